Source: an optimization exercise on an open RTL-to-GDS flow (aim: small area and a short achievable clock period). Production flows keep margins and buffers that such runs may drop.
The RTL was checked by simulation tests, not by an equivalence proof against the original design.
Runs are listed by start time; runs that overlapped did not see each other's results, and the first one shown may already differ from the original design.
Not every run is shown, and edits may drop behaviour that the tests do not exercise.
Power figures rest on the tool's default switching activity, not on a simulated workload.

**flow/constraint.sdc**
```tcl
create_clock -name core_clock -period 7.0 [get_ports {clk}]
set_input_delay 1.4000 -clock core_clock [delete_from_list [all_inputs] [get_ports {clk}]]
set_output_delay 1.4000 -clock core_clock [all_outputs]
set_load 0.01 [all_outputs]
```
**flow/run.sh**
```bash
#!/bin/bash
# synth_recipe.tcl (not shown) runs the flow's synth.tcl, then flattens the netlist and writes it again
# the make line also repeats each setting of config.mk as NAME=value (left out here)
make -C /OpenROAD-flow-scripts/flow DESIGN_CONFIG=/design/flow/config.mk WORK_HOME=/design/flow/orfs CLKGATE_MAP_FILE= SYNTH_SCRIPT=/design/flow/synth_recipe.tcl finish
```
**flow/design.v**
```verilog
module mips (
    input             clk,
    input             rst,
    output     [ 7:0] imem_addr,
    input      [31:0] imem_data,
    output     [31:0] ret,
    output            st_en,
    output     [ 7:0] st_addr,
    output     [31:0] st_data
);
    reg  [ 7:0] curr_address;
    reg  [31:0] registers [0:12];
    reg  [31:0] curr_instr;
    reg  [31:0] stack     [0:31];
    reg  [ 4:0] stack_addr;
    reg  [31:0] memory    [0:31];
    wire [7:0] opcode;
    wire [7:0] dest;
    wire [7:0] src1;
    wire [7:0] src2;
    assign {opcode, dest, src1, src2} = curr_instr;
    localparam NOOP = 8'h0;
    localparam LOAD = 8'h1;
    localparam LDNM = 8'h2;
    localparam STR  = 8'h3;
    localparam ADD  = 8'h4;
    localparam SUB  = 8'h5;
    localparam XOR  = 8'h6;
    localparam AND  = 8'h7;
    localparam JMP  = 8'h8;
    localparam JMP0 = 8'h9;
    localparam PUSH = 8'hA;
    localparam POP  = 8'hB;
    wire [31:0] reg_s1  = (src1 < 8'd13) ? registers[src1[3:0]] : 32'h0;
    wire [31:0] reg_s2  = (src2 < 8'd13) ? registers[src2[3:0]] : 32'h0;
    wire [31:0] mem_s2  = (src2 < 8'd32) ? memory[src2[4:0]]    : 32'h0;
    wire [ 4:0] stack_top = stack_addr - 5'd1;
    assign imem_addr = curr_address;
    assign ret       = registers[12];
    assign st_en     = (opcode == STR);
    assign st_addr   = dest;
    assign st_data   = reg_s2;
    integer i;
    always @(posedge clk) begin
        if (rst) begin
            curr_instr   <= 32'h0;
            curr_address <= 8'h0;
            stack_addr   <= 5'h0;
            for (i = 0; i < 13; i = i + 1)
                registers[i] <= 32'h0;
            for (i = 0; i < 32; i = i + 1)
                stack[i] <= 32'h0;
            for (i = 0; i < 32; i = i + 1)
                memory[i] <= 32'h0;
            memory[0] <= 32'hF;  
            memory[2] <= 32'h3;  
            memory[3] <= 32'hF;
        end else begin
            curr_instr <= imem_data;
            case (opcode)
                JMP:
                    curr_address <= dest;
                JMP0: begin
                    if (reg_s2 != 0)
                        curr_address <= dest;
                    else
                        curr_address <= curr_address + 8'd1;
                end
                default:
                    curr_address <= curr_address + 8'd1;
            endcase
            case (opcode)
                NOOP: begin end
                LOAD:
                    if (dest < 8'd13) registers[dest[3:0]] <= mem_s2;
                LDNM:
                    if (dest < 8'd13) registers[dest[3:0]] <= {24'h0, src2};
                STR:
                    if (dest < 8'd32) memory[dest[4:0]] <= reg_s2;
                PUSH: begin
                    stack[stack_addr] <= reg_s2;
                    stack_addr <= stack_addr + 5'd1;
                end
                POP: begin
                    stack_addr <= stack_top;
                    if (dest < 8'd13) registers[dest[3:0]] <= stack[stack_top];
                end
                ADD:
                    if (dest < 8'd13) registers[dest[3:0]] <= reg_s1 + reg_s2;
                SUB:
                    if (dest < 8'd13) registers[dest[3:0]] <= reg_s1 - reg_s2;
                XOR:
                    if (dest < 8'd13) registers[dest[3:0]] <= reg_s1 ^ reg_s2;
                AND:
                    if (dest < 8'd13) registers[dest[3:0]] <= reg_s1 & reg_s2;
                default: begin end
            endcase
        end
    end
endmodule
```
**flow/config.mk**
```make
export PLATFORM = sky130hd
export DESIGN_NAME = mips
export DESIGN_NICKNAME = mips
export VERILOG_FILES = /design/flow/design.v
export SDC_FILE = /design/flow/constraint.sdc
export NUM_CORES = 4
export LEC_CHECK = 0
export CAP_MARGIN = 20
export CORE_MARGIN = 2
export CORE_UTILIZATION = 45
export PLACE_DENSITY = 0.6
export SLEW_MARGIN = 20
```
==> results.yml, run 1 <==
timing:
  setup_ws_ns: 0.3511
  final-hold-violation-count: 0
  clock_skew_ns: 0.07706
  setup_viol: 0
  fmax_ghz: 0.1504
  worstMarginPinSlew_ns: 1.186
  finalMaxSlewViolations: 0
  finalSetupTns_ns: 0
  period_needed_ns: 6.649
  maxSlewHeadroom_pct: 18.69
  finalCritPeriodShare_pct: 94.98
  rsz0062_at_grt: "no"
drt:
  drc: 0
  dr.pass1.iters: 6
  route.detailed.wl_per_inst_microns: 32.66
  routed_via_density: 6.215
  vias: 75430
  dr.first_iter.drc_count: 10440
  drt_wl_total_mm: 396.4
  ant_nets: 0
hold_path:
  min_path_type: "register to register"
critical_path:
  path_buf_inv: 5
  critPathRequiredTime_ns: 5.60
  worstPathArrival_ns: 5.25
  max_stage_delay_ns: 0.84
  critical-path-slowest-cell: "dfxtp_4"
  worst-path-max-fanout: 66
  endpoint_kind: "output port"
  worst_setup_path_start_kind: "register"
  crit_chain: "buf_12 > buf_12 > mux4_2 > mux4_2 > nand2_4 > buf_4 > inv_1 > clkdlybuf4s50_1"
  worstSetupPathType: "register to output port"
  cp_top_family: "buffers and inverters"
placed_design:
  gp_congestion: 0.9685
  dp_slack_ns: 0.7746
  place_area_sq_um: 126500
  hpwl_mm: 245.3
  io_buffers: 114
clocking:
  cts_tree: "done"
  clock_sinks: 2605
  numCtsBuffers: 288
  ctsHtreeMaxLevel: 5
  cts_hold_buf: 0
  cts_resized: 0
  clock_latency_ns: 0.93
  postCtsSetupBuffers: 0
  clock_tree.root_cell: "clkbuf_16"
  cts.clk_slew.worst_paths_ns: 0.06
  clock_path_buffers: 4
logic_synthesis:
  syn_area_sq_um: 120700
  synth_most_common_cell: "edfxtp_1"
  ys_top_cells_by_area: "edfxtp_1 64%, mux4_2 17%, nor2_1 7.6%"
  synth_edf_count: 2560
  yosys_register_bits: 2605
  synth_seq_area_share_pct: 64.45
  avgSynthCellArea_sq_um: 14.49
  synth_cells: 8328
  ys_warn_count: 1
  yosys.cell_types.count: 86
  yosys-top-cells-count: "2560 x edfxtp_1, 2455 x nor2_1, 888 x mux4_2"
  async_flop_share_pct: 0
  synth_ff_type: "edfxtp_1"
  yosys.area.top_type: "edfxtp_1"
  synth_top_cell_area_share_pct: 63.71
power_and_ir_drop:
  p_leak_nw: 45.50
  powerDensity_nw_per_um2: 266.8
  vdd_ir_drop_max_uv: 200.6
layout:
  finalNetCount: 8464
  final_layout_size_suffix_gt1_share_pct: 20.46
  final_area_sq_um: 135500
  syn2layout_area_growth_pct: 12.32
grt:
  grt_max_degree: 84
  grt_pass1_vias: 74610
  grt_overflow: 0
  grt_util_all_layers_pct: 28.90
  grt_pass1_wl_mm: 558.7
  antenna_found_initial: 17
floorplan:
  io_pins: 115
  die_x_microns: 521.8
  std_cell_rows: 190
  die_area_sq_um: 272300
  die_h_microns: 521.8
  start_util_pct: 45.12
  core_sq_um: 267400
flow_run:
  drv_cap: 0
run_status:
  status: "timing/DRC/antenna clean"
-- stage by stage --
| stage | utilization (%) | power [mW] | std cells | hold WS [ns] |
|---|---|---|---|---|
| 2_1_floorplan | - | 20.16 | 8423 | 0.4861 |
| 5_1_grt | 50.68 | 37.07 | 12140 | 0.5411 |
| 3_3_place_gp | 47.31 | 21.69 | 11620 | 0.5057 |
| 4_1_cts | 50.65 | 36.26 | 12130 | 0.5202 |
| 6_report | 50.68 | 36.17 | 12140 | 0.5212 |
| 3_5_place_dp | 47.32 | 21.74 | 11620 | 0.5120 |
-- worst reg2reg max path, stage by stage (launching register included) --
cell and delay, ns:
dfxtp_4 0.84, buf_4 0.43, mux4_2 0.53, mux4_2 0.55
nand2_4 0.31, inv_1 0.15, ha_1 0.37, o21ba_2 0.25
o21ai_0 0.07, nand2_1 0.12, a31oi_1 0.16, o211a_1 0.34
or3_1 0.38, nand3_1 0.12, o2bb2ai_1 0.13, or3b_2 0.47
a21oi_2 0.63, nor3_1 0.18
-- layout make-up --
| cell class | instances | area, sq um |
|---|---|---|
| Fill cell | 22440 | 131900 |
| Timing Repair Buffer | 451 | 3965 |
| Tap cell | 3552 | 4444 |
| Inverter | 105 | 401.6 |
| Antenna cell | 8 | 20.02 |
| Clock buffer | 354 | 7507 |
| Multi-Input combinational cell | 4908 | 39980 |
| Clock inverter | 155 | 1418 |
| Sequential cell | 2605 | 77800 |
-- cell families after synthesis --
group | share of synthesized area, %
AND/OR/NAND/NOR | 10.33
XOR/XNOR | 0.3401
AO/OA/AOI/OAI | 2.988
flip-flops | 64.45
other | 0.003108
adder cells (fa/ha/maj) | 0.7486
buffers and inverters | 3.125
multiplexers | 18.01
-- cell usage in the layout, fill, tap and decap left out, drive strengths merged, types with 51 or more instances in the layout --
cell type / n
and2: 55
nand2: 304
a22oi: 51
o21ai: 69
nor3: 57
mux2i: 160
a21oi: 161
nand3: 63
clkbuf: 354
a211oi: 51
edfxtp: 2560
clkinv: 125
nor2: 2455
mux4: 888
conb: 96
clkdlybuf4s50: 113
inv: 114
ha: 69
buf: 338
-- state kept, by name (all words and copies together) (netlist names) --
register / flops
curr_address: 8
curr_instr: 32
stack: 1024
memory: 1024
stack_addr: 5
registers: 512
-- routing by layer --
layer	up-vias	global-route usage [%]	wire, microns
met4	4	12.55	19070
met1	39430	39.77	151700
met3	694	6.114	41970
met2	4298	44.63	183600
li1	31010	-	-
met5	-	0	28
-- worst paths after layout --
check | start | end | slack, ns | cells past startpoint
hold reg to reg | curr_instr[23] | curr_address[7] | 0.52 | 2
hold / removal | curr_instr[23] | curr_address[7] | 0.52 | 2
setup reg to reg | curr_instr[0] | registers[14][26] | 0.69 | 17
setup / recovery | curr_instr[0] | st_data[26] | 0.35 | 8
-- power breakdown --
part           internal (mW)  switching [mW]
Sequential              17.6           0.225
Clock                   8.36            6.33
Combinational           1.16            2.44
Total                   27.2            9.00
==> inputs of run 2 (changes only) <==
==> flow/design.v (replaced) <==
module mips (
    input             clk,
    input             rst,
    output     [ 7:0] imem_addr,
    input      [31:0] imem_data,
    output     [31:0] ret,
    output            st_en,
    output     [ 7:0] st_addr,
    output     [31:0] st_data
);
    localparam NOOP = 8'h0;
    localparam LOAD = 8'h1;
    localparam LDNM = 8'h2;
    localparam STR  = 8'h3;
    localparam ADD  = 8'h4;
    localparam SUB  = 8'h5;
    localparam XOR  = 8'h6;
    localparam AND  = 8'h7;
    localparam JMP  = 8'h8;
    localparam JMP0 = 8'h9;
    localparam PUSH = 8'hA;
    localparam POP  = 8'hB;
    integer i;
    reg  [ 7:0] pc;
    reg  [31:0] rf    [0:12];
    reg  [12:0] rf_v;
    reg  [31:0] mem   [0:31];
    reg  [31:0] mem_v;
    reg  [31:0] stk   [0:31];
    reg  [31:0] stk_v;
    reg  [ 4:0] sp;
    reg         d_load, d_ldnm, d_str, d_add, d_sub, d_xor, d_and;
    reg         d_jmp, d_jmp0, d_push, d_pop;
    reg  [ 7:0] d_dest;
    reg  [ 7:0] d_src2;
    reg  [12:0] d_sel1;    
    reg  [12:0] d_sel2;    
    reg  [12:0] d_we;      
    reg  [31:0] rs1, rs2;
    always @* begin
        rs1 = 32'h0;
        rs2 = 32'h0;
        for (i = 0; i < 13; i = i + 1) begin
            rs1 = rs1 | (rf[i] & {32{d_sel1[i]}});
            rs2 = rs2 | (rf[i] & {32{d_sel2[i]}});
        end
    end
    wire        m_in  = (d_src2[7:5] == 3'b000);
    wire [ 4:0] m_idx = d_src2[4:0];
    wire        m_vld = mem_v[m_idx];
    reg  [31:0] m_init;
    always @* begin
        case (m_idx)
            5'd0:    m_init = 32'hF;
            5'd2:    m_init = 32'h3;
            5'd3:    m_init = 32'hF;
            default: m_init = 32'h0;
        endcase
    end
    wire [31:0] m_rd = !m_in ? 32'h0 : (m_vld ? mem[m_idx] : m_init);
    wire [ 4:0] sp_top = sp - 5'd1;
    wire [31:0] s_rd   = stk[sp_top] & {32{stk_v[sp_top]}};
    wire [31:0] sum = rs1 + ((d_sub ? ~rs2 : rs2)) + {31'h0, d_sub};
    wire [31:0] wd  = ((d_add | d_sub) ? sum : 32'h0)
                    | (d_xor  ? (rs1 ^ rs2)      : 32'h0)
                    | (d_and  ? (rs1 & rs2)      : 32'h0)
                    | (d_load ? m_rd             : 32'h0)
                    | (d_ldnm ? {24'h0, d_src2}  : 32'h0)
                    | (d_pop  ? s_rd             : 32'h0);
    always @(posedge clk) begin
        for (i = 0; i < 13; i = i + 1)
            if (d_we[i]) rf[i] <= wd;
    end
    wire [12:0] rf_v_nx = rst ? 13'h0 : (rf_v | d_we);
    always @(posedge clk) rf_v <= rf_v_nx;
    wire [31:0] m_we = (d_str && d_dest[7:5] == 3'b000) ? (32'h1 << d_dest[4:0]) : 32'h0;
    always @(posedge clk) begin
        for (i = 0; i < 32; i = i + 1)
            if (m_we[i]) mem[i] <= rs2;
        mem_v <= rst ? 32'h0 : (mem_v | m_we);
    end
    wire [31:0] s_we = d_push ? (32'h1 << sp) : 32'h0;
    always @(posedge clk) begin
        for (i = 0; i < 32; i = i + 1)
            if (s_we[i]) stk[i] <= rs2;
        stk_v <= rst ? 32'h0 : (stk_v | s_we);
        if (rst)         sp <= 5'd0;
        else if (d_push) sp <= sp + 5'd1;
        else if (d_pop)  sp <= sp_top;
    end
    wire take = d_jmp | (d_jmp0 & (|rs2));
    always @(posedge clk) begin
        if (rst)       pc <= 8'h0;
        else if (take) pc <= d_dest;
        else           pc <= pc + 8'd1;
    end
    wire [7:0] f_op   = imem_data[31:24];
    wire [7:0] f_dest = imem_data[23:16];
    wire [7:0] f_src1 = imem_data[15:8];
    wire [7:0] f_src2 = imem_data[7:0];
    wire f_wr = (f_op == LOAD) | (f_op == LDNM) | (f_op == ADD) | (f_op == SUB) |
                (f_op == XOR)  | (f_op == AND)  | (f_op == POP);
    reg [12:0] f_sel1, f_sel2, f_we;
    always @* begin
        for (i = 0; i < 13; i = i + 1) begin
            f_sel1[i] = (f_src1 == i) & rf_v_nx[i];
            f_sel2[i] = (f_src2 == i) & rf_v_nx[i];
            f_we[i]   = (f_dest == i) & f_wr;
        end
    end
    always @(posedge clk) begin
        if (rst) begin
            d_load <= 1'b0; d_ldnm <= 1'b0; d_str  <= 1'b0; d_add  <= 1'b0;
            d_sub  <= 1'b0; d_xor  <= 1'b0; d_and  <= 1'b0; d_jmp  <= 1'b0;
            d_jmp0 <= 1'b0; d_push <= 1'b0; d_pop  <= 1'b0;
            d_sel1 <= 13'h0; d_sel2 <= 13'h0; d_we <= 13'h0;
            d_dest <= 8'h0; d_src2 <= 8'h0;
        end else begin
            d_load <= (f_op == LOAD);
            d_ldnm <= (f_op == LDNM);
            d_str  <= (f_op == STR);
            d_add  <= (f_op == ADD);
            d_sub  <= (f_op == SUB);
            d_xor  <= (f_op == XOR);
            d_and  <= (f_op == AND);
            d_jmp  <= (f_op == JMP);
            d_jmp0 <= (f_op == JMP0);
            d_push <= (f_op == PUSH);
            d_pop  <= (f_op == POP);
            d_sel1 <= f_sel1;
            d_sel2 <= f_sel2;
            d_we   <= f_we;
            d_dest <= f_dest;
            d_src2 <= f_src2;
        end
    end
    assign imem_addr = pc;
    assign ret       = rf[12] & {32{rf_v[12]}};
    assign st_en     = d_str;
    assign st_addr   = d_dest;
    assign st_data   = rs2;
endmodule
==> results.yml, run 2 <==
critical_path:
  endpoint_kind: "register"
  worstPathArrival_ns: 6.83
  reg2reg_slack_ns: 0.69
  rr_endpoint: "rf[2][26]"
  critPathRequiredTime_ns: 7.52
  worst_setup_path_start_kind: "register"
  worstSetupPathType: "register to register"
  worst-path-max-fanout: 32
  r2r_start: "d_sel1[4]"
  rr_worst_depth: 15
clocking:
  numCtsBuffers: 288
  clock_sinks: 2620
  clock_path_buffers: 4
  cts_resized: 0
  cts_hold_buf: 0
  postCtsSetupBuffers: 0
  ctsHtreeMaxLevel: 5
  cts_tree: "done"
  clock_latency_ns: 0.94
  cts.clk_slew.worst_paths_ns: 0.06
  clock_tree.root_cell: "clkbuf_16"
hold_path:
  min_path_type: "register to register"
  holdPathStages: 2
  min_to: "stk_v[21]"
  holdCritStartpoint: "stk_v[21]"
layout:
  stdcell_count: 9692
  fin_util_pct: 52.32
  mostFrequentLayoutCells: "2464 x edfxtp_1, 790 x a22oi_1, 313 x buf_4"
  top_regs: "mem x1024, stk x1024, rf x416"
  finalNetCount: 6606
  syn2layout_area_growth_pct: 15.81
  final_layout_size_suffix_gt1_share_pct: 14.29
  final_common_cell: "edfxtp_1"
floorplan:
  std_cell_rows: 173
  core_sq_um: 221900
  die_h_microns: 476.0
  die_x_microns: 476.0
  die_area_sq_um: 226500
  start_util_pct: 45.18
  io_pins: 115
grt:
  grt_max_degree: 79
  antenna_found_initial: 30
  grt_pass1_vias: 62390
  grt_pass1_wl_mm: 506.8
  grt_util_all_layers_pct: 32.25
  grt_overflow: 0
drt:
  dr.pass1.iters: 14
  ant_nets: 0
  drc: 0
  vias: 66710
  routed_via_density: 6.882
  dr.first_iter.drc_count: 14070
  drt_wl_total_mm: 372.1
  route.detailed.wl_per_inst_microns: 38.39
logic_synthesis:
  synth_most_common_cell: "edfxtp_1"
  ys_warn_count: 4
  ys_top_cells_by_area: "edfxtp_1 74%, a22oi_1 5.9%, dfxtp_1 3.1%"
  synth_ff_type: "edfxtp_1"
  yosys_register_bits: 2620
  avgSynthCellArea_sq_um: 16.35
  synth_seq_area_share_pct: 76.93
  yosys-top-cells-count: "2464 x edfxtp_1, 790 x a22oi_1, 375 x nor2_1"
  yosys.cell_types.count: 90
  yosys.area.top_type: "edfxtp_1"
  synth_edf_count: 2464
  synth_top_cell_area_share_pct: 73.82
  async_flop_share_pct: 0
  synth_cells: 6132
  syn_area_sq_um: 100200
power_and_ir_drop:
  powerDensity_nw_per_um2: 275.2
  vdd_ir_drop_max_uv: 180.4
  p_leak_nw: 33.03
timing:
  clock_skew_ns: 0.09950
  maxSlewHeadroom_pct: 7.495
  finalMaxSlewViolations: 0
  final-hold-violation-count: 0
  period_needed_ns: 6.314
  finalCritPeriodShare_pct: 90.21
  rsz0062_at_grt: "no"
  fmax_ghz: 0.1584
  finalSetupTns_ns: 0
  setup_ws_ns: 0.6855
  setup_viol: 0
  worstMarginPinSlew_ns: 1.375
placed_design:
  gp_congestion: 0.9562
  io_buffers: 114
  dp_slack_ns: 0.9314
  dp_cells: 9184
  hpwl_mm: 215.7
flow_run:
  drv_cap: 0
run_status:
  status: "timing/DRC/antenna clean"
-- run 2: cell count changes after synthesis, sizes merged, moves of 207 or more --
cell,before,now
nor2,2455,376
a221oi,9,216
mux4,888,18
a22oi,51,790
clkbuf,490,249
buf,315,108
-- run 2: routing by layer --
metal | part of all wire, % | track usage [%]
met5 | 0.037 | 0
met4 | 4.9 | 13.96
met3 | 14 | 7.836
met2 | 44 | 48.39
met1 | 37 | 44.90
-- run 2: worst max path at each step --
stage	startpoint	end	slack, ns	cells after the start
2_1_floorplan	d_sel2[0]	rf[0][30]	1.76	17
3_3_place_gp	d_sel1[4]	rf[12][24]	0.85	15
3_5_place_dp	d_sel1[4]	rf[3][24]	0.93	15
4_1_cts	d_sel1[4]	rf[8][24]	0.93	15
5_1_grt	d_sel1[4]	rf[2][26]	0.53	15
6_report	d_sel1[4]	rf[2][26]	0.69	15
-- run 2: logic make-up (layout without fill, tap and decap cells) --
family / Yosys count / count (layout) / share of synthesized area, %
multiplexers: 45 / 45 / 0.6866
AO/OA/AOI/OAI: 1695 / 1695 / 13.36
flip-flops: 2620 / 2620 / 76.93
adder cells (fa/ha/maj): 72 / 72 / 0.9063
buffers and inverters: 422 / 994 / 1.688
XOR/XNOR: 59 / 59 / 0.5155
AND/OR/NAND/NOR: 1219 / 1219 / 5.909
other: 0 / 13 / 0
-- run 2: power by group --
| part | internal [mW] | switching [mW] |
|---|---|---|
| Sequential | 16.9 | 0.0131 |
| Combinational | 0.168 | 0.372 |
| Clock | 8.48 | 6.04 |
-- run 2: worst max-delay path: stages (launching register included) --
cell and delay, ns:
dfxtp_1 0.31, buf_4 0.31, a222oi_1 0.45, nand3_1 0.13
nor3_1 0.70, a21oi_1 0.28, fa_1 0.50, a21o_1 0.20
a21oi_1 0.25, o21bai_1 0.14, a2111oi_2 0.55, nor2_1 0.23
a211o_1 0.33, a31oi_1 0.48, a32oi_1 0.11, o2111ai_1 0.97
-- run 2: layout make-up --
cell class,count,area (sq um)
tap,2975,3722
fill,17740,105800
antenna,13,32.53
clock buffer,371,7864
clock inverter,123,1005
inverter,65,244.0
sequential,2620,77130
timing repair buffer,435,3661
multi-input combinational,3090,22420
-- run 2: per-stage QoR --
| stage | power, mW | area [sq um] | hold slack [ns] |
|---|---|---|---|
| 2_1_floorplan | 17.45 | 100200 | 0.4348 |
| 3_3_place_gp | 17.73 | 107100 | 0.4442 |
| 3_5_place_dp | 17.73 | 107100 | 0.4567 |
| 4_1_cts | 32.00 | 116000 | 0.4709 |
| 5_1_grt | 32.62 | 116100 | 0.4928 |
| 6_report | 31.95 | 116100 | 0.4661 |
==> inputs of run 3 (changes only) <==
--- a/flow/design.v
+++ b/flow/design.v
@@ -35,14 +35,4 @@
     reg  [ 7:0] d_src2;
-    reg  [12:0] d_sel1;    
-    reg  [12:0] d_sel2;    
     reg  [12:0] d_we;      
-    reg  [31:0] rs1, rs2;
-    always @* begin
-        rs1 = 32'h0;
-        rs2 = 32'h0;
-        for (i = 0; i < 13; i = i + 1) begin
-            rs1 = rs1 | (rf[i] & {32{d_sel1[i]}});
-            rs2 = rs2 | (rf[i] & {32{d_sel2[i]}});
-        end
-    end
+    reg  [31:0] op1, op2;  
     wire        m_in  = (d_src2[7:5] == 3'b000);
@@ -62,6 +52,6 @@
     wire [31:0] s_rd   = stk[sp_top] & {32{stk_v[sp_top]}};
-    wire [31:0] sum = rs1 + ((d_sub ? ~rs2 : rs2)) + {31'h0, d_sub};
+    wire [31:0] sum = op1 + ((d_sub ? ~op2 : op2)) + {31'h0, d_sub};
     wire [31:0] wd  = ((d_add | d_sub) ? sum : 32'h0)
-                    | (d_xor  ? (rs1 ^ rs2)      : 32'h0)
-                    | (d_and  ? (rs1 & rs2)      : 32'h0)
+                    | (d_xor  ? (op1 ^ op2)      : 32'h0)
+                    | (d_and  ? (op1 & op2)      : 32'h0)
                     | (d_load ? m_rd             : 32'h0)
@@ -70,7 +60,8 @@
     always @(posedge clk) begin
-        for (i = 0; i < 13; i = i + 1)
+        for (i = 0; i < 12; i = i + 1)
             if (d_we[i]) rf[i] <= wd;
+        if (rst)           rf[12] <= 32'h0;
+        else if (d_we[12]) rf[12] <= wd;
     end
-    wire [12:0] rf_v_nx = rst ? 13'h0 : (rf_v | d_we);
-    always @(posedge clk) rf_v <= rf_v_nx;
+    always @(posedge clk) rf_v <= rst ? 13'h0 : (rf_v | d_we);
     wire [31:0] m_we = (d_str && d_dest[7:5] == 3'b000) ? (32'h1 << d_dest[4:0]) : 32'h0;
@@ -78,3 +69,3 @@
         for (i = 0; i < 32; i = i + 1)
-            if (m_we[i]) mem[i] <= rs2;
+            if (m_we[i]) mem[i] <= op2;
         mem_v <= rst ? 32'h0 : (mem_v | m_we);
@@ -84,3 +75,3 @@
         for (i = 0; i < 32; i = i + 1)
-            if (s_we[i]) stk[i] <= rs2;
+            if (s_we[i]) stk[i] <= op2;
         stk_v <= rst ? 32'h0 : (stk_v | s_we);
@@ -90,3 +81,3 @@
     end
-    wire take = d_jmp | (d_jmp0 & (|rs2));
+    wire take = d_jmp | (d_jmp0 & (|op2));
     always @(posedge clk) begin
@@ -103,10 +94,23 @@
     reg [12:0] f_sel1, f_sel2, f_we;
+    reg [31:0] f_rd1, f_rd2;
     always @* begin
         for (i = 0; i < 13; i = i + 1) begin
-            f_sel1[i] = (f_src1 == i) & rf_v_nx[i];
-            f_sel2[i] = (f_src2 == i) & rf_v_nx[i];
+            f_sel1[i] = (f_src1 == i);
+            f_sel2[i] = (f_src2 == i);
             f_we[i]   = (f_dest == i) & f_wr;
         end
+        f_rd1 = 32'h0;
+        f_rd2 = 32'h0;
+        for (i = 0; i < 13; i = i + 1) begin
+            f_rd1 = f_rd1 | (rf[i] & {32{f_sel1[i] & rf_v[i]}});
+            f_rd2 = f_rd2 | (rf[i] & {32{f_sel2[i] & rf_v[i]}});
+        end
     end
+    wire f_fw1 = |(f_sel1 & d_we);
+    wire f_fw2 = |(f_sel2 & d_we);
     always @(posedge clk) begin
+        op1 <= f_fw1 ? wd : f_rd1;
+        op2 <= f_fw2 ? wd : f_rd2;
+        d_dest <= f_dest;
+        d_src2 <= f_src2;
         if (rst) begin
@@ -115,4 +119,3 @@
             d_jmp0 <= 1'b0; d_push <= 1'b0; d_pop  <= 1'b0;
-            d_sel1 <= 13'h0; d_sel2 <= 13'h0; d_we <= 13'h0;
-            d_dest <= 8'h0; d_src2 <= 8'h0;
+            d_we   <= 13'h0;
         end else begin
@@ -129,7 +132,3 @@
             d_pop  <= (f_op == POP);
-            d_sel1 <= f_sel1;
-            d_sel2 <= f_sel2;
             d_we   <= f_we;
-            d_dest <= f_dest;
-            d_src2 <= f_src2;
         end
@@ -137,6 +136,6 @@
     assign imem_addr = pc;
-    assign ret       = rf[12] & {32{rf_v[12]}};
+    assign ret       = rf[12];
     assign st_en     = d_str;
     assign st_addr   = d_dest;
-    assign st_data   = rs2;
+    assign st_data   = op2;
 endmodule
==> results.yml, run 3 <==
logic_synthesis:
  avgSynthCellArea_sq_um: 15.51
  synth_seq_area_share_pct: 74.66
  synth_cells: 6698
  ys_warn_count: 4
  synth_edf_count: 2432
  syn_area_sq_um: 103900
  async_flop_share_pct: 0
  yosys.area.top_type: "edfxtp_1"
  synth_top_cell_area_share_pct: 70.30
  ys_top_cells_by_area: "edfxtp_1 70%, a22oi_1 5.6%, dfxtp_1 4.4%"
  yosys_register_bits: 2658
  synth_most_common_cell: "edfxtp_1"
  yosys-top-cells-count: "2432 x edfxtp_1, 780 x a22oi_1, 388 x nor2_1"
  synth_ff_type: "edfxtp_1"
  yosys.cell_types.count: 99
clocking:
  clock_tree.root_cell: "clkbuf_16"
  ctsHtreeMaxLevel: 5
  cts_tree: "done"
  cts_hold_buf: 0
  clock_sinks: 2658
  cts.clk_slew.worst_paths_ns: 0.06
  clock_path_buffers: 4
  numCtsBuffers: 294
  clock_latency_ns: 0.99
  cts_resized: 0
  postCtsSetupBuffers: 0
timing:
  final-hold-violation-count: 0
  finalMaxSlewViolations: 0
  maxSlewHeadroom_pct: 14.37
  setup_viol: 0
  fmax_ghz: 0.1545
  worstMarginPinSlew_ns: 1.284
  finalCritPeriodShare_pct: 92.45
  clock_skew_ns: 0.08163
  rsz0062_at_grt: "no"
  period_needed_ns: 6.471
  finalSetupTns_ns: 0
grt:
  grt_max_degree: 79
  antenna_found_initial: 28
  grt_util_all_layers_pct: 34.67
  grt_pass1_vias: 67170
  grt_overflow: 0
  grt_pass1_wl_mm: 563.5
critical_path:
  reg2reg_slack_ns: 0.53
  endpoint_kind: "register"
  worst_setup_path_start_kind: "register"
  worstPathArrival_ns: 7.09
  worstSetupPathType: "register to register"
  critPathRequiredTime_ns: 7.62
  worst-path-max-fanout: 36
layout:
  mostFrequentLayoutCells: "2432 x edfxtp_1, 780 x a22oi_1, 349 x buf_4"
  syn2layout_area_growth_pct: 15.51
  finalNetCount: 7136
  top_regs: "mem x1024, stk x1024, rf x416"
  stdcell_count: 10280
  final_common_cell: "edfxtp_1"
  fin_util_pct: 52.24
  final_layout_size_suffix_gt1_share_pct: 14.51
drt:
  routed_via_density: 7.082
  drt_wl_total_mm: 418.1
  dr.first_iter.drc_count: 15700
  ant_nets: 0
  dr.pass1.iters: 10
  vias: 72810
  drc: 0
  route.detailed.wl_per_inst_microns: 40.67
placed_design:
  dp_cells: 9751
  hpwl_mm: 246.0
  gp_congestion: 0.9980
  io_buffers: 114
floorplan:
  die_x_microns: 484.5
  std_cell_rows: 176
  die_area_sq_um: 234700
  core_sq_um: 229700
  die_h_microns: 484.5
  io_pins: 115
  start_util_pct: 45.23
power_and_ir_drop:
  combinationalPowerShare_pct: 1.6
  vdd_ir_drop_max_uv: 273.3
  p_leak_nw: 41.07
  internal_power_mw: 25.93
  netSwitchingFraction_pct: 20.27
  power.switching_mw: 6.595
  powerDensity_nw_per_um2: 271.1
  pwr-share-clk_pct: 45.8
  power_frac_seq_pct: 52.7
hold_path:
  min_path_type: "register to register"
run_status:
  status: "timing/DRC/antenna clean"
flow_run:
  drv_cap: 0
[run 3: cell types whose count changed after synthesis, moves of 55 or more]
cell / change
nand3_1: +97
dfxtp_1: +70
and3_1: +69
a22o_1: -55
a221oi_1: -158
nor3_1: +57
clkbuf_1: +123
[run 3: cell families after synthesis]
family	after synthesis	share of synthesized area (%)
muxes	97	1.239
xor gates and xnor gates	65	0.5625
and+or+nand+nor	1497	7.172
AOI/OAI and AO/OA	1818	13.57
adders and majority gates	79	0.9588
buffers and inverters	484	1.838
DFF	2658	74.66
[run 3: power by group through the flow]
stage	Clock [mW]	Sequential [mW]	Combinational [mW]
6_report	14.9	17.1	0.506
5_1_grt	15.5	17.1	0.510
4_1_cts	14.9	17.1	0.485
3_5_place_dp	0	17.5	0.483
3_3_place_gp	0	17.5	0.480
2_1_floorplan	0	17.5	0.186
[run 3: stage by stage]
| stage | total power [mW] | hold slack (ns) | cell area (sq um) | setup slack, ns |
|---|---|---|---|---|
| after floorplan | 17.66 | 0.4348 | 103900 | 2.349 |
| after global placement | 17.95 | 0.4441 | 110800 | 0.9789 |
| after detailed placement | 17.95 | 0.4542 | 110800 | 0.7459 |
| after global routing | 33.15 | 0.4839 | 120000 | 0.4334 |
| after CTS | 32.54 | 0.4661 | 119900 | 0.7623 |
| final | 32.53 | 0.4702 | 120000 | 0.5286 |
[run 3: worst max-delay path, stage by stage, from the launching register on]
cell and delay [ns]:
dfxtp_1 1.00, inv_1 0.33, ha_1 0.32, buf_4 0.29
and3b_1 0.32, a31oi_2 0.56, buf_4 0.39, nor2_1 0.11
buf_4 0.25, a22o_1 0.26, nor4_1 0.56, o2111ai_1 0.56
a221oi_2 0.83, inv_1 0.35
[run 3: path summary, 6_finish.rpt]
kind	start	to	cells past startpoint
worst max-delay path	sp[0]	rf[10][21]	13
worst min-delay path	mem_v[12]	mem_v[12]	2
worst max register to register	sp[0]	rf[10][21]	13
worst min register to register	mem_v[12]	mem_v[12]	2
[run 3: layout make-up]
cell class / count / area, sq um
well taps: 3026 / 3786
flip-flops and latches: 2658 / 77640
diodes: 20 / 50.05
fillers: 18510 / 109700
inverters: 43 / 161.4
clock buffers: 392 / 7996
clock inverters: 116 / 1089
repair buffers: 470 / 3871
multi-input cells: 3556 / 25400
[run 3: metal layers]
metal	track usage [%]	share of wire (%)
met1	47.02	36
met2	50.85	43
met3	10.36	15
met4	17.20	6.0
met5	0	0.0098
==> inputs of run 4 (changes only) <==
==> flow/design.v (replaced) <==
module mips (
    input             clk,
    input             rst,
    output     [ 7:0] imem_addr,
    input      [31:0] imem_data,
    output     [31:0] ret,
    output            st_en,
    output     [ 7:0] st_addr,
    output     [31:0] st_data
);
    localparam NOOP = 8'h0;
    localparam LOAD = 8'h1;
    localparam LDNM = 8'h2;
    localparam STR  = 8'h3;
    localparam ADD  = 8'h4;
    localparam SUB  = 8'h5;
    localparam XOR  = 8'h6;
    localparam AND  = 8'h7;
    localparam JMP  = 8'h8;
    localparam JMP0 = 8'h9;
    localparam PUSH = 8'hA;
    localparam POP  = 8'hB;
    integer i, k;
    reg  [ 7:0] pc;
    reg  [31:0] rf    [0:12];
    reg  [11:0] rf_v;
    reg  [31:0] mem   [0:31];
    reg  [31:0] mem_v;
    reg  [31:0] stk   [0:31];
    reg  [31:0] stk_v;
    reg  [ 4:0] sp;
    reg         d_str, d_arith, d_sub, d_xor, d_and, d_jmp, d_jmp0, d_push, d_pop;
    reg  [ 7:0] d_dest;
    reg  [12:0] d_we;      
    reg  [31:0] op1;       
    reg  [31:0] op2;       
    reg  [31:0] op2w;      
    reg  [31:0] ld_q;      
    wire [31:0] p = op1 ^ op2;
    wire [31:0] g = op1 & op2;
    reg  [31:0] gg, pp, gn, pn;
    always @* begin
        gg = g;
        pp = p;
        gg[0] = g[0] | (p[0] & d_sub);
        for (k = 1; k < 32; k = k * 2) begin
            gn = gg;
            pn = pp;
            for (i = k; i < 32; i = i + 1) begin
                gn[i] = gg[i] | (pp[i] & gg[i-k]);
                pn[i] = pp[i] & pp[i-k];
            end
            gg = gn;
            pp = pn;
        end
    end
    wire [31:0] cy    = {gg[30:0], d_sub};       
    wire [31:0] sum   = p ^ cy;
    wire [31:0] other = (d_xor ? p : 32'h0) | (d_and ? g : 32'h0) | ld_q;
    wire [31:0] wd    = d_arith ? sum : other;
    always @(posedge clk) begin
        for (i = 0; i < 12; i = i + 1)
            if (d_we[i]) rf[i] <= wd;
        if (rst)           rf[12] <= 32'h0;
        else if (d_we[12]) rf[12] <= wd;
        rf_v <= rst ? 12'h0 : (rf_v | d_we[11:0]);
    end
    wire [31:0] m_we = (d_str && d_dest[7:5] == 3'b000) ? (32'h1 << d_dest[4:0]) : 32'h0;
    always @(posedge clk) begin
        for (i = 0; i < 32; i = i + 1)
            if (m_we[i]) mem[i] <= op2w;
        mem_v <= rst ? 32'h0 : (mem_v | m_we);
    end
    wire [31:0] s_we = d_push ? (32'h1 << sp) : 32'h0;
    always @(posedge clk) begin
        for (i = 0; i < 32; i = i + 1)
            if (s_we[i]) stk[i] <= op2w;
        stk_v <= rst ? 32'h0 : (stk_v | s_we);
        if (rst)         sp <= 5'd0;
        else if (d_push) sp <= sp + 5'd1;
        else if (d_pop)  sp <= sp - 5'd1;
    end
    wire take = d_jmp | (d_jmp0 & (|op2w));
    always @(posedge clk) begin
        if (rst)       pc <= 8'h0;
        else if (take) pc <= d_dest;
        else           pc <= pc + 8'd1;
    end
    wire [7:0] f_op   = imem_data[31:24];
    wire [7:0] f_dest = imem_data[23:16];
    wire [7:0] f_src1 = imem_data[15:8];
    wire [7:0] f_src2 = imem_data[7:0];
    wire f_load = (f_op == LOAD);
    wire f_ldnm = (f_op == LDNM);
    wire f_sub  = (f_op == SUB);
    wire f_pop  = (f_op == POP);
    wire f_wr   = f_load | f_ldnm | (f_op == ADD) | f_sub | (f_op == XOR) |
                  (f_op == AND) | f_pop;
    reg [12:0] f_sel1, f_sel2, f_we;
    reg [31:0] f_rd1, f_rd2;
    always @* begin
        for (i = 0; i < 13; i = i + 1) begin
            f_sel1[i] = (f_src1 == i);
            f_sel2[i] = (f_src2 == i);
            f_we[i]   = (f_dest == i) & f_wr;
        end
        f_rd1 = 32'h0;
        f_rd2 = 32'h0;
        for (i = 0; i < 13; i = i + 1) begin
            f_rd1 = f_rd1 | (rf[i] & {32{f_sel1[i] & ((i == 12) | rf_v[i % 12])}});
            f_rd2 = f_rd2 | (rf[i] & {32{f_sel2[i] & ((i == 12) | rf_v[i % 12])}});
        end
    end
    wire        f_fw1 = |(f_sel1 & d_we);
    wire        f_fw2 = |(f_sel2 & d_we);
    wire [31:0] f_sx  = {32{f_sub}};
    wire [31:0] f_mhit = (32'h1 << f_src2[4:0]) & {32{f_src2[7:5] == 3'b000}};
    reg  [31:0] f_mrd;
    always @* begin
        f_mrd = 32'h0;
        for (i = 0; i < 32; i = i + 1)
            f_mrd = f_mrd | (mem[i] & {32{f_mhit[i] & mem_v[i]}});
        if (f_mhit[0] & ~mem_v[0]) f_mrd = f_mrd | 32'hF;
        if (f_mhit[2] & ~mem_v[2]) f_mrd = f_mrd | 32'h3;
        if (f_mhit[3] & ~mem_v[3]) f_mrd = f_mrd | 32'hF;
    end
    wire        f_mfw  = |(f_mhit & m_we);
    wire [31:0] f_mval = f_mfw ? op2w : f_mrd;
    wire [ 4:0] f_sidx = d_pop ? (sp - 5'd2) : (sp - 5'd1);
    wire [31:0] f_shit = 32'h1 << f_sidx;
    reg  [31:0] f_srd;
    always @* begin
        f_srd = 32'h0;
        for (i = 0; i < 32; i = i + 1)
            f_srd = f_srd | (stk[i] & {32{f_shit[i] & stk_v[i]}});
    end
    wire [31:0] f_sval = d_push ? op2w : f_srd;
    always @(posedge clk) begin
        op1  <= f_fw1 ? wd : f_rd1;
        op2  <= f_fw2 ? (wd ^ f_sx) : (f_rd2 ^ f_sx);
        op2w <= f_fw2 ? wd : f_rd2;
        d_dest <= f_dest;
        if (rst) begin
            d_str  <= 1'b0; d_arith <= 1'b0; d_sub  <= 1'b0; d_xor  <= 1'b0;
            d_and  <= 1'b0; d_jmp   <= 1'b0; d_jmp0 <= 1'b0; d_push <= 1'b0;
            d_pop  <= 1'b0;
            d_we   <= 13'h0;
            ld_q   <= 32'h0;
        end else begin
            d_str   <= (f_op == STR);
            d_arith <= (f_op == ADD) | f_sub;
            d_sub   <= f_sub;
            d_xor   <= (f_op == XOR);
            d_and   <= (f_op == AND);
            d_jmp   <= (f_op == JMP);
            d_jmp0  <= (f_op == JMP0);
            d_push  <= (f_op == PUSH);
            d_pop   <= f_pop;
            d_we    <= f_we;
            ld_q    <= (f_load ? f_mval : 32'h0) | (f_pop ? f_sval : 32'h0) |
                       (f_ldnm ? {24'h0, f_src2} : 32'h0);
        end
    end
    assign imem_addr = pc;
    assign ret       = rf[12];
    assign st_en     = d_str;
    assign st_addr   = d_dest;
    assign st_data   = op2w;
endmodule
--- a/flow/config.mk
+++ b/flow/config.mk
@@ -11,2 +11,3 @@
 export PLACE_DENSITY = 0.6
+export SETUP_SLACK_MARGIN = 4.0
 export SLEW_MARGIN = 20
==> results.yml, run 4 <==
hold_path:
  min_path_type: "register to register"
floorplan:
  start_util_pct: 45.28
  io_pins: 115
  die_h_microns: 482.5
  core_sq_um: 227500
  std_cell_rows: 175
  die_area_sq_um: 232800
  die_x_microns: 482.5
drt:
  drc: 0
  ant_nets: 0
  drt_wl_total_mm: 423.8
  vias: 73490
  dr.first_iter.drc_count: 14380
  routed_via_density: 7.085
  dr.pass1.iters: 8
  route.detailed.wl_per_inst_microns: 40.86
logic_synthesis:
  muxShareOfSynthArea_pct: 0.2356
  yosys.cell_types.count: 99
  synthAdderAreaFrac_pct: 0.5611
  ys_warn_count: 4
  yosys-top-cells-count: "2432 x edfxtp_1, 719 x a22oi_1, 313 x nor2_1"
  synth_top_cell_area_share_pct: 70.89
  synth_ff_type: "edfxtp_1"
  syn_area_sq_um: 103000
  synth-simple-area-share_pct: 6.146
  synth_top_family_by_area: "compound AO/OA/AOI/OAI gates"
  synthXorXnorAreaFrac_pct: 0.4870
  synth-compound-area-share_pct: 14.08
  async_flop_share_pct: 0
  synth_seq_area_share_pct: 76.31
  avgSynthCellArea_sq_um: 16.14
  synth_cells: 6381
  ys_top_cells_by_area: "edfxtp_1 71%, dfxtp_1 5.4%, a22oi_1 5.2%"
  yosys_register_bits: 2711
  synth_most_common_cell: "edfxtp_1"
  synth_edf_count: 2432
  yosys.area.top_type: "edfxtp_1"
timing:
  rsz0062_at_grt: "yes"
  finalCritPeriodShare_pct: 50.12
  fmax_ghz: 0.2850
  finalSetupTns_ns: 0
  period_needed_ns: 3.509
  maxSlewHeadroom_pct: 29.63
  setup_viol: 0
  final-hold-violation-count: 0
  worstMarginPinSlew_ns: 1.056
  clock_skew_ns: 0.04459
  finalMaxSlewViolations: 0
clocking:
  numCtsBuffers: 293
  cts.clk_slew.worst_paths_ns: 0.06
  clock_path_buffers: 4
  cts_hold_buf: 0
  clock_sinks: 2711
  clock_latency_ns: 0.96
  ctsHtreeMaxLevel: 5
  clock_tree.root_cell: "clkbuf_16"
  cts_tree: "done"
grt:
  grt_overflow: 0
  grt_pass1_wl_mm: 564.2
  grt_max_degree: 69
  grt_pass1_vias: 67840
  antenna_found_initial: 50
  grt_util_all_layers_pct: 35.24
critical_path:
  endpoint_kind: "register"
  critPathRequiredTime_ns: 7.88
  worst_setup_path_start_kind: "register"
  worst-path-max-fanout: 6
  worstSetupPathType: "register to register"
  worstPathArrival_ns: 4.39
placed_design:
  dp_cells: 9348
  io_buffers: 114
  gp_congestion: 0.8938
  hpwl_mm: 207.8
layout:
  final_common_cell: "edfxtp_1"
  finalNetCount: 7214
  top_regs: "mem x1024, stk x1024, rf x416"
  stdcell_count: 10370
  syn2layout_area_growth_pct: 24.89
  final_layout_size_suffix_gt1_share_pct: 26.74
  mostFrequentLayoutCells: "2432 x edfxtp_1, 667 x a22oi_1, 417 x buf_4"
flow_run:
  drv_cap: 0
run_status:
  status: "timing/DRC/antenna clean"
[run 4: cell type report]
| class | instances | area (sq um) |
|---|---|---|
| Tap cell | 3009 | 3765 |
| Inverter | 67 | 351.6 |
| Timing Repair inverter | 16 | 116.4 |
| Timing Repair Buffer | 866 | 10480 |
| Fill cell | 17080 | 98850 |
| Clock buffer | 384 | 7940 |
| Sequential cell | 2711 | 78900 |
| Clock inverter | 112 | 983.4 |
| Antenna cell | 28 | 70.07 |
| Multi-Input combinational cell | 3180 | 26050 |
[run 4: worst max-delay path, cell delays in order (launching register included)]
cell       delay (ns)
dfxtp_4          0.38
inv_6            0.06
ha_4             0.15
nand3b_1         0.14
and3b_2          0.29
buf_6            0.15
o21ai_4          0.07
buf_12           0.14
nor4_4           0.82
bufbuf_16        0.43
a22oi_1          0.08
nand4_1          0.14
a2111oi_2        0.06
a31oi_2          0.40
a21o_1           0.13
[run 4: worst paths after layout]
| check | to | depth (start not counted) | slack [ns] | from |
|---|---|---|---|---|
| setup / recovery | ld_q[22] | 14 | 3.49 | sp[1] |
| setup reg to reg | ld_q[22] | 14 | 3.49 | sp[1] |
| hold reg to reg | mem_v[22] | 1 | 0.46 | mem_v[22] |
| hold / removal | mem_v[22] | 1 | 0.46 | mem_v[22] |
[run 4: through the flow]
step                utilization [%]  hold WS, ns  setup slack (ns)  cell area [sq um]
detailed placement            48.08       0.4497             1.259             109400
floorplan                         -       0.4317             3.243             103900
global placement              48.07       0.4407             1.314             109400
global route                  56.53       0.4705             3.432             128600
finish                        56.55       0.4568             3.491             128700
CTS                           55.35       0.4619             3.589             125900
[run 4: cell families (layout without fill, tap and decap cells)]
family / Yosys count / after routing
DFF: 2711 / 2711
AOI/OAI and AO/OA: 1876 / 1877
and+or+nand+nor: 1174 / 1183
buffers and inverters: 500 / 1445
xor gates and xnor gates: 53 / 53
adders and majority gates: 45 / 45
muxes: 22 / 22
other: 0 / 28
[run 4: repair_timing]
| action | 4_1_cts | 5_1_grt |
|---|---|---|
| pin swaps | 197 | 141 |
| setup endpoints to repair | 638 | 477 |
| endpoints found under the hold margin | 0 | 0 |
| gates resized for setup | 1119 | 322 |
| setup buffers | 297 | 116 |
| gates cloned | 69 | 18 |
[run 4: metal layers]
layer  wire [microns]  vias up  GRT usage [%]
li1                 -    28080              -
met2           181000     6988          51.28
met1           143000    36840          45.37
met5              482        -              0
met4            29400       56          19.86
met3            69960     1528          13.26
Power of run 4 is not shown: the default activity estimate is doubtful for this run.
==> inputs of run 5 (changes only) <==
--- a/flow/design.v
+++ b/flow/design.v
@@ -38,2 +38,3 @@
     reg  [31:0] ld_q;      
+    reg  [31:0] s_sel;     
     wire [31:0] p = op1 ^ op2;
@@ -57,5 +58,6 @@
     wire [31:0] cy    = {gg[30:0], d_sub};       
-    wire [31:0] sum   = p ^ cy;
     wire [31:0] other = (d_xor ? p : 32'h0) | (d_and ? g : 32'h0) | ld_q;
-    wire [31:0] wd    = d_arith ? sum : other;
+    wire [31:0] wd0   = d_arith ?  p : other;
+    wire [31:0] wd1   = d_arith ? ~p : other;
+    wire [31:0] wd    = (cy & wd1) | (~cy & wd0);
     always @(posedge clk) begin
@@ -82,2 +84,3 @@
     end
+    always @(posedge clk) s_sel <= rst ? 32'h0 : s_sel_d;
     wire take = d_jmp | (d_jmp0 & (|op2w));
@@ -128,4 +131,2 @@
     wire [31:0] f_mval = f_mfw ? op2w : f_mrd;
-    wire [ 4:0] f_sidx = d_pop ? (sp - 5'd2) : (sp - 5'd1);
-    wire [31:0] f_shit = 32'h1 << f_sidx;
     reg  [31:0] f_srd;
@@ -134,5 +135,8 @@
         for (i = 0; i < 32; i = i + 1)
-            f_srd = f_srd | (stk[i] & {32{f_shit[i] & stk_v[i]}});
+            f_srd = f_srd | (stk[i] & {32{s_sel[i]}});
     end
     wire [31:0] f_sval = d_push ? op2w : f_srd;
+    wire [ 4:0] sp_nx   = d_push ? sp + 5'd1 : d_pop ? sp - 5'd1 : sp;
+    wire [ 4:0] s_idx   = (f_op == POP) ? (sp_nx - 5'd2) : (sp_nx - 5'd1);
+    wire [31:0] s_sel_d = (32'h1 << s_idx) & (stk_v | s_we);
     always @(posedge clk) begin
--- a/flow/config.mk
+++ b/flow/config.mk
@@ -10,2 +10,4 @@
 export CORE_UTILIZATION = 45
+export CTS_CLUSTER_DIAMETER = 80
+export CTS_CLUSTER_SIZE = 25
 export PLACE_DENSITY = 0.6
==> results.yml, run 5 <==
timing:
  period_needed_ns: 3.217
  final-hold-violation-count: 0
  finalMaxSlewViolations: 0
  finalCritPeriodShare_pct: 45.95
  fmax_ghz: 0.3109
  worstMarginPinSlew_ns: 1.443
  maxSlewHeadroom_pct: 2.788
  rsz0062_at_grt: "yes"
  setup_viol: 0
  clock_skew_ns: 0.06041
  finalSetupTns_ns: 0
logic_synthesis:
  yosys_register_bits: 2743
  yosys.area.top_type: "edfxtp_1"
  synthAdderAreaFrac_pct: 0.5197
  synth_edf_count: 2432
  synth_most_common_cell: "edfxtp_1"
  yosys.cell_types.count: 97
  synth_ff_type: "edfxtp_1"
  synth_top_cell_area_share_pct: 70.55
  synthXorXnorAreaFrac_pct: 0.5161
  synth-compound-area-share_pct: 13.97
  syn_area_sq_um: 103500
  ys_top_cells_by_area: "edfxtp_1 71%, dfxtp_1 6.0%, a22oi_1 4.7%"
  synth-simple-area-share_pct: 5.942
  muxShareOfSynthArea_pct: 0.4980
  synth_top_family_by_area: "compound AO/OA/AOI/OAI gates"
  avgSynthCellArea_sq_um: 16.12
  synth_seq_area_share_pct: 76.56
  ys_warn_count: 4
  yosys-top-cells-count: "2432 x edfxtp_1, 642 x a22oi_1, 351 x nor2_1"
  async_flop_share_pct: 0
  synth_cells: 6422
drt:
  dr.pass1.iters: 10
  dr.first_iter.drc_count: 15140
  vias: 73390
  drc: 0
  route.detailed.wl_per_inst_microns: 43.13
  routed_via_density: 7.246
  drt_wl_total_mm: 436.8
  ant_nets: 0
placed_design:
  hpwl_mm: 218.0
  io_buffers: 114
  place_area_sq_um: 109800
  gp_congestion: 0.9322
floorplan:
  die_x_microns: 483.6
  std_cell_rows: 176
  die_h_microns: 483.6
  start_util_pct: 45.11
  io_pins: 115
  core_sq_um: 229500
  die_area_sq_um: 233900
layout:
  mostFrequentLayoutCells: "2432 x edfxtp_1, 600 x a22oi_1, 485 x buf_4"
  multi_input_area_sq_um: 25240
  top_regs: "mem x1024, stk x1024, rf x416"
  fillers: 18080
  final_area_sq_um: 122900
  final_layout_size_suffix_gt1_share_pct: 22.71
  syn2layout_area_growth_pct: 18.75
  finalNetCount: 7070
  register_area_sq_um: 79540
  final_common_cell: "edfxtp_1"
clocking:
  clock_path_buffers: 3
  numCtsBuffers: 136
  cts_tree: "done"
  cts.clk_slew.worst_paths_ns: 0.09
  clock_sinks: 2743
  clock_latency_ns: 0.87
  clock_tree.root_cell: "clkbuf_16"
  ctsHtreeMaxLevel: 4
grt:
  grt_overflow: 0
  grt_pass1_wl_mm: 573.0
  grt_util_all_layers_pct: 35.58
  grt_max_degree: 67
  antenna_found_initial: 46
  grt_pass1_vias: 66290
flow_run:
  drv_cap: 0
critical_path:
  endpoint_kind: "register"
  worst_setup_path_start_kind: "input port"
  r2r_start: "s_sel[19]"
  cp_top_family: "simple AND/OR/NAND/NOR gates"
  critPathRequiredTime_ns: 7.73
  crit_chain: "buf_16 > nor3b_1 > clkbuf_8 > and4_4 > buf_4 > a22oi_1 > o21ai_0 > or4_4 > nor2_4 > o21ai_1"
  worst-path-max-fanout: 18
  rr_endpoint: "ld_q[2]"
  max_stage_delay_ns: 0.73
  path_buf_inv: 3
  worstSetupPathType: "input port to register"
  critical-path-slowest-cell: "or4_4"
  worstPathArrival_ns: 3.95
  rr_worst_depth: 9
  reg2reg_slack_ns: 3.85
hold_path:
  min_path_type: "register to register"
  holdPathStages: 1
  min_to: "mem_v[18]"
  holdCritStartpoint: "mem_v[18]"
run_status:
  status: "timing/DRC/antenna clean"
[run 5: cell count changes after synthesis, sizes merged, moves of 37 or more]
cell    change
a22oi      -77
nand3      -59
a22o       +49
nor2       +37
a21oi      -37
clkbuf     +41
buf        -39
[run 5: cells by family (layout without fill, tap and decap cells)]
family | count (synthesis) | after routing
AO/OA/AOI/OAI | 1848 | 1848
XOR/XNOR | 61 | 61
adder cells (fa/ha/maj) | 43 | 43
buffers and inverters | 488 | 1123
flip-flops | 2743 | 2743
multiplexers | 50 | 50
other | 0 | 35
AND/OR/NAND/NOR | 1189 | 1200
[run 5: per-layer routing]
metal / global-route usage [%] / routed length (microns) / part of all wire (%) / vias up
met2: 52.17 / 185600 / 42 / 7031
met1: 45.28 / 145800 / 33 / 37040
li1: - / - / - / 27740
met3: 11.26 / 67390 / 15 / 1543
met4: 24.09 / 37820 / 8.7 / 38
met5: 0 / 249 / 0.057 / -
[run 5: worst register-to-register path, delay by kind of cell (launching register included)]
| family | cells | cell delay (ns) |
|---|---|---|
| and+or+nand+nor | 5 | 1.57 |
| buffers and inverters | 2 | 0.62 |
| DFF | 1 | 0.32 |
| AOI/OAI and AO/OA | 2 | 0.53 |
[run 5: how the worst max path moves through the flow]
| stage | from | end | cells after the start |
|---|---|---|---|
| 6_report | imem_data[3] | ld_q[9] | 10 |
| 5_1_grt | imem_data[2] | ld_q[0] | 10 |
| 4_1_cts | imem_data[5] | ld_q[1] | 10 |
| 3_5_place_dp | imem_data[1] | ld_q[15] | 10 |
| 3_3_place_gp | imem_data[1] | ld_q[15] | 10 |
| 2_1_floorplan | d_dest[1] | mem[19][0] | 3 |
[run 5: per-stage QoR]
stage          instances  util [%]  hold WS, ns  setup slack, ns
6_report           10130     53.57       0.4651            3.783
5_1_grt            10100     53.54       0.4852            3.806
4_1_cts             9949     52.37       0.4681            3.863
3_5_place_dp        9401     47.83       0.4438            1.475
3_3_place_gp        9400     47.82       0.4357            1.475
2_1_floorplan       6422         -       0.4267            3.212
[run 5: final cells by class]
type | instances | share of cell area [%]
Multi-Input combinational cell | 3202 | 20.53
Clock buffer | 179 | 3.020
Clock inverter | 34 | 0.3227
Timing Repair Buffer | 854 | 8.070
Inverter | 53 | 0.1853
Timing Repair inverter | 3 | 0.01730
Sequential cell | 2743 | 64.70
Tap cell | 3026 | 3.080
Antenna cell | 35 | 0.07125
[run 5: repair_timing]
action                                   CTS  global route
endpoints found under the setup margin  1065           350
cloned                                    63            17
setup buffers                            272           127
hold buffers                               0             0
resized for setup                        844           292
pin swaps                                143           150
Power of run 5 is not shown: the default activity estimate is doubtful for this run.
==> inputs of run 6 (changes only) <==
--- a/flow/design.v
+++ b/flow/design.v
@@ -34,2 +34,3 @@
     reg  [12:0] d_we;      
+    reg         d_wr;      
     reg  [31:0] op1;       
@@ -37,2 +38,3 @@
     reg  [31:0] op2w;      
+    reg  [31:0] st_d;      
     reg  [31:0] ld_q;      
@@ -116,4 +118,4 @@
     end
-    wire        f_fw1 = |(f_sel1 & d_we);
-    wire        f_fw2 = |(f_sel2 & d_we);
+    wire        f_fw1 = d_wr & (f_src1 == d_dest);
+    wire        f_fw2 = d_wr & (f_src2 == d_dest);
     wire [31:0] f_sx  = {32{f_sub}};
@@ -129,3 +131,3 @@
     end
-    wire        f_mfw  = |(f_mhit & m_we);
+    wire        f_mfw  = d_str & (d_dest == f_src2) & (f_src2[7:5] == 3'b000);
     wire [31:0] f_mval = f_mfw ? op2w : f_mrd;
@@ -139,4 +141,5 @@
     wire [ 4:0] sp_nx   = d_push ? sp + 5'd1 : d_pop ? sp - 5'd1 : sp;
-    wire [ 4:0] s_idx   = (f_op == POP) ? (sp_nx - 5'd2) : (sp_nx - 5'd1);
-    wire [31:0] s_sel_d = (32'h1 << s_idx) & (stk_v | s_we);
+    wire [31:0] s_oh1   = (32'h1 << (sp_nx - 5'd1)) & (stk_v | s_we);
+    wire [31:0] s_oh2   = (32'h1 << (sp_nx - 5'd2)) & (stk_v | s_we);
+    wire [31:0] s_sel_d = f_pop ? s_oh2 : s_oh1;
     always @(posedge clk) begin
@@ -151,2 +154,4 @@
             d_we   <= 13'h0;
+            d_wr   <= 1'b0;
+            st_d   <= 32'h0;
             ld_q   <= 32'h0;
@@ -163,2 +168,4 @@
             d_we    <= f_we;
+            d_wr    <= |f_we;
+            st_d    <= (f_op == STR) ? (f_fw2 ? wd : f_rd2) : 32'h0;
             ld_q    <= (f_load ? f_mval : 32'h0) | (f_pop ? f_sval : 32'h0) |
@@ -171,3 +178,3 @@
     assign st_addr   = d_dest;
-    assign st_data   = op2w;
+    assign st_data   = st_d;
 endmodule
==> results.yml, run 6 <==
critical_path:
  critical-path-slowest-cell: "or4_4"
  cp_common_cell: "buf_12"
  rr_worst_depth: 6
  critPathRequiredTime_ns: 7.70
  worstPathArrival_ns: 3.95
  crit_chain: "buf_12 > or4_4 > nor3b_4 > buf_6 > buf_12 > and3_4 > buf_12 > buf_12 > buf_12 > a22oi_2 > nand3_2 > nor2_4 > a21oi_4 > xnor2_1"
  worst_setup_path_start_kind: "input port"
  reg2reg_slack_ns: 3.88
  r2r_start: "s_sel[5]"
  endpoint_kind: "register"
  worst-path-max-fanout: 6
  rr_endpoint: "ld_q[11]"
  worstSetupPathType: "input port to register"
  max_stage_delay_ns: 0.64
grt:
  grt_max_degree: 68
  grt_pass1_vias: 65110
  antenna_found_initial: 27
  grt_util_all_layers_pct: 33.82
  grt_overflow: 0
  grt_pass1_wl_mm: 549.7
layout:
  stdcell_count: 10090
  final_common_cell: "edfxtp_1"
  syn2layout_area_growth_pct: 18.47
  final_layout_size_suffix_gt1_share_pct: 24.01
  finalNetCount: 7041
  top_regs: "mem x1024, stk x1024, rf x416"
  mostFrequentLayoutCells: "2432 x edfxtp_1, 466 x buf_4, 442 x a22oi_1"
  fillers: 18010
logic_synthesis:
  yosys.cell_types.count: 85
  synth_edf_count: 2432
  avgSynthCellArea_sq_um: 16.18
  synth_most_common_cell: "edfxtp_1"
  async_flop_share_pct: 0
  synth_top_cell_area_share_pct: 70.59
  yosys_register_bits: 2776
  yosys.area.top_type: "edfxtp_1"
  ys_top_cells_by_area: "edfxtp_1 71%, dfxtp_1 6.7%, a22oi_1 4.1%"
  synth_seq_area_share_pct: 77.25
  synth_cells: 6395
  ys_warn_count: 4
  synth_ff_type: "edfxtp_1"
  yosys-top-cells-count: "2432 x edfxtp_1, 559 x a22oi_1, 356 x a221oi_1"
  syn_area_sq_um: 103500
timing:
  rsz0062_at_grt: "yes"
  final-hold-violation-count: 0
  finalSetupTns_ns: 0
  finalMaxSlewViolations: 0
  period_needed_ns: 3.245
  worstMarginPinSlew_ns: 1.274
  hold_ws_ns: 0.4801
  maxSlewHeadroom_pct: 14.41
  finalCritPeriodShare_pct: 46.36
  setup_ws_ns: 3.755
  clock_skew_ns: 0.04280
  fmax_ghz: 0.3082
  setup_viol: 0
placed_design:
  dp_cells: 9402
  dp_slack_ns: 1.608
  io_buffers: 114
  gp_congestion: 0.8924
  hpwl_mm: 220.1
hold_path:
  min_path_type: "register to register"
  holdCritStartpoint: "stk_v[17]"
  holdPathStages: 2
  min_to: "stk_v[17]"
clocking:
  numCtsBuffers: 139
  clock_latency_ns: 0.86
  cts_hold_buf: 0
  clock_tree.root_cell: "clkbuf_16"
  ctsHtreeMaxLevel: 4
  cts.clk_slew.worst_paths_ns: 0.11
  clock_sinks: 2776
  cts_tree: "done"
  clock_path_buffers: 3
drt:
  drc: 0
  drt_wl_total_mm: 410.9
  route.detailed.wl_per_inst_microns: 40.71
  dr.first_iter.drc_count: 14390
  vias: 71200
  ant_nets: 0
  dr.pass1.iters: 8
  routed_via_density: 7.054
floorplan:
  die_h_microns: 483.5
  core_sq_um: 229200
  start_util_pct: 45.13
  die_area_sq_um: 233700
  die_x_microns: 483.5
  io_pins: 115
  std_cell_rows: 176
run_status:
  status: "timing/DRC/antenna clean"
flow_run:
  drv_cap: 0
[run 6: cell count changes in the layout (fill, tap and decap cells not counted), moves of 36 or more]
cell | before | now
dfxtp_2 | 71 | 116
a22o_1 | 282 | 320
bufbuf_16 | 42 | 6
a222oi_1 | 133 | 96
a22oi_2 | 42 | 117
nand3_1 | 134 | 181
a22oi_1 | 600 | 442
a221oi_2 | 20 | 62
[run 6: cells by family (layout without fill, tap and decap cells)]
| kind of cell | after synthesis | count (layout) | synth area share [%] |
|---|---|---|---|
| AND/OR/NAND/NOR | 1157 | 1180 | 5.550 |
| multiplexers | 15 | 15 | 0.1524 |
| XOR/XNOR | 76 | 76 | 0.6434 |
| AO/OA/AOI/OAI | 1851 | 1851 | 13.98 |
| buffers and inverters | 477 | 1111 | 1.906 |
| adder cells (fa/ha/maj) | 43 | 43 | 0.5201 |
| other | 0 | 16 | 0 |
| flip-flops | 2776 | 2776 | 77.25 |
[run 6: through the flow]
stage | utilization, % | cell area (sq um)
after floorplan | - | 104700
after global placement | 48.08 | 110200
after detailed placement | 48.09 | 110200
after CTS | 52.08 | 119400
after global routing | 53.45 | 122500
final | 53.46 | 122600
[run 6: worst max path at each step]
stage,start,to,slack [ns],cells past startpoint
after floorplan,imem_data[7],op2[26],3.69,10
after global placement,imem_data[0],ld_q[17],1.57,10
after detailed placement,imem_data[1],ld_q[17],1.61,10
after CTS,imem_data[4],st_d[17],3.93,12
after global routing,imem_data[5],ld_q[30],3.76,14
final,imem_data[5],op2[15],3.76,14
[run 6: area by class of cell]
cell class / count / area [sq um] / share of cell area, %
Antenna cell: 16 / 40.04 / 0.03267
Clock buffer: 187 / 3732 / 3.045
Clock inverter: 42 / 535.5 / 0.4369
Inverter: 57 / 242.7 / 0.1981
Multi-Input combinational cell: 3165 / 25360 / 20.70
Sequential cell: 2776 / 80170 / 65.41
Tap cell: 3026 / 3786 / 3.089
Timing Repair Buffer: 819 / 8645 / 7.053
Timing Repair inverter: 6 / 45.04 / 0.03675
[run 6: timing repair]
action                     4_1_cts  5_1_grt
pin swaps                      113      181
setup buffers                  242      154
setup endpoints to repair      531      495
cloned                          36       15
gates resized for setup        716      321
[run 6: metal layers]
| metal | share of wire, % | global-route usage (%) | vias to the layer above |
|---|---|---|---|
| li1 | - | - | 27420 |
| met3 | 14 | 8.268 | 1334 |
| met2 | 45 | 52.56 | 6343 |
| met1 | 34 | 44.37 | 36090 |
| met4 | 6.6 | 17.16 | 22 |
| met5 | 0.034 | 0 | - |
[run 6: critical path, delay by kind of cell]
family / cells / cell delay (ns)
buffers and inverters: 6 / 0.80
xor gates and xnor gates: 1 / 0.11
AOI/OAI and AO/OA: 2 / 0.35
and+or+nand+nor: 5 / 1.26
Power of run 6 is not shown: the default activity estimate is doubtful for this run.
==> inputs of run 7 (changes only) <==
--- a/flow/design.v
+++ b/flow/design.v
@@ -30,3 +30,3 @@
     reg  [31:0] stk_v;
-    reg  [ 4:0] sp;
+    reg  [31:0] sp_oh;     
     reg         d_str, d_arith, d_sub, d_xor, d_and, d_jmp, d_jmp0, d_push, d_pop;
@@ -39,4 +39,7 @@
     reg  [31:0] st_d;      
-    reg  [31:0] ld_q;      
+    reg  [31:0] m_sel;     
+    reg         m_i3;      
+    reg         m_if;      
     reg  [31:0] s_sel;     
+    reg  [ 7:0] d_imm;     
     wire [31:0] p = op1 ^ op2;
@@ -60,3 +63,11 @@
     wire [31:0] cy    = {gg[30:0], d_sub};       
-    wire [31:0] other = (d_xor ? p : 32'h0) | (d_and ? g : 32'h0) | ld_q;
+    reg  [31:0] ld;
+    always @* begin
+        ld = {24'h0, d_imm};
+        for (i = 0; i < 32; i = i + 1)
+            ld = ld | (mem[i] & {32{m_sel[i]}}) | (stk[i] & {32{s_sel[i]}});
+        ld[1:0] = ld[1:0] | {2{m_i3 | m_if}};
+        ld[3:2] = ld[3:2] | {2{m_if}};
+    end
+    wire [31:0] other = (d_xor ? p : 32'h0) | (d_and ? g : 32'h0) | ld;
     wire [31:0] wd0   = d_arith ?  p : other;
@@ -72,2 +83,3 @@
     wire [31:0] m_we = (d_str && d_dest[7:5] == 3'b000) ? (32'h1 << d_dest[4:0]) : 32'h0;
+    wire [31:0] mem_v_nx = mem_v | m_we;
     always @(posedge clk) begin
@@ -75,5 +87,8 @@
             if (m_we[i]) mem[i] <= op2w;
-        mem_v <= rst ? 32'h0 : (mem_v | m_we);
+        mem_v <= rst ? 32'h0 : mem_v_nx;
     end
-    wire [31:0] s_we = d_push ? (32'h1 << sp) : 32'h0;
+    wire [31:0] s_we     = d_push ? sp_oh : 32'h0;
+    wire [31:0] stk_v_nx = stk_v | s_we;
+    wire [31:0] sp_oh_nx = d_push ? {sp_oh[30:0], sp_oh[31]} :
+                           d_pop  ? {sp_oh[0], sp_oh[31:1]}  : sp_oh;
     always @(posedge clk) begin
@@ -81,8 +96,5 @@
             if (s_we[i]) stk[i] <= op2w;
-        stk_v <= rst ? 32'h0 : (stk_v | s_we);
-        if (rst)         sp <= 5'd0;
-        else if (d_push) sp <= sp + 5'd1;
-        else if (d_pop)  sp <= sp - 5'd1;
+        stk_v <= rst ? 32'h0 : stk_v_nx;
+        sp_oh <= rst ? 32'h1 : sp_oh_nx;
     end
-    always @(posedge clk) s_sel <= rst ? 32'h0 : s_sel_d;
     wire take = d_jmp | (d_jmp0 & (|op2w));
@@ -121,25 +133,4 @@
     wire [31:0] f_sx  = {32{f_sub}};
-    wire [31:0] f_mhit = (32'h1 << f_src2[4:0]) & {32{f_src2[7:5] == 3'b000}};
-    reg  [31:0] f_mrd;
-    always @* begin
-        f_mrd = 32'h0;
-        for (i = 0; i < 32; i = i + 1)
-            f_mrd = f_mrd | (mem[i] & {32{f_mhit[i] & mem_v[i]}});
-        if (f_mhit[0] & ~mem_v[0]) f_mrd = f_mrd | 32'hF;
-        if (f_mhit[2] & ~mem_v[2]) f_mrd = f_mrd | 32'h3;
-        if (f_mhit[3] & ~mem_v[3]) f_mrd = f_mrd | 32'hF;
-    end
-    wire        f_mfw  = d_str & (d_dest == f_src2) & (f_src2[7:5] == 3'b000);
-    wire [31:0] f_mval = f_mfw ? op2w : f_mrd;
-    reg  [31:0] f_srd;
-    always @* begin
-        f_srd = 32'h0;
-        for (i = 0; i < 32; i = i + 1)
-            f_srd = f_srd | (stk[i] & {32{s_sel[i]}});
-    end
-    wire [31:0] f_sval = d_push ? op2w : f_srd;
-    wire [ 4:0] sp_nx   = d_push ? sp + 5'd1 : d_pop ? sp - 5'd1 : sp;
-    wire [31:0] s_oh1   = (32'h1 << (sp_nx - 5'd1)) & (stk_v | s_we);
-    wire [31:0] s_oh2   = (32'h1 << (sp_nx - 5'd2)) & (stk_v | s_we);
-    wire [31:0] s_sel_d = f_pop ? s_oh2 : s_oh1;
+    wire [31:0] f_mhit = (32'h1 << f_src2[4:0]) & {32{f_load && f_src2[7:5] == 3'b000}};
+    wire [31:0] f_stop = {sp_oh_nx[0], sp_oh_nx[31:1]};
     always @(posedge clk) begin
@@ -156,3 +147,7 @@
             st_d   <= 32'h0;
-            ld_q   <= 32'h0;
+            m_sel  <= 32'h0;
+            m_i3   <= 1'b0;
+            m_if   <= 1'b0;
+            s_sel  <= 32'h0;
+            d_imm  <= 8'h0;
         end else begin
@@ -170,4 +165,7 @@
             st_d    <= (f_op == STR) ? (f_fw2 ? wd : f_rd2) : 32'h0;
-            ld_q    <= (f_load ? f_mval : 32'h0) | (f_pop ? f_sval : 32'h0) |
-                       (f_ldnm ? {24'h0, f_src2} : 32'h0);
+            m_sel   <= f_mhit & mem_v_nx;
+            m_i3    <= f_mhit[2] & ~mem_v_nx[2];
+            m_if    <= (f_mhit[0] & ~mem_v_nx[0]) | (f_mhit[3] & ~mem_v_nx[3]);
+            s_sel   <= f_stop & stk_v_nx & {32{f_pop}};
+            d_imm   <= f_ldnm ? f_src2 : 8'h0;
         end
==> results.yml, run 7 <==
run_status:
  status: "timing/DRC/antenna clean"
drt:
  route.detailed.wl_per_inst_microns: 48.67
  ant_nets: 0
  dr.pass1.iters: 10
  drt_wl_total_mm: 488.6
  drc: 0
  vias: 74890
  routed_via_density: 7.461
  dr.first_iter.drc_count: 18240
floorplan:
  core_sq_um: 230300
  die_area_sq_um: 235700
  die_x_microns: 485.5
  io_pins: 115
  std_cell_rows: 176
  die_h_microns: 485.5
  start_util_pct: 45.29
critical_path:
  endpoint_kind: "register"
  crit_chain: "ha_4 > a22oi_2 > nand3_2 > or4_4 > nor4_4 > a2111oi_4 > buf_6 > mux2i_1 > nor2_1"
  worst_setup_path_start_kind: "register"
  path_buf_inv: 1
  critPathRequiredTime_ns: 7.73
  cp_top_family: "simple AND/OR/NAND/NOR gates"
  critical-path-slowest-cell: "nor4_4"
  worstSetupPathType: "register to register"
  worst-path-max-fanout: 12
  worstPathArrival_ns: 4.31
  max_stage_delay_ns: 0.93
layout:
  final_common_cell: "edfxtp_1"
  mostFrequentLayoutCells: "2432 x edfxtp_1, 662 x a22oi_1, 419 x buf_4"
  final_layout_size_suffix_gt1_share_pct: 22.44
  top_regs: "mem x1024, stk x1024, rf x416"
  finalNetCount: 6984
  syn2layout_area_growth_pct: 18.19
  fillers: 18350
placed_design:
  hpwl_mm: 266.8
  io_buffers: 114
  gp_congestion: 0.9251
logic_synthesis:
  synth_edf_count: 2432
  syn_area_sq_um: 104300
  synth_top_family_by_area: "compound AO/OA/AOI/OAI gates"
  synthXorXnorAreaFrac_pct: 0.5541
  synth-simple-area-share_pct: 6.014
  synthAdderAreaFrac_pct: 0.3958
  async_flop_share_pct: 0
  yosys.area.top_type: "edfxtp_1"
  avgSynthCellArea_sq_um: 16.44
  synth_top_cell_area_share_pct: 70.01
  muxShareOfSynthArea_pct: 0.6549
  yosys-top-cells-count: "2432 x edfxtp_1, 695 x a22oi_1, 427 x nor2_1"
  synth-compound-area-share_pct: 13.23
  yosys_register_bits: 2813
  synth_seq_area_share_pct: 77.32
  yosys.cell_types.count: 103
  synth_most_common_cell: "edfxtp_1"
  ys_top_cells_by_area: "edfxtp_1 70%, dfxtp_1 7.3%, a22oi_1 5.0%"
  synth_ff_type: "edfxtp_1"
  synth_cells: 6344
  ys_warn_count: 4
timing:
  clock_skew_ns: 0.05578
  setup_viol: 0
  worstMarginPinSlew_ns: 1.314
  period_needed_ns: 3.581
  finalMaxSlewViolations: 0
  fmax_ghz: 0.2792
  finalCritPeriodShare_pct: 51.16
  maxSlewHeadroom_pct: 12.41
  rsz0062_at_grt: "yes"
  final-hold-violation-count: 0
  finalSetupTns_ns: 0
flow_run:
  drv_cap: 0
grt:
  globalRouteMet1Util_pct: 51.08
  grt.met3_usage_pct: 13.41
  grt_pass1_wl_mm: 623.7
  grt_pass1_vias: 66980
  grtUsageMet2_pct: 58.49
  grt-busiest-layer: "met2"
  grt_overflow: 0
  grt_util_all_layers_pct: 39.67
  antenna_found_initial: 30
  grt_max_degree: 92
hold_path:
  min_path_type: "register to register"
clocking:
  cts.clk_slew.worst_paths_ns: 0.10
  clock_path_buffers: 3
  clock_latency_ns: 0.86
  cts_hold_buf: 0
  numCtsBuffers: 140
  clock_sinks: 2813
  clock_tree.root_cell: "clkbuf_16"
  cts_tree: "done"
  ctsHtreeMaxLevel: 4
[run 7: changes by cell type in the layout (fill, tap and decap cells not counted), sizes merged, moves of 39 or more]
| cell | delta |
|---|---|
| a22oi | +136 |
| o21ai | -77 |
| nor2 | +76 |
| a21oi | -73 |
| nor4 | +56 |
| mux2i | +51 |
| nand2 | -50 |
| a221oi | -42 |
| and3 | -39 |
[run 7: cell families (layout without fill, tap and decap cells)]
| family | after synthesis | in the layout |
|---|---|---|
| other | 0 | 21 |
| DFF | 2813 | 2813 |
| adders and majority gates | 33 | 33 |
| muxes | 67 | 67 |
| xor gates and xnor gates | 66 | 66 |
| and+or+nand+nor | 1211 | 1218 |
| AOI/OAI and AO/OA | 1706 | 1706 |
| buffers and inverters | 448 | 1088 |
[run 7: repair_timing]
| item | 4_1_cts | 5_1_grt |
|---|---|---|
| gates resized for setup | 739 | 321 |
| cloned | 19 | 23 |
| pin swaps | 140 | 146 |
| setup endpoints to repair | 1194 | 771 |
| setup buffers | 258 | 134 |
[run 7: metrics by stage]
| step | setup slack [ns] | utilization, % | std cells | hold WS [ns] | instance area (sq um) |
|---|---|---|---|---|---|
| 4_1_cts | 3.729 | 52.19 | 9860 | 0.4509 | 120200 |
| 3_5_place_dp | 1.643 | 48.08 | 9367 | 0.4235 | 110800 |
| 5_1_grt | 3.558 | 53.51 | 10020 | 0.4791 | 123300 |
| 3_3_place_gp | 1.779 | 47.99 | 9358 | 0.4233 | 110500 |
| 2_1_floorplan | 3.830 | - | 6344 | 0.4004 | 105200 |
| 6_report | 3.419 | 53.53 | 10040 | 0.4561 | 123300 |
[run 7: final cells by class]
cell class | instances | area, sq um | area share, %
Timing Repair Buffer | 805 | 9024 | 7.319
Inverter | 59 | 284.0 | 0.2304
Antenna cell | 21 | 52.55 | 0.04262
Timing Repair inverter | 8 | 60.06 | 0.04871
Sequential cell | 2813 | 81120 | 65.79
Multi-Input combinational cell | 3090 | 24700 | 20.04
Tap cell | 3026 | 3786 | 3.071
Clock inverter | 32 | 405.4 | 0.3288
Clock buffer | 184 | 3859 | 3.130
[run 7: final timing paths]
path	cells after the start	endpoint	slack [ns]	from
max	9	rf[12][23]	3.42	op2[23]
max reg2reg	9	rf[12][23]	3.42	op2[23]
min	1	m_i3	0.46	mem_v[2]
min reg2reg	1	m_i3	0.46	mem_v[2]
[run 7: layer usage]
metal	up-vias	routed length [microns]	share of wire, %
li1	27270	-	-
met5	-	142	0.029
met1	37560	160400	33
met2	8164	205200	42
met4	18	41370	8.5
met3	1886	81570	17
Power of run 7 is not shown: the default activity estimate is doubtful for this run.
==> inputs of run 8 (changes only) <==
--- a/flow/design.v
+++ b/flow/design.v
@@ -22,3 +22,3 @@
     localparam POP  = 8'hB;
-    integer i, k;
+    integer i;
     reg  [ 7:0] pc;
@@ -44,21 +44,4 @@
     reg  [ 7:0] d_imm;     
-    wire [31:0] p = op1 ^ op2;
-    wire [31:0] g = op1 & op2;
-    reg  [31:0] gg, pp, gn, pn;
-    always @* begin
-        gg = g;
-        pp = p;
-        gg[0] = g[0] | (p[0] & d_sub);
-        for (k = 1; k < 32; k = k * 2) begin
-            gn = gg;
-            pn = pp;
-            for (i = k; i < 32; i = i + 1) begin
-                gn[i] = gg[i] | (pp[i] & gg[i-k]);
-                pn[i] = pp[i] & pp[i-k];
-            end
-            gg = gn;
-            pp = pn;
-        end
-    end
-    wire [31:0] cy    = {gg[30:0], d_sub};       
+    wire [31:0] p, g, cy;    
+    mips_add u_add (.a(op1), .b(op2), .cin(d_sub), .p(p), .g(g), .c(cy));
     reg  [31:0] ld;
@@ -178 +161,58 @@
 endmodule
+module mips_add (
+    input  [31:0] a,
+    input  [31:0] b,
+    input         cin,
+    output [31:0] p,
+    output [31:0] g,
+    output [31:0] c       
+);
+    assign p = a ^ b;
+    assign g = a & b;
+    wire [31:0] g0 = {g[31:1], g[0] | (p[0] & cin)};
+    wire [31:0] ng1, np1, g2, p2, ng3, np3, g4, p4, ng5, np5;
+    mips_pfx_pn #(1)  l1 (.gi(g0),  .pi(p),   .go(ng1), .po(np1));
+    mips_pfx_np #(2)  l2 (.gi(ng1), .pi(np1), .go(g2),  .po(p2));
+    mips_pfx_pn #(4)  l3 (.gi(g2),  .pi(p2),  .go(ng3), .po(np3));
+    mips_pfx_np #(8)  l4 (.gi(ng3), .pi(np3), .go(g4),  .po(p4));
+    mips_pfx_pn #(16) l5 (.gi(g4),  .pi(p4),  .go(ng5), .po(np5));
+    assign c = {~ng5[30:0], cin};
+endmodule
+module mips_pfx_pn #(parameter D = 1) (
+    input  [31:0] gi,
+    input  [31:0] pi,
+    output [31:0] go,
+    output [31:0] po
+);
+    genvar i;
+    generate
+        for (i = 0; i < 32; i = i + 1) begin : b
+            if (i >= D) begin : m
+                assign go[i] = ~(gi[i] | (pi[i] & gi[i-D]));
+                assign po[i] = ~(pi[i] & pi[i-D]);
+            end else begin : w
+                assign go[i] = ~gi[i];
+                assign po[i] = ~pi[i];
+            end
+        end
+    endgenerate
+endmodule
+module mips_pfx_np #(parameter D = 1) (
+    input  [31:0] gi,
+    input  [31:0] pi,
+    output [31:0] go,
+    output [31:0] po
+);
+    genvar i;
+    generate
+        for (i = 0; i < 32; i = i + 1) begin : b
+            if (i >= D) begin : m
+                assign go[i] = ~(gi[i] & (pi[i] | gi[i-D]));
+                assign po[i] = ~(pi[i] | pi[i-D]);
+            end else begin : w
+                assign go[i] = ~gi[i];
+                assign po[i] = ~pi[i];
+            end
+        end
+    endgenerate
+endmodule
--- a/flow/config.mk
+++ b/flow/config.mk
@@ -15 +15,2 @@
 export SLEW_MARGIN = 20
+export SYNTH_HIERARCHICAL = 1
==> results.yml, run 8 <==
timing:
  finalMaxSlewViolations: 0
  worstMarginPinSlew_ns: 1.310
  period_needed_ns: 3.093
  clock_skew_ns: 0.05158
  final-hold-violation-count: 0
  rsz0062_at_grt: "yes"
  setup_viol: 0
  finalCritPeriodShare_pct: 44.19
  maxSlewHeadroom_pct: 12.67
  finalSetupTns_ns: 0
  fmax_ghz: 0.3233
grt:
  grt_max_degree: 80
  grt_pass1_vias: 65950
  grtUsageMet2_pct: 55.73
  grt_util_all_layers_pct: 38.86
  grt_pass1_wl_mm: 609.6
  grt_overflow: 0
  globalRouteMet1Util_pct: 50.68
  antenna_found_initial: 34
  grt.met3_usage_pct: 14.55
  grt-busiest-layer: "met2"
placed_design:
  hpwl_mm: 261.6
  place_area_sq_um: 109800
  io_buffers: 114
  gp_congestion: 0.9587
layout:
  syn2layout_area_growth_pct: 13.24
  mostFrequentLayoutCells: "2432 x edfxtp_1, 819 x a22oi_1, 370 x nor2_1"
  finalNetCount: 6681
  final_common_cell: "edfxtp_1"
  final_layout_size_suffix_gt1_share_pct: 17.04
  final_area_sq_um: 117600
  top_regs: "mem x1024, stk x1024, rf x416"
  fin_util_pct: 51.19
floorplan:
  die_x_microns: 484.3
  die_h_microns: 484.3
  std_cell_rows: 176
  die_area_sq_um: 234600
  start_util_pct: 45.20
  io_pins: 115
  core_sq_um: 229700
clocking:
  clock_latency_ns: 0.88
  clock_path_buffers: 3
  cts_tree: "done"
  numCtsBuffers: 137
  cts.clk_slew.worst_paths_ns: 0.10
  clock_tree.root_cell: "clkbuf_16"
  cts_hold_buf: 0
  ctsHtreeMaxLevel: 4
  clock_sinks: 2813
critical_path:
  worst-path-max-fanout: 15
  worstSetupPathType: "register to register"
  critPathRequiredTime_ns: 7.74
  worstPathArrival_ns: 3.83
  worst_setup_path_start_kind: "register"
  reg2reg_slack_ns: 3.91
  endpoint_kind: "register"
logic_synthesis:
  syn_area_sq_um: 103800
  synth_cells: 6307
  avgSynthCellArea_sq_um: 16.46
  ys_warn_count: 10
drt:
  dr.pass1.iters: 10
  drt_wl_total_mm: 470.5
  route.detailed.wl_per_inst_microns: 48.30
  vias: 73530
  ant_nets: 0
  drc: 0
  routed_via_density: 7.549
  dr.first_iter.drc_count: 18050
flow_run:
  drv_cap: 0
hold_path:
  min_path_type: "register to register"
run_status:
  status: "timing/DRC/antenna clean"
[run 8: metal layers]
| metal | vias up | share of wire (%) |
|---|---|---|
| met4 | 28 | 7.6 |
| met5 | - | 0.052 |
| li1 | 26360 | - |
| met1 | 36860 | 33 |
| met3 | 1889 | 18 |
| met2 | 8401 | 42 |
[run 8: worst paths after layout]
kind              startpoint      end  depth (start not counted)
setup / recovery      op1[2]  op2[12]                         12
hold / removal      mem_v[2]     m_i3                          1
setup reg to reg      op1[2]  op2[12]                         12
hold reg to reg     mem_v[2]     m_i3                          1
[run 8: cell type report]
| class | count | area (sq um) |
|---|---|---|
| repair buffers | 560 | 5707 |
| flip-flops and latches | 2813 | 81050 |
| clock buffers | 187 | 3731 |
| repair inverters | 3 | 15.01 |
| inverters | 99 | 386.6 |
| diodes | 20 | 50.05 |
| multi-input cells | 3000 | 22370 |
| fillers | 18590 | 112100 |
| clock inverters | 33 | 485.5 |
| well taps | 3026 | 3786 |
[run 8: through the flow]
stage	instances	hold WS [ns]	setup slack, ns
floorplan	6307	0.4004	3.923
global placement	9339	0.4075	2.050
detailed placement	9340	0.4282	2.037
CTS	9657	0.4427	3.944
global route	9722	0.4574	3.959
finish	9741	0.4441	3.907
[run 8: repair_timing]
action,4_1_cts,5_1_grt
cloned,10,7
pin swaps,40,33
setup buffers,87,57
endpoints found under the setup margin,1102,495
resized for setup,498,185
[run 8: worst max-delay path, cell delays in order (launching register included)]
cell and delay [ns]:
dfxtp_1 0.35, ha_2 0.53, nand2_1 0.17, o21ai_1 0.34, inv_1 0.11, o21ai_1 0.24
inv_1 0.17, inv_1 0.10, xnor2_1 0.10, a22oi_1 0.25, buf_6 0.26, o21ai_2 0.11
xor2_1 0.19
Power of run 8 is not shown: the default activity estimate is doubtful for this run.
==> inputs of run 9 (changes only) <==
--- a/flow/config.mk
+++ b/flow/config.mk
@@ -12,4 +12,4 @@
 export CTS_CLUSTER_SIZE = 25
-export PLACE_DENSITY = 0.6
-export SETUP_SLACK_MARGIN = 4.0
+export PLACE_DENSITY = 0.75
+export SETUP_SLACK_MARGIN = 4.15
 export SLEW_MARGIN = 20
==> results.yml, run 9 <==
drt:
  ant_nets: 0
  dr.pass1.iters: 21
  routed_via_density: 7.664
  dr.first_iter.drc_count: 20100
  drc: 0
  drt_wl_total_mm: 444.6
  route.detailed.wl_per_inst_microns: 45.43
  vias: 75000
critical_path:
  worst_setup_path_start_kind: "register"
  critPathCapture: "rf[10][10]"
  rr_worst_depth: 8
  endpoint_kind: "register"
  worstPathArrival_ns: 3.75
  r2r_start: "s_sel[15]"
  worst-path-max-fanout: 15
  reg2reg_slack_ns: 3.88
  cp-startpoint: "s_sel[15]"
  critPathRequiredTime_ns: 7.63
  rr_endpoint: "rf[10][10]"
  worstSetupPathType: "register to register"
grt:
  antenna_found_initial: 30
  globalRouteMet1Util_pct: 43.66
  grt_overflow: 0
  grt_util_all_layers_pct: 36.25
  grt_pass1_wl_mm: 577.6
  grtUsageMet2_pct: 49.95
  grt.met3_usage_pct: 18.83
  grt_max_degree: 105
  grt-busiest-layer: "met2"
  grt_pass1_vias: 67240
timing:
  clock_skew_ns: 0.04843
  finalSetupTns_ns: 0
  maxSlewHeadroom_pct: 16.28
  finalCritPeriodShare_pct: 44.62
  final-hold-violation-count: 0
  finalMaxSlewViolations: 0
  rsz0062_at_grt: "yes"
  worstMarginPinSlew_ns: 1.256
  fmax_ghz: 0.3201
  setup_viol: 0
  period_needed_ns: 3.124
logic_synthesis:
  syn_area_sq_um: 103800
  avgSynthCellArea_sq_um: 16.46
  synth_cells: 6307
  ys_warn_count: 10
floorplan:
  io_pins: 115
  die_h_microns: 484.3
  core_sq_um: 229700
  std_cell_rows: 176
  start_util_pct: 45.20
  die_x_microns: 484.3
  die_area_sq_um: 234600
clocking:
  clock_path_buffers: 3
  cts_hold_buf: 0
  numCtsBuffers: 137
  clock_latency_ns: 0.89
  ctsHtreeMaxLevel: 4
  clock_sinks: 2813
  clock_tree.root_cell: "clkbuf_16"
  cts.clk_slew.worst_paths_ns: 0.09
  cts_tree: "done"
layout:
  syn2layout_area_growth_pct: 14.37
  fillers: 17890
  top_regs: "mem x1024, stk x1024, rf x416"
  final_common_cell: "edfxtp_1"
  mostFrequentLayoutCells: "2432 x edfxtp_1, 799 x a22oi_1, 365 x nor2_1"
  final_layout_size_suffix_gt1_share_pct: 20.46
  finalNetCount: 6739
flow_run:
  drv_cap: 0
hold_path:
  min_path_type: "register to register"
placed_design:
  hpwl_mm: 237.5
  gp_congestion: 1.026
  io_buffers: 114
run_status:
  status: "timing/DRC/antenna clean"
run 9: what timing repair did:
| action | 4_1_cts | 5_1_grt |
|---|---|---|
| endpoints found under the hold margin | 0 | 0 |
| setup buffers | 108 | 99 |
| endpoints found under the setup margin | 1638 | 497 |
| pin swaps | 39 | 44 |
| gates cloned | 18 | 7 |
| resized for setup | 834 | 273 |
run 9: how the worst min path moves through the flow:
stage,from,cells after the start,end,slack [ns]
floorplan,mem_v[2],1,m_i3,0.40
finish,stk_v[23],2,stk_v[23],0.47
global route,stk_v[25],2,stk_v[25],0.49
detailed placement,mem_v[2],1,m_i3,0.43
CTS,mem_v[2],1,m_i3,0.44
global placement,mem_v[2],1,m_i3,0.41
run 9: metrics by stage:
step | utilization (%) | hold WS, ns | worst slack (ns) | area (sq um) | cells
6_report | 51.70 | 0.4657 | 3.876 | 118700 | 9786
5_1_grt | 51.68 | 0.4889 | 4.029 | 118700 | 9770
4_1_cts | 50.84 | 0.4402 | 4.040 | 116800 | 9664
3_5_place_dp | 47.81 | 0.4272 | 2.269 | 109800 | 9327
3_3_place_gp | 47.81 | 0.4089 | 2.299 | 109800 | 9327
2_1_floorplan | - | 0.4004 | 3.923 | 104500 | 6307
run 9: final cells by class:
| cell class | instances | area, sq um | share of cell area [%] |
|---|---|---|---|
| timing repair inverter | 3 | 17.52 | 0.01475 |
| inverter | 99 | 394.1 | 0.3319 |
| timing repair buffer | 617 | 6245 | 5.259 |
| tap | 3026 | 3786 | 3.188 |
| antenna | 16 | 40.04 | 0.03372 |
| clock buffer | 177 | 3674 | 3.094 |
| sequential | 2813 | 81200 | 68.38 |
| clock inverter | 34 | 483.0 | 0.4067 |
| multi-input combinational | 3001 | 22910 | 19.29 |
run 9: critical path, stage by stage (launching register included):
cell and delay [ns]:
dfxtp_2 0.43, buf_6 0.28, a22o_1 0.25, a221oi_1 0.20
nand3_1 0.18, nor4_4 0.82, a22oi_2 0.29, buf_6 0.24
clkbuf_16 0.16
run 9: per-layer routing:
| metal | wire length [microns] | up-vias | share of wire [%] |
|---|---|---|---|
| met5 | 663 | - | 0.15 |
| met4 | 45130 | 42 | 10 |
| met3 | 93990 | 2854 | 21 |
| met2 | 173100 | 10010 | 39 |
| met1 | 131700 | 35620 | 30 |
| li1 | - | 26470 | - |
Power of run 9 is not shown: the default activity estimate is doubtful for this run.
==> inputs of run 10 (changes only) <==
--- a/flow/design.v
+++ b/flow/design.v
@@ -169,4 +169,4 @@
 );
-    assign p = a ^ b;
-    assign g = a & b;
+    mips_xor32 u_p (.a(a), .b(b), .y(p));
+    mips_and32 u_g (.a(a), .b(b), .y(g));
     wire [31:0] g0 = {g[31:1], g[0] | (p[0] & cin)};
@@ -218 +218,7 @@
 endmodule
+module mips_xor32 (input [31:0] a, input [31:0] b, output [31:0] y);
+    assign y = a ^ b;
+endmodule
+module mips_and32 (input [31:0] a, input [31:0] b, output [31:0] y);
+    assign y = a & b;
+endmodule
==> results.yml, run 10 <==
critical_path:
  worstSetupPathType: "register to register"
  r2r_start: "m_sel[19]"
  endpoint_kind: "register"
  rr_endpoint: "rf[8][4]"
  max_stage_delay_ns: 0.63
  crit_chain: "buf_16 > a22o_4 > a221oi_4 > nand4_1 > or4_4 > o21ai_4 > buf_12 > clkinvlp_4 > buf_6"
  critPathCapture: "rf[8][4]"
  critPathRequiredTime_ns: 7.61
  rr_worst_depth: 9
  reg2reg_slack_ns: 3.95
  worst_setup_path_start_kind: "register"
  critical-path-slowest-cell: "or4_4"
  worstPathArrival_ns: 3.66
  cp-startpoint: "m_sel[19]"
  worst-path-max-fanout: 9
timing:
  period_needed_ns: 3.048
  finalMaxSlewViolations: 0
  maxSlewHeadroom_pct: 12.78
  fmax_ghz: 0.3281
  finalCritPeriodShare_pct: 43.54
  final-hold-violation-count: 0
  finalSetupTns_ns: 0
  setup_viol: 0
  clock_skew_ns: 0.06542
  rsz0062_at_grt: "yes"
  worstMarginPinSlew_ns: 1.308
grt:
  antenna_found_initial: 33
  grt_overflow: 0
  grt_max_degree: 110
  grt_util_all_layers_pct: 37.65
  grt_pass1_vias: 67810
  grt_pass1_wl_mm: 594.5
clocking:
  clock_tree.root_cell: "clkbuf_16"
  ctsHtreeMaxLevel: 4
  clock_sinks: 2813
  cts_tree: "done"
  cts.clk_slew.worst_paths_ns: 0.10
  cts_hold_buf: 0
  clock_path_buffers: 3
  numCtsBuffers: 141
  clock_latency_ns: 0.90
logic_synthesis:
  avgSynthCellArea_sq_um: 16.44
  synth_cells: 6308
  syn_area_sq_um: 103700
  ys_warn_count: 10
floorplan:
  std_cell_rows: 176
  die_area_sq_um: 234200
  die_h_microns: 484.0
  io_pins: 115
  core_sq_um: 229500
  start_util_pct: 45.18
  die_x_microns: 484.0
layout:
  fin_util_pct: 52.41
  finalNetCount: 6815
  syn2layout_area_growth_pct: 16.01
  mostFrequentLayoutCells: "2432 x edfxtp_1, 801 x a22oi_1, 368 x buf_4"
  final_common_cell: "edfxtp_1"
  top_regs: "mem x1024, stk x1024, rf x416"
  final_layout_size_suffix_gt1_share_pct: 21.67
  fillers: 17910
placed_design:
  io_buffers: 114
  gp_congestion: 1.038
  hpwl_mm: 253.1
drt:
  drc: 0
  dr.first_iter.drc_count: 19980
  dr.pass1.iters: 14
  vias: 76010
  routed_via_density: 7.665
  drt_wl_total_mm: 462.2
  route.detailed.wl_per_inst_microns: 46.61
  ant_nets: 0
hold_path:
  min_path_type: "register to register"
flow_run:
  drv_cap: 0
run_status:
  status: "timing/DRC/antenna clean"
==> run 10: worst min path at each step <==
stage                     startpoint       end  slack [ns]  cells past startpoint
final                       mem_v[2]      m_i3        0.45                      1
after global routing        stk_v[9]  stk_v[9]        0.49                      2
after CTS                   mem_v[2]      m_i3        0.45                      1
after detailed placement    mem_v[2]      m_i3        0.43                      1
after global placement      mem_v[2]      m_i3        0.41                      1
after floorplan             mem_v[2]      m_i3        0.40                      1
==> run 10: cell type report <==
type	instances	area [sq um]	share of cell area (%)
multi-input cells	3031	23340	19.41
clock buffers	176	3706	3.081
diodes	34	85.08	0.07074
repair inverters	1	5.005	0.004161
repair buffers	693	7151	5.946
inverters	99	392.9	0.3267
flip-flops and latches	2813	81240	67.55
clock inverters	44	558.0	0.4640
well taps	3026	3786	3.148
==> run 10: worst max-delay path, delay by kind of cell, from the launching register on <==
kind	cells	cell delay (ns)
compound gates	3	0.70
flops	1	0.37
simple gates	2	1.04
buf+inv	4	0.64
==> run 10: through the flow <==
stage                     setup WS, ns  instance area, sq um  hold WS, ns  cells
after floorplan                  3.923                104300       0.4004   6308
after global placement           2.108                110100       0.4097   9371
after detailed placement         2.232                110200       0.4327   9373
after CTS                        4.082                117800       0.4456   9754
after global routing             4.032                120200       0.4856   9887
final                            3.952                120300       0.4550   9917
==> run 10: metal layers <==
metal | routed length [microns] | global-route usage (%) | up-vias
met5 | 870 | 0.2858 | -
met3 | 94940 | 18.68 | 2642
met1 | 140100 | 45.97 | 36770
li1 | - | - | 26720
met2 | 182100 | 52.00 | 9842
met4 | 44210 | 25.89 | 36
==> run 10: what timing repair did <==
action	CTS	global route
endpoints found under the hold margin	0	0
pin swaps	71	66
buffers inserted	154	119
setup endpoints to repair	1642	808
gates cloned	7	10
gates resized for setup	889	265
Power of run 10 is not shown: the default activity estimate is doubtful for this run.

## separate check: timing with driven ports
The flow's constraints put no driver on any port. The routed layouts listed below were extracted and timed again, unchanged, in two steps.
Step 1 assumes that a clkbuf_16 drives the clock port and a buf_2 every other input.
Step 2 moves the port delays by t, midway between the first and last clock arrival at a register: inputs arrive t later, outputs are due t later. That takes back most of the time a late clock gives input paths.
Slacks: no drivers / after step 1 / after step 2; pairs: no drivers / after step 1.
run | t, ns | setup slack, ns | worst register clock-pin slew, ns
run 1 | 0.990 | 0.351 / 0.251 / 0.694 | 0.07 / 0.07
run 2 | 0.993 | 0.686 / 0.686 / 0.686 | 0.06 / 0.06
run 3 | 1.033 | 0.529 / 0.529 / 0.529 | 0.07 / 0.07
run 4 | 1.055 | 3.491 / 3.491 / 2.626 | 0.07 / 0.07
run 5 | 0.935 | 3.783 / 3.775 / 2.840 | 0.11 / 0.11
run 6 | 0.935 | 3.755 / 3.803 / 2.868 | 0.11 / 0.11
run 7 | 0.941 | 3.419 / 3.419 / 3.126 | 0.10 / 0.10
run 8 | 0.961 | 3.907 / 3.907 / 3.088 | 0.11 / 0.11
run 9 | 0.965 | 3.876 / 3.876 / 3.265 | 0.11 / 0.11
run 10 | 0.964 | 3.952 / 3.952 / 3.198 | 0.11 / 0.11
After both steps setup and hold are still met in every run listed. For run 5, which loses most, drivers alone change the setup slack by -0.008 ns; drivers and shift together by -0.943 ns.
